From an optimization exercise on the open Yosys and OpenROAD flow, aimed at small area; shortcuts taken in it are not production practice. In this exercise RTL edits were held to simulation tests only and were not proved equivalent to the original. Runs are listed by start time; runs that overlapped did not see each other's results, and the first one shown may already differ from the original design. The series may have gaps, and a smaller design here may also do less where the tests do not look. Power figures rest on the tool's default switching activity, not on a simulated workload.

==> flow/design.v <==
`timescale 1ns / 1ps
module rampgen
  ( frequency,
    amplitude,
    M_AXIS_ACLK,
    M_AXIS_ARESETN,
    M_AXIS_TREADY,
    M_AXIS_TDATA,
    M_AXIS_TSTRB,
    M_AXIS_TLAST,
    M_AXIS_TVALID
  );
  parameter C_S_AXIS_TDATA_WIDTH = 256;
  input  [31:0] frequency;
  input  [31:0] amplitude;
  input wire  M_AXIS_ACLK;
  input wire  M_AXIS_ARESETN;
  input wire  M_AXIS_TREADY;
  output wire [C_S_AXIS_TDATA_WIDTH-1 : 0] M_AXIS_TDATA;
  output wire [(C_S_AXIS_TDATA_WIDTH/8)-1 : 0] M_AXIS_TSTRB;
  output wire  M_AXIS_TLAST;
  output reg  M_AXIS_TVALID;
  localparam SKIP = 3'd6;
  assign M_AXIS_TSTRB = {(C_S_AXIS_TDATA_WIDTH/8){1'b0}};
  assign M_AXIS_TLAST = 1'b0;
  wire clk = M_AXIS_ACLK;
  wire acc = M_AXIS_ARESETN & M_AXIS_TREADY;
  wire upd = M_AXIS_TVALID;           
  reg  [31:0] f_q;
  reg  [15:0] a_q;
  wire ev = !M_AXIS_ARESETN || (frequency != f_q) || (amplitude[15:0] != a_q);
  reg  [27:0] q;                       
  wire [27:0] q_step = q + frequency[27:0];
  reg  [5:0] cnt;
  reg  [2:0] skip;
  reg        xfer;
  wire [5:0] cnt_n = ev ? 6'd0 : (cnt == 6'd48) ? cnt : cnt + 6'd1;
  reg  mul, first, stag, run, rdy, snap, ld1, dbl_on, c17, c18;
  reg  [2:0] clr;                      
  reg  sel_r, sel_s16;                 
  wire [2:0] skip_n = ev ? 3'd0 : (cnt == 6'd31) ? SKIP :
                      (run && upd && skip != 3'd0) ? skip - 3'd1 : skip;
  wire xfer_n = ev ? 1'b0 : (cnt == 6'd31) ? 1'b1 : sel_r ? 1'b0 : xfer;
  always @(posedge clk) begin
    cnt  <= cnt_n;
    skip <= skip_n;
    xfer <= xfer_n;
    mul   <= (cnt_n < 6'd16) || (cnt_n >= 6'd32 && cnt_n < 6'd48);
    first <= (cnt_n == 6'd0) || (cnt_n == 6'd32);
    stag  <= (cnt_n >= 6'd17) && (cnt_n <= 6'd30);
    run   <= (cnt_n >= 6'd32);
    rdy   <= (cnt_n == 6'd48);
    snap  <= (cnt_n == 6'd31);
    ld1   <= (cnt_n == 6'd16);
    dbl_on <= (cnt_n >= 6'd17) && (cnt_n <= 6'd20);
    c17   <= (cnt_n == 6'd17);
    c18   <= (cnt_n == 6'd18);
    clr[0] <= (cnt_n == 6'd28);
    clr[1] <= (cnt_n == 6'd21);
    clr[2] <= (cnt_n == 6'd16);
    sel_r   <= acc && (cnt_n >= 6'd32) && (skip_n == 3'd0) && xfer_n && (cnt_n == 6'd48);
    sel_s16 <= acc && (cnt_n >= 6'd32) && (skip_n == 3'd0) && !(xfer_n && (cnt_n == 6'd48));
  end
  reg  [47:0] r;
  reg  [27:0] xs;
  wire [31:0] mx = (cnt < 6'd16) ? f_q : {xs, 4'b0000};
  wire        abit = a_q[~cnt[3:0]];
  wire [47:0] r_next = (first ? 48'd0 : {r[46:0], 1'b0}) + (abit ? {16'd0, mx} : 48'd0);
  reg  [31:0] d1;                      
  reg  [15:0] h1, h2, h4, hw;          
  reg  [15:0] p1, p2, p4;              
  wire [16:0] dbl_s = {hw, d1[{3'b111, ~(cnt[1:0] - 2'd1)}]};
  wire [17:0] dbl_t = {1'b0, dbl_s} - {2'b00, a_q};
  wire [15:0] dbl   = dbl_t[17] ? dbl_s[15:0] : dbl_t[15:0];
  wire [15:0] kin   = ld1 ? r[47:32] : dbl;
  wire [15:0] kout  = kin - a_q;
  wire [31:0] bus_l = sel_r ? r[31:0] : sel_s16 ? {d1[27:0], 4'b0000} : stag ? d1 : 32'd0;
  wire [15:0] bus_h = sel_r ? r[47:32] : sel_s16 ? hw : stag ? h1 : 16'd0;
  always @(posedge clk) begin
    M_AXIS_TVALID <= acc;
    f_q <= frequency;
    a_q <= amplitude[15:0];
    if (!M_AXIS_ARESETN)
      q <= 28'd0;
    else if (M_AXIS_TREADY)
      q <= q_step;
    if (mul)
      r <= r_next;
    if (snap)
      xs <= q_step;
    if (ld1) begin
      d1 <= r[31:0];
      h1 <= r[47:32];
      hw <= r[47:32];
    end
    if (dbl_on)
      hw <= dbl;
    if (c17)
      h2 <= dbl;
    if (c18)
      h4 <= dbl;
    if (ld1)
      p1 <= kout;
    if (c17)
      p2 <= kout;
    if (c18)
      p4 <= kout;
  end
  wire [15:0] sh [0:2];
  wire [31:0] sn [0:2];                
  genvar g;
  generate
    for (g = 0; g < 3; g = g + 1) begin : st
      localparam integer J = (g == 0) ? 2 : (g == 1) ? 9 : 14;
      reg  [15:0] h;
      reg  [31:0] l;
      wire [32:0] ls  = {1'b0, l} + {1'b0, bus_l};
      wire [16:0] u   = {1'b0, h} + {1'b0, bus_h} + {16'd0, ls[32]};
      wire [17:0] t   = {1'b0, u} - {2'b00, a_q};
      always @(posedge clk) begin
        l <= clr[g] ? 32'd0 : ls[31:0];
        h <= clr[g] ? 16'd0 : t[17] ? u[15:0] : t[15:0];
      end
      assign sh[g] = h;
      assign sn[g] = clr[g] ? 32'd0 : ls[31:0];
    end
  endgenerate
  wire [15:0] samp [0:15];
  assign samp[2]  = sh[0];
  assign samp[9]  = sh[1];
  assign samp[14] = sh[2];
  generate
    for (g = 0; g < 16; g = g + 1) begin : dl
      if (g != 2 && g != 9 && g != 14) begin : c
        localparam integer S = (g <= 4 || g == 6) ? 0 : (g <= 11 || g == 13) ? 1 : 2;
        localparam integer B = (S == 0) ? 2 : (S == 1) ? 9 : 14;
        localparam integer K = g - B;
        localparam integer KA = (K < 0) ? -K : K;
        wire [31:0] dk = (KA == 1) ? d1 : (KA == 2) ? {d1[30:0], 1'b0} : {d1[29:0], 2'b00};
        wire [15:0] hk = (KA == 1) ? h1 : (KA == 2) ? h2 : h4;
        wire [15:0] pk = (KA == 1) ? p1 : (KA == 2) ? p2 : p4;
        wire [15:0] hb = sh[S];
        wire [31:0] ln = sn[S];
        wire [32:0] cc;
        reg         cq;
        assign cc[0] = (K < 0);
        genvar i;
        for (i = 0; i < 32; i = i + 1) begin : cy
          wire dki = (K < 0) ? ~dk[i] : dk[i];
          assign cc[i+1] = (ln[i] & dki) | (cc[i] & (ln[i] | dki));
        end
        always @(posedge clk)
          cq <= cc[32];
        wire [15:0] xa = (K < 0) ? ~hk : hk;
        wire [15:0] xb = (K < 0) ? ~pk : pk;
        wire [16:0] ca, cb;
        wire [15:0] sa, sb;
        assign ca[0] = cq;
        assign cb[0] = cq;
        for (i = 0; i < 16; i = i + 1) begin : ad
          assign sa[i]   = hb[i] ^ xa[i] ^ ca[i];
          assign ca[i+1] = (hb[i] & xa[i]) | (ca[i] & (hb[i] ^ xa[i]));
          assign sb[i]   = hb[i] ^ xb[i] ^ cb[i];
          assign cb[i+1] = (hb[i] & xb[i]) | (cb[i] & (hb[i] ^ xb[i]));
        end
        if (K > 0) begin : p
          assign samp[g] = cb[16] ? sb : sa;
        end else begin : m
          assign samp[g] = ca[16] ? sa : sb;
        end
      end
    end
  endgenerate
  generate
    for (g = 0; g < 16; g = g + 1) begin : o
      assign M_AXIS_TDATA[16*g +: 16] = {~samp[g][15], samp[g][14:2], 2'b00};
    end
  endgenerate
endmodule
==> flow/run.sh <==
#!/bin/bash
# synth_recipe.tcl (not shown) runs the flow's synth.tcl, then flattens the netlist and writes it again
# the make line also repeats each setting of config.mk as NAME=value (left out here)
make -C /OpenROAD-flow-scripts/flow DESIGN_CONFIG=/design/flow/config.mk WORK_HOME=/design/flow/orfs CLKGATE_MAP_FILE= SYNTH_SCRIPT=/design/flow/synth_recipe.tcl finish
==> flow/config.mk <==
export PLATFORM = sky130hd
export DESIGN_NAME = rampgen
export DESIGN_NICKNAME = rampgen
export VERILOG_FILES = /design/flow/design.v
export SDC_FILE = /design/flow/constraint.sdc
export NUM_CORES = 4
export LEC_CHECK = 0
export CAP_MARGIN = 20
export CORE_MARGIN = 2
export CORE_UTILIZATION = 40
export SLEW_MARGIN = 20
==> flow/constraint.sdc <==
create_clock -name core_clock -period 10.0 [get_ports {M_AXIS_ACLK}]
set_input_delay 2.0000 -clock core_clock [delete_from_list [all_inputs] [get_ports {M_AXIS_ACLK}]]
set_output_delay 2.0000 -clock core_clock [all_outputs]
set_load 0.01 [all_outputs]
==> results.json, run 1 <==
{
  "status": "complete, no violations",
  "ys_seq_area_share_pct": 25.27,
  "ys_top_cells_by_area": "fa_1, edfxtp_1, dfxtp_1",
  "stdcell_count": 6823,
  "fill_cells": 11020,
  "via_per_inst": 5.589,
  "critPathLaunchType": "register",
  "synth.distinct_cells": 106,
  "slowest_stage": "fa_1",
  "path_clk_slew_ns": 0.06,
  "period_share_pct": 97.81,
  "dp_hpwl_um": 115000,
  "synth_ff_type": "dfxtp_1",
  "fin_crit_ns": 9.781,
  "insertion_delay_ns": 0.67,
  "grt_antenna_before_repair": 2,
  "ir_worst_vdd_uv": 132.9,
  "syn_area_um2": 46500,
  "num_antenna_cells": 0,
  "cts_root_buf": "clkbuf_16",
  "start_util_pct": 40.18,
  "crit_path_start": "h1[0]",
  "grt_overflow_total": 0,
  "cap_violations": 0,
  "io_pins": 357,
  "p_per_area_nw_per_um2": 206.9,
  "async_flop_share_pct": 0,
  "io_buffers": 275,
  "cp_cell_sequence": "inv_1 > ha_1 > a21o_1 > a21oi_1 > fa_2 > fa_1 > fa_1 > fa_2 > fa_1 > fa_1 > fa_1 > fa_1 > fa_1 > fa_1 > fa_1 > fa_1 > inv_1 > fa_1 > inv_1 > fa_2 > buf_12 > mux2i_2 > dlygate4sd2_1",
  "avgSynthCellArea_um2": 9.473,
  "vias": 38130,
  "rows": 125,
  "skew_ns": 0.04923,
  "ys_warn_count": 1,
  "yosysMostFrequentCell": "fa_1",
  "hold_path_class": "register to register",
  "grt_usage_pct": 23.80,
  "avgRoutedWirePerCell_um": 20.99,
  "synth_edf_count": 220,
  "endpoint_kind": "output port",
  "grt_max_degree": 58,
  "worst_ep_arrival_time_ns": 7.78,
  "area_growth_pct": 17.36,
  "grt_pass1_vias": 36840,
  "critPathKind": "register to output port",
  "dr.first_iter.drc_count": 2758,
  "first_pass_iters": 6,
  "hp-start": "r[5]",
  "leakage_nw": 22.91,
  "postRouteAntennaNets": 0,
  "cp_num_buf_inv": 5,
  "grt_pass1_wl_um": 220300,
  "setup_violations": 0,
  "fmaxAchievable_mhz": 102.2,
  "cts.htree.levels": 2,
  "synth_top_area_share_pct": 15.80,
  "slew-limit-headroom_pct": 27.59,
  "core_um2": 115700,
  "synth_cells": 4909,
  "dpl_cell_area_um2": 51780,
  "path_max_fanout": 15,
  "drt-total-wl_um": 143200,
  "cts_buffers": 56,
  "critical_path.top_delay_family": "adder cells",
  "cts_sinks": 477,
  "final_hold_viol_count": 0,
  "cpMostUsedCell": "fa_1",
  "tightest_slew_ns": 1.085,
  "ys_top_cells_by_count": "fa_1, inv_1, a21oi_1",
  "die_height_um": 345.0,
  "r2r_start": "stag",
  "ys_ff_latch": 477,
  "critical_path_required_ns": 8.00,
  "globalplace.congestion": 0.9455,
  "fin_area_um2": 54570,
  "die_x_um": 345.0,
  "die-area_um2": 119000,
  "nets": 6029,
  "remaining_drc_errors": 0,
  "cts_tree": "built",
  "netlist.top_cell.by_area": "fa_1",
  "final_core_util_pct": 47.15,
  "max_stage_delay_ns": 0.42,
  "cts_max_path_buffers": 3,
  "drive_above_1_share_pct": 15.21,
  "place_inst": 6706,
  "drv_slew": 0
}
power breakdown:
group / leakage [nW] / switching (mW) / internal, mW
sequential: 4.22 / 0.310 / 2.21
clock: 0.946 / 0.937 / 1.25
combinational: 17.7 / 3.47 / 3.12
layer usage:
layer | vias to the layer above | wire, um | track usage, %
met5 | - | 14 | 0
met4 | 2 | 4858 | 7.576
met3 | 195 | 6851 | 2.122
met2 | 1128 | 65800 | 38.60
met1 | 18670 | 65660 | 33.57
li1 | 18140 | - | -
worst paths after layout:
| path | end | slack, ns | depth (start not counted) |
|---|---|---|---|
| max | M_AXIS_TDATA[133] | 0.22 | 23 |
| min | d1[5] | 0.48 | 0 |
| max reg2reg | st[2].h[5] | 0.57 | 52 |
| min reg2reg | d1[5] | 0.48 | 0 |
state kept, by name (all words and copies together) (netlist names), 16 cells and up:
register / flops
a_q: 16
d1: 32
f_q: 32
h1: 16
h2: 16
h4: 16
hw: 16
p1: 16
p2: 16
p4: 16
q: 28
r: 48
st.h: 48
st.l: 96
xs: 28
worst reg2reg max path, delay by kind of cell (launching register included):
| family | cells | cell delay, ns |
|---|---|---|
| compound gates | 35 | 6.00 |
| xor+xnor | 1 | 0.07 |
| fa+ha+maj | 4 | 1.35 |
| mux | 1 | 0.21 |
| simple gates | 6 | 0.62 |
| flops | 1 | 0.36 |
| buf+inv | 5 | 0.67 |
cell usage in the layout, fill, tap and decap left out, drive strengths merged, types with 41 or more instances in the layout:
cell type / Yosys / routed
a211oi: 46 / 46
a21o: 101 / 101
a21oi: 360 / 360
a22oi: 55 / 55
a31oi: 42 / 42
buf: 139 / 268
clkbuf: 178 / 90
clkdlybuf4s50: 0 / 95
clkinv: 24 / 46
conb: 1 / 65
dfxtp: 257 / 257
dlygate4sd2: 0 / 127
edfxtp: 220 / 220
fa: 367 / 367
ha: 344 / 344
inv: 377 / 378
maj3: 117 / 117
mux2: 120 / 120
mux2i: 144 / 144
nand2: 319 / 319
nand3: 59 / 59
nor2: 316 / 316
nor2b: 75 / 75
nor3: 96 / 96
o21a: 41 / 41
o21ai: 227 / 227
o21bai: 85 / 85
xnor2: 174 / 174
xor2: 83 / 83
cell families after synthesis:
logic type      Yosys count  synth area share [%]
compound gates         1304                 18.72
xor+xnor                257                 4.840
fa+ha+maj               828                 27.65
buf+inv                 718                 6.673
flops                   477                 25.27
mux                     270                 6.296
other cells               1              0.008064
simple gates           1054                 10.54
cell type report:
| class | count | area, um^2 | share of cell area (%) |
|---|---|---|---|
| Multi-Input combinational cell | 3778 | 32770 | 60.05 |
| Clock buffer | 73 | 1577 | 2.889 |
| Timing Repair Buffer | 537 | 4664 | 8.547 |
| Inverter | 401 | 1506 | 2.760 |
| Tap cell | 1524 | 1907 | 3.494 |
| Clock inverter | 33 | 369.1 | 0.6763 |
| Sequential cell | 477 | 11780 | 21.58 |
per-stage QoR:
step / setup TNS [ns] / power (mW) / hold slack, ns / setup slack [ns]
finish: 0 / 11.29 / 0.4767 / 0.2192
global route: -0.3010 / 12.13 / 0.4883 / -0.04498
CTS: 0 / 11.30 / 0.4729 / 0.002533
detailed placement: -6.539 / 9.164 / 0.4667 / -0.2360
global placement: -2.924 / 9.031 / 0.4615 / -0.1469
floorplan: 0 / 6.088 / 0.4415 / 0.05812
what timing repair did:
| item | CTS | global route |
|---|---|---|
| hold buffers | 0 | 0 |
| gates resized for setup | 334 | 178 |
| buffers inserted | 6 | 5 |
| setup endpoints to repair | 228 | 209 |
| hold endpoints to repair | 0 | 0 |
| pin swaps | 4 | 16 |
==> run 2, diff against run 1 <==
--- a/flow/config.mk
+++ b/flow/config.mk
@@ -7,5 +7,6 @@
 export LEC_CHECK = 0
 export CAP_MARGIN = 20
 export CORE_MARGIN = 2
-export CORE_UTILIZATION = 40
+export CORE_UTILIZATION = 60
+export CTS_BUF_LIST = sky130_fd_sc_hd__clkbuf_4 sky130_fd_sc_hd__clkbuf_8
 export SLEW_MARGIN = 20
==> results.json, run 2 <==
{
  "drive_above_1_share_pct": 15.26,
  "critical_path_required_ns": 8.00,
  "nets": 6031,
  "setup_violations": 0,
  "synth_ff_type": "dfxtp_1",
  "grt_antenna_before_repair": 5,
  "grt_pass1_wl_um": 206600,
  "synth_edf_count": 220,
  "status": "complete, no violations",
  "hold_path_class": "register to register",
  "final_hold_viol_count": 0,
  "rows": 102,
  "path_max_fanout": 15,
  "use_met3_pct": 5.228,
  "die_x_um": 282.4,
  "p_switching_mw": 4.664,
  "critPathKind": "register to output port",
  "p_sw_share_pct": 42.15,
  "grt_overflow_total": 0,
  "max_stage_delay_ns": 0.43,
  "rsz0062_at_grt": "yes",
  "avgSynthCellArea_um2": 9.473,
  "ys_ff_latch": 477,
  "leakage_nw": 22.91,
  "ys_warn_count": 1,
  "internal_power_mw": 6.400,
  "largestRegisters": "st.l: 96 flops, r: 48 flops, st.h: 48 flops",
  "area_growth_pct": 15.45,
  "cts_root_buf": "clkbuf_8",
  "endpoint_kind": "output port",
  "async_flop_share_pct": 0,
  "insertion_delay_ns": 0.74,
  "final_common_cell": "inv_1",
  "dpl_cell_area_um2": 50900,
  "first_pass_iters": 6,
  "combinationalPowerShare_pct": 58.3,
  "worst_ep_arrival_time_ns": 7.85,
  "cap_violations": 0,
  "p_per_area_nw_per_um2": 206.1,
  "cts.htree.levels": 3,
  "largest_reg_flops": 96,
  "drv_slew": 0,
  "slew-limit-headroom_pct": 31.84,
  "ys_top_cells_by_count": "fa_1, inv_1, a21oi_1",
  "ys_top_cells_by_area": "fa_1, edfxtp_1, dfxtp_1",
  "dp_hpwl_um": 108300,
  "yosysMostFrequentCell": "fa_1",
  "skew_ns": 0.05898,
  "fin_area_um2": 53690,
  "met1_usage_pct": 45.63,
  "mostFrequentLayoutCells": "inv_1, ha_1, a21oi_1, nand2_1, nor2_1",
  "netlist.top_cell.by_area": "fa_1",
  "grt_pass1_vias": 36450,
  "io_buffers": 275,
  "power_mw": 11.06,
  "cts_max_path_buffers": 3,
  "die-area_um2": 79750,
  "cts_tree": "built",
  "grt_usage_pct": 33.58,
  "remaining_drc_errors": 0,
  "synth.distinct_cells": 106,
  "grt_most_used_layer": "met2",
  "ys_seq_area_share_pct": 25.27,
  "dr.first_iter.drc_count": 3173,
  "critPathLaunchType": "register",
  "grt_max_degree": 74,
  "globalplace.congestion": 0.9223,
  "period_share_pct": 98.51,
  "ir_worst_vdd_uv": 129.2,
  "cts_buffers": 90,
  "grt_use_met2_pct": 54.47,
  "io_pins": 357,
  "start_util_pct": 60.33,
  "die_height_um": 282.4,
  "core_um2": 77080,
  "drt-total-wl_um": 136300,
  "syn_area_um2": 46500,
  "p_seq_share_pct": 23.2,
  "fmaxAchievable_mhz": 101.5,
  "avgRoutedWirePerCell_um": 21.40,
  "largest-register": "st.l",
  "hold_slack_ns": 0.4749,
  "cts_hold_buf": 0,
  "cts_sinks": 477,
  "synth_top_area_share_pct": 15.80,
  "fin_crit_ns": 9.851,
  "tightest_slew_ns": 1.012,
  "postRouteAntennaNets": 0,
  "clockPowerShare_pct": 18.5,
  "critical_path.top_delay_family": "adder cells",
  "cp_cell_sequence": "inv_1 > ha_1 > a21o_1 > a21oi_1 > fa_1 > fa_1 > fa_2 > fa_2 > fa_1 > fa_1 > fa_1 > fa_1 > fa_1 > fa_1 > fa_1 > fa_1 > inv_1 > fa_1 > inv_1 > fa_1 > buf_12 > mux2i_2 > dlygate4sd2_1",
  "slowest_stage": "fa_1",
  "cpMostUsedCell": "fa_1",
  "synth_cells": 4909,
  "path_clk_slew_ns": 0.06,
  "cp_num_buf_inv": 5,
  "via_per_inst": 6.002,
  "vias": 38230
}
==> run 2: changes by cell type in the layout (fill, tap and decap cells not counted), sizes merged, moves of 4 or more <==
cell,delta
clkbuf,+43
buf,-37
dlymetal6s2s,+14
clkinv,+9
inv,+5
clkinvlp,-4
==> run 2: kinds of logic after synthesis <==
group / after synthesis / synth area share [%]
flip-flops: 477 / 25.27
XOR/XNOR: 257 / 4.840
buffers and inverters: 718 / 6.673
AND/OR/NAND/NOR: 1054 / 10.54
AO/OA/AOI/OAI: 1304 / 18.72
multiplexers: 270 / 6.296
adder cells (fa/ha/maj): 828 / 27.65
other: 1 / 0.008064
==> run 2: cell type report <==
class / count / area [um^2]
Multi-Input combinational cell: 3778 / 32670
Fill cell: 6222 / 23400
Sequential cell: 477 / 11780
Timing Repair Buffer: 505 / 4558
Clock buffer: 125 / 1533
Inverter: 401 / 1506
Tap cell: 1040 / 1301
Clock inverter: 41 / 330.3
Antenna cell: 2 / 5.005
==> run 2: stage by stage <==
stage | setup TNS, ns | utilization (%) | worst slack (ns) | std cells
final | 0 | 69.65 | 0.1493 | 6369
after global routing | -0.8198 | 69.64 | -0.06563 | 6368
after CTS | -0.6976 | 68.88 | -0.09334 | 6361
after detailed placement | -6.942 | 66.04 | -0.1944 | 6187
after global placement | -0.6186 | 66.04 | -0.04870 | 6187
after floorplan | 0 | - | 0.05812 | 4973
==> run 2: layer usage <==
layer	vias to the layer above	part of all wire (%)	routed length (um)
met2	1278	47	63380
met3	227	6.7	9114
met5	-	0.015	20
met4	2	3.7	5012
met1	18570	43	58770
li1	18150	-	-
==> run 2: power by group through the flow <==
stage | Sequential (mW) | Combinational, mW | Clock (mW)
2_1_floorplan | 2.53 | 3.55 | 0
3_3_place_gp | 2.59 | 6.25 | 0
3_5_place_dp | 2.60 | 6.47 | 0
4_1_cts | 2.56 | 6.33 | 2.08
5_1_grt | 2.60 | 7.09 | 2.16
6_report | 2.57 | 6.45 | 2.05
==> run 2: final timing paths <==
| kind | depth (start not counted) | endpoint | start | slack, ns |
|---|---|---|---|---|
| max | 23 | M_AXIS_TDATA[133] | h1[0] | 0.15 |
| min | 0 | h1[9] | r[41] | 0.47 |
| max reg2reg | 49 | st[1].h[7] | stag | 0.49 |
| min reg2reg | 0 | h1[9] | r[41] | 0.47 |
==> run 2: timing repair <==
action | in CTS | in global routing
buffers inserted | 8 | 5
gates resized for setup | 291 | 183
setup endpoints to repair | 228 | 192
cloned | 0 | 1
pin swaps | 1 | 22
==> run 3, diff against run 2 <==
--- a/flow/design.v
+++ b/flow/design.v
@@ -29,6 +29,7 @@
   reg  [31:0] f_q;
   reg  [15:0] a_q;
   wire ev = !M_AXIS_ARESETN || (frequency != f_q) || (amplitude[15:0] != a_q);
+  wire [15:0] na = ~a_q;
   reg  [27:0] q;                       
   wire [27:0] q_step = q + frequency[27:0];
   reg  [5:0] cnt;
@@ -37,10 +38,14 @@
   wire [5:0] cnt_n = ev ? 6'd0 : (cnt == 6'd48) ? cnt : cnt + 6'd1;
   reg  mul, first, stag, run, rdy, snap, ld1, dbl_on, c17, c18;
   reg  [2:0] clr;                      
-  reg  sel_r, sel_s16;                 
+  reg  [2:0] clrh;                     
+  reg  sel_r;                          
   wire [2:0] skip_n = ev ? 3'd0 : (cnt == 6'd31) ? SKIP :
                       (run && upd && skip != 3'd0) ? skip - 3'd1 : skip;
   wire xfer_n = ev ? 1'b0 : (cnt == 6'd31) ? 1'b1 : sel_r ? 1'b0 : xfer;
+  wire live_n   = acc && (cnt_n >= 6'd32) && (skip_n == 3'd0);
+  wire sel_r_n  = live_n && xfer_n && rdy;
+  wire sel_s_n  = live_n && !(xfer_n && rdy);
   always @(posedge clk) begin
     cnt  <= cnt_n;
     skip <= skip_n;
@@ -58,8 +63,8 @@
     clr[0] <= (cnt_n == 6'd28);
     clr[1] <= (cnt_n == 6'd21);
     clr[2] <= (cnt_n == 6'd16);
-    sel_r   <= acc && (cnt_n >= 6'd32) && (skip_n == 3'd0) && xfer_n && (cnt_n == 6'd48);
-    sel_s16 <= acc && (cnt_n >= 6'd32) && (skip_n == 3'd0) && !(xfer_n && (cnt_n == 6'd48));
+    clrh  <= clr;
+    sel_r <= sel_r_n;
   end
   reg  [47:0] r;
   reg  [27:0] xs;
@@ -74,12 +79,14 @@
   wire [15:0] dbl   = dbl_t[17] ? dbl_s[15:0] : dbl_t[15:0];
   wire [15:0] kin   = ld1 ? r[47:32] : dbl;
   wire [15:0] kout  = kin - a_q;
-  wire [31:0] bus_l = sel_r ? r[31:0] : sel_s16 ? {d1[27:0], 4'b0000} : stag ? d1 : 32'd0;
-  wire [15:0] bus_h = sel_r ? r[47:32] : sel_s16 ? hw : stag ? h1 : 16'd0;
+  wire [31:0] bus_l = sel_r_n ? r[31:0] : sel_s_n ? {d1[27:0], 4'b0000} : stag ? d1 : 32'd0;
+  wire [15:0] bus_h = sel_r_n ? r[47:32] : sel_s_n ? hw : stag ? h1 : 16'd0;
+  reg  [15:0] bh;
   always @(posedge clk) begin
     M_AXIS_TVALID <= acc;
     f_q <= frequency;
     a_q <= amplitude[15:0];
+    bh  <= bus_h;
     if (!M_AXIS_ARESETN)
       q <= 28'd0;
     else if (M_AXIS_TREADY)
@@ -107,22 +114,32 @@
       p4 <= kout;
   end
   wire [15:0] sh [0:2];
-  wire [31:0] sn [0:2];                
-  genvar g;
+  wire [31:0] sl [0:2];
+  genvar g, i;
   generate
     for (g = 0; g < 3; g = g + 1) begin : st
-      localparam integer J = (g == 0) ? 2 : (g == 1) ? 9 : 14;
       reg  [15:0] h;
       reg  [31:0] l;
-      wire [32:0] ls  = {1'b0, l} + {1'b0, bus_l};
-      wire [16:0] u   = {1'b0, h} + {1'b0, bus_h} + {16'd0, ls[32]};
-      wire [17:0] t   = {1'b0, u} - {2'b00, a_q};
+      reg         pc;                  
+      wire [32:0] ls = {1'b0, l} + {1'b0, bus_l};
       always @(posedge clk) begin
-        l <= clr[g] ? 32'd0 : ls[31:0];
-        h <= clr[g] ? 16'd0 : t[17] ? u[15:0] : t[15:0];
+        l  <= clr[g] ? 32'd0 : ls[31:0];
+        pc <= ls[32];
       end
+      wire [16:0] cu, ct;
+      wire [15:0] u, t;
+      assign cu[0] = pc;
+      assign ct[0] = 1'b1;
+      for (i = 0; i < 16; i = i + 1) begin : ad
+        assign u[i]    = h[i] ^ bh[i] ^ cu[i];
+        assign cu[i+1] = (h[i] & bh[i]) | (cu[i] & (h[i] ^ bh[i]));
+        assign t[i]    = u[i] ^ na[i] ^ ct[i];
+        assign ct[i+1] = (u[i] & na[i]) | (ct[i] & (u[i] ^ na[i]));
+      end
+      always @(posedge clk)
+        h <= clrh[g] ? 16'd0 : (cu[16] | ct[16]) ? t : u;
       assign sh[g] = h;
-      assign sn[g] = clr[g] ? 32'd0 : ls[31:0];
+      assign sl[g] = l;
     end
   endgenerate
   wire [15:0] samp [0:15];
@@ -140,14 +157,13 @@
         wire [15:0] hk = (KA == 1) ? h1 : (KA == 2) ? h2 : h4;
         wire [15:0] pk = (KA == 1) ? p1 : (KA == 2) ? p2 : p4;
         wire [15:0] hb = sh[S];
-        wire [31:0] ln = sn[S];
+        wire [31:0] lb = sl[S];
         wire [32:0] cc;
         reg         cq;
         assign cc[0] = (K < 0);
-        genvar i;
         for (i = 0; i < 32; i = i + 1) begin : cy
           wire dki = (K < 0) ? ~dk[i] : dk[i];
-          assign cc[i+1] = (ln[i] & dki) | (cc[i] & (ln[i] | dki));
+          assign cc[i+1] = (lb[i] & dki) | (cc[i] & (lb[i] | dki));
         end
         always @(posedge clk)
           cq <= cc[32];
--- a/flow/config.mk
+++ b/flow/config.mk
@@ -7,6 +7,5 @@
 export LEC_CHECK = 0
 export CAP_MARGIN = 20
 export CORE_MARGIN = 2
-export CORE_UTILIZATION = 60
-export CTS_BUF_LIST = sky130_fd_sc_hd__clkbuf_4 sky130_fd_sc_hd__clkbuf_8
+export CORE_UTILIZATION = 40
 export SLEW_MARGIN = 20
==> results.json, run 3 <==
{
  "status": "complete, no violations",
  "fmaxAchievable_mhz": 101.4,
  "cts_sinks": 498,
  "die-area_um2": 114600,
  "fill_cells": 10460,
  "cts.htree.levels": 2,
  "worst_ep_arrival_time_ns": 7.87,
  "ir_worst_vdd_uv": 130.9,
  "rows": 122,
  "grt_pass1_wl_um": 199500,
  "slew-limit-headroom_pct": 24.00,
  "synth_ff_type": "dfxtp_1",
  "rsz0062_at_grt": "no",
  "cts_buffers": 56,
  "leakage_nw": 20.80,
  "synth_top_area_share_pct": 20.16,
  "final_core_util_pct": 46.24,
  "core_um2": 110800,
  "drv_slew": 0,
  "hold_path_class": "register to register",
  "grt_max_degree": 84,
  "synth_edf_count": 220,
  "grt_overflow_total": 0,
  "p_per_area_nw_per_um2": 225.5,
  "async_flop_share_pct": 0,
  "setup_violations": 0,
  "grt_pass1_vias": 32850,
  "skew_ns": 0.02547,
  "vias": 33570,
  "cap_violations": 0,
  "synth_cells": 4563,
  "ys_ff_latch": 498,
  "path_max_fanout": 7,
  "die_height_um": 338.6,
  "cts_root_buf": "clkbuf_16",
  "cts_max_path_buffers": 3,
  "grt_antenna_before_repair": 2,
  "nets": 5496,
  "period_share_pct": 98.65,
  "mostFrequentLayoutCells": "nor2_1, inv_1, fa_1, dfxtp_1, a21oi_1",
  "syn_area_um2": 44780,
  "insertion_delay_ns": 0.64,
  "ys_warn_count": 1,
  "largestRegisters": "st.l: 96 flops, r: 48 flops, st.h: 48 flops",
  "io_pins": 357,
  "start_util_pct": 40.41,
  "ys_seq_area_share_pct": 27.18,
  "cts_tree": "built",
  "multiInputGateArea_um2": 30500,
  "drt-total-wl_um": 129400,
  "dr.first_iter.drc_count": 2410,
  "avgSynthCellArea_um2": 9.814,
  "final_hold_viol_count": 0,
  "endpoint_kind": "output port",
  "dp_hpwl_um": 103900,
  "critPathKind": "register to output port",
  "globalplace.congestion": 0.8989,
  "largest-register": "st.l",
  "first_pass_iters": 6,
  "yosysMostFrequentCell": "fa_1",
  "area_growth_pct": 14.42,
  "die_x_um": 338.6,
  "critPathLaunchType": "register",
  "drive_above_1_share_pct": 12.18,
  "netlist.top_cell.by_area": "fa_1",
  "final_common_cell": "nor2_1",
  "fin_setup_tns_ns": 0,
  "grt_usage_pct": 22.20,
  "ys_top_cells_by_count": "fa_1, nor2_1, inv_1",
  "avgRoutedWirePerCell_um": 20.68,
  "synth.distinct_cells": 82,
  "tightest_slew_ns": 1.138,
  "seqCellArea_um2": 12190,
  "ys_top_cells_by_area": "fa_1, edfxtp_1, dfxtp_1",
  "critical_path_required_ns": 8.00,
  "fin_crit_ns": 9.865,
  "largest_reg_flops": 96,
  "remaining_drc_errors": 0,
  "path_clk_slew_ns": 0.06,
  "postRouteAntennaNets": 0,
  "via_per_inst": 5.363,
  "io_buffers": 275
}
## run 3: cell count changes after synthesis, moves of 29 or more
cell      change
nand2_1      -64
xnor2_1      -44
nor2_1       +69
a21oi_1      -80
a22oi_1      -29
o21bai_1     -46
fa_1         +84
nand3_1      +61
a21o_1       -50
ha_1         -90
## run 3: final cells by class
cell class / count / area share, %
clock buffers: 75 / 3.138
well taps: 1488 / 3.634
diodes: 1 / 0.004884
multi-input cells: 3441 / 59.53
clock inverters: 30 / 0.5812
inverters: 368 / 2.696
flip-flops and latches: 498 / 23.79
repair buffers: 359 / 6.627
## run 3: cell families after synthesis
| group | count (synthesis) | share of synthesized area (%) |
|---|---|---|
| AO/OA/AOI/OAI | 998 | 14.51 |
| XOR/XNOR | 206 | 4.029 |
| adder cells (fa/ha/maj) | 811 | 29.66 |
| buffers and inverters | 688 | 6.653 |
| flip-flops | 498 | 27.18 |
| multiplexers | 291 | 7.047 |
| other | 1 | 0.008374 |
| AND/OR/NAND/NOR | 1070 | 10.92 |
## run 3: power breakdown
part	internal [mW]	switching, mW
registers	2.30	0.383
logic	3.23	3.52
clock network	1.21	0.903
total	6.74	4.81
## run 3: repair_timing
item | CTS | global route
gates resized for setup | 323 | 107
hold endpoints to repair | 0 | 0
hold buffers | 0 | 0
setup buffers | 2 | 0
pin swaps | 9 | 14
cloned | 0 | 0
endpoints found under the setup margin | 182 | 162
## run 3: routing by layer
metal | part of all wire, % | track usage [%] | up-vias
li1 | - | - | 16190
met1 | 45 | 30.68 | 16220
met2 | 46 | 36.50 | 981
met3 | 5.3 | 2.866 | 177
met4 | 2.9 | 6.241 | 2
met5 | 0.012 | 0 | -
## run 3: per-stage QoR
| step | hold WS, ns | power, mW | cells | area [um^2] | setup slack [ns] |
|---|---|---|---|---|---|
| 6_report | 0.4745 | 11.55 | 6260 | 51240 | 0.1347 |
| 5_1_grt | 0.4941 | 12.37 | 6259 | 51240 | 0.001196 |
| 4_1_cts | 0.4734 | 11.60 | 6259 | 51070 | 0.0001075 |
| 3_5_place_dp | 0.4572 | 9.621 | 6152 | 48820 | 0.005488 |
| 3_3_place_gp | 0.4581 | 9.480 | 6152 | 48820 | 0.006382 |
| 2_1_floorplan | 0.3765 | 6.323 | 4627 | 45020 | 1.023 |
## run 3: critical path, stage by stage, from the launching register on
cell             delay, ns
dfxtp_2               0.37
buf_4                 0.17
ha_1                  0.29
inv_1                 0.04
a21oi_1               0.17
o21bai_1              0.18
fa_1                  0.45
fa_2                  0.39
fa_1                  0.41
fa_1                  0.43
fa_2                  0.39
fa_1                  0.43
fa_1                  0.41
fa_1                  0.41
fa_1                  0.43
fa_1                  0.45
fa_1                  0.40
fa_1                  0.45
fa_1                  0.40
xor2_1                0.14
nor2_1                0.05
a21oi_1               0.11
clkdlybuf4s15_2       0.27
## run 3: worst paths after layout
check                  start                 to  slack [ns]  cells after the start
setup reg to reg      cnt[1]             p1[15]        0.83                     41
hold reg to reg        r[13]             d1[13]        0.47                      0
hold / removal         r[13]             d1[13]        0.47                      0
setup / recovery  st[1].h[0]  M_AXIS_TDATA[175]        0.13                     22
==> run 4, diff against run 3 <==
==> flow/flow/run.sh (new file) <==
#!/bin/bash
# Own layout flow: the standard flow (standard synthesis unchanged), with
# plain minimum-size buffers on the ports and a clock tree without dummy loads.
set -euo pipefail
export BUFFER_PORTS_ARGS="-buffer_cell sky130_fd_sc_hd__buf_1"
export CTS_ARGS="-sink_clustering_enable -repair_clock_nets -dont_use_dummy_load"
bash standard.sh > standard_flow.log 2>&1
==> flow/standard.sh (new file) <==
#!/bin/bash
# synth_recipe.tcl (not shown) runs the flow's synth.tcl, then flattens the netlist and writes it again
# the make line also repeats each setting of config.mk as NAME=value (left out here)
make -C /OpenROAD-flow-scripts/flow DESIGN_CONFIG=/design/flow/config.mk WORK_HOME=/design/flow/orfs CLKGATE_MAP_FILE= SYNTH_SCRIPT=/design/flow/synth_recipe.tcl "${@:-finish}"
removed: flow/run.sh
==> results.json, run 4 <==
{
  "status": "complete, no violations",
  "endpoint_kind": "output port",
  "critPathLaunchType": "register",
  "worst_ep_arrival_time_ns": 7.85,
  "io_pins": 357,
  "cts_tree": "built",
  "first_pass_iters": 9,
  "ys_top_cells_by_area": "fa_1, edfxtp_1, dfxtp_1",
  "dp_hpwl_um": 102500,
  "ys_seq_area_share_pct": 27.18,
  "grt_usage_pct": 21.89,
  "leakage_nw": 19.47,
  "path_clk_slew_ns": 0.06,
  "mostFrequentLayoutCells": "fa_1, nor2_1, inv_1, dfxtp_1, a21oi_1",
  "grt_antenna_before_repair": 7,
  "cts_hold_buf": 0,
  "hold_path_class": "register to register",
  "largest-register": "st.l",
  "avgRoutedWirePerCell_um": 20.66,
  "cap_violations": 0,
  "core_um2": 110800,
  "globalplace.congestion": 0.8786,
  "grt_max_degree": 72,
  "fin_setup_tns_ns": 0,
  "dp_slack_ns": 0.2598,
  "die-area_um2": 114600,
  "cts.htree.levels": 2,
  "dpl_cell_area_um2": 46890,
  "start_util_pct": 40.41,
  "yosysMostFrequentCell": "fa_1",
  "synth.distinct_cells": 82,
  "use_met3_pct": 3.275,
  "hold_slack_ns": 0.4683,
  "io_buffers": 275,
  "drt-total-wl_um": 128100,
  "die_height_um": 338.6,
  "grt_pass1_wl_um": 197500,
  "place_inst": 6142,
  "setup_violations": 0,
  "largestRegisters": "st.l: 96 flops, r: 48 flops, st.h: 48 flops",
  "final_core_util_pct": 44.12,
  "slowest_stage": "fa_1",
  "drv_slew": 0,
  "syn_area_um2": 44780,
  "power_mw": 10.44,
  "fin_area_um2": 48890,
  "async_flop_share_pct": 0,
  "grt_most_used_layer": "met2",
  "dr.first_iter.drc_count": 2378,
  "drive_above_1_share_pct": 9.675,
  "avgSynthCellArea_um2": 9.814,
  "cts_max_path_buffers": 3,
  "ys_ff_latch": 498,
  "netlist.top_cell.by_area": "fa_1",
  "synth_top_area_share_pct": 20.16,
  "remaining_drc_errors": 0,
  "ir_worst_vdd_uv": 173.0,
  "vias": 33660,
  "synth_ff_type": "dfxtp_1",
  "critPathKind": "register to output port",
  "ys_top_cells_by_count": "fa_1, nor2_1, inv_1",
  "nets": 5487,
  "ys_warn_count": 1,
  "met1_usage_pct": 30.18,
  "critical_path_required_ns": 8.00,
  "die_x_um": 338.6,
  "grt_use_met2_pct": 35.93,
  "cp_cell_sequence": "inv_1 > ha_1 > inv_1 > a21oi_2 > o21bai_2 > fa_1 > fa_1 > fa_2 > fa_1 > fa_2 > fa_2 > fa_1 > fa_2 > fa_1 > fa_1 > fa_1 > fa_1 > inv_1 > fa_1 > inv_1 > fa_1 > buf_6 > mux2_2 > buf_2",
  "via_per_inst": 5.427,
  "period_share_pct": 98.47,
  "skew_ns": 0.06879,
  "path_max_fanout": 16,
  "postRouteAntennaNets": 0,
  "cts_root_buf": "clkbuf_16",
  "p_per_area_nw_per_um2": 213.4,
  "tightest_slew_ns": 1.042,
  "cts_buffers": 57,
  "fmaxAchievable_mhz": 101.6,
  "slew-limit-headroom_pct": 30.41,
  "fin_crit_ns": 9.847,
  "fin_ws_ns": 0.1533,
  "insertion_delay_ns": 0.64,
  "grt_pass1_vias": 32630,
  "largest_reg_flops": 96,
  "cp_num_buf_inv": 6,
  "final_common_cell": "fa_1",
  "stdcell_count": 6203,
  "cts_sinks": 498,
  "max_stage_delay_ns": 0.42,
  "area_growth_pct": 9.181,
  "grt_overflow_total": 0,
  "final_hold_viol_count": 0,
  "synth_cells": 4563,
  "rows": 122,
  "critical_path.top_delay_family": "adder cells",
  "cpMostUsedCell": "fa_1",
  "synth_edf_count": 220
}
run 4: cell counts after synthesis:
Identical to the previous run, type by type.
run 4: worst register-to-register path: cells and delay by family, from the launching register on:
| family | cells | cell delay, ns |
|---|---|---|
| compound gates | 26 | 5.08 |
| xor+xnor | 2 | 0.37 |
| fa+ha+maj | 3 | 0.93 |
| buf+inv | 1 | 0.17 |
| flops | 1 | 0.44 |
| mux | 3 | 1.04 |
| simple gates | 6 | 0.82 |
run 4: worst paths after layout:
kind / startpoint / depth (start not counted) / slack [ns] / end
setup / recovery: p1[0] / 24 / 0.15 / M_AXIS_TDATA[55]
hold / removal: r[9] / 0 / 0.47 / d1[9]
setup reg to reg: cnt[1] / 41 / 0.89 / p1[15]
hold reg to reg: r[9] / 0 / 0.47 / d1[9]
run 4: metal layers:
layer	part of all wire, %	vias to the layer above
li1	-	16120
met5	0.044	-
met2	47	985
met1	45	16370
met3	5.6	176
met4	2.7	8
run 4: final cells by class:
type	count	area (um^2)
inverter	368	1381
multi-input combinational	3441	30350
sequential	498	12190
clock buffer	57	1426
fill	10700	61930
tap	1488	1862
timing repair buffer	349	1677
antenna	2	5.005
run 4: power breakdown:
group          internal (mW)  total [mW]  switching [mW]  leakage [nW]
clock                  0.988        1.79           0.802         0.702
combinational           2.49        5.95            3.47          14.4
sequential              2.30        2.69           0.388          4.37
total                   5.78        10.4            4.66          19.5
run 4: cell families after synthesis:
logic type | synth area share [%]
other | 0.008374
muxes | 7.047
AOI/OAI and AO/OA | 14.51
and+or+nand+nor | 10.92
buffers and inverters | 6.653
xor gates and xnor gates | 4.029
adders and majority gates | 29.66
DFF | 27.18
run 4: repair_timing:
| item | 4_1_cts | 5_1_grt |
|---|---|---|
| endpoints found under the setup margin | 169 | 185 |
| setup buffers | 1 | 1 |
| gates resized for setup | 61 | 112 |
| pin swaps | 1 | 1 |
==> run 5, diff against run 4 <==
--- a/flow/design.v
+++ b/flow/design.v
@@ -36,10 +36,12 @@
   reg  [2:0] skip;
   reg        xfer;
   wire [5:0] cnt_n = ev ? 6'd0 : (cnt == 6'd48) ? cnt : cnt + 6'd1;
-  reg  mul, first, stag, run, rdy, snap, ld1, dbl_on, c17, c18;
+  reg  mul, first, stag, run, rdy, snap, ld1, dbl_on, c17, c18, c19;
   reg  [2:0] clr;                      
   reg  [2:0] clrh;                     
   reg  sel_r;                          
+  reg  sel_s;                          
+  reg  stag_h;                         
   wire [2:0] skip_n = ev ? 3'd0 : (cnt == 6'd31) ? SKIP :
                       (run && upd && skip != 3'd0) ? skip - 3'd1 : skip;
   wire xfer_n = ev ? 1'b0 : (cnt == 6'd31) ? 1'b1 : sel_r ? 1'b0 : xfer;
@@ -60,11 +62,14 @@
     dbl_on <= (cnt_n >= 6'd17) && (cnt_n <= 6'd20);
     c17   <= (cnt_n == 6'd17);
     c18   <= (cnt_n == 6'd18);
+    c19   <= (cnt_n == 6'd19);
     clr[0] <= (cnt_n == 6'd28);
     clr[1] <= (cnt_n == 6'd21);
     clr[2] <= (cnt_n == 6'd16);
     clrh  <= clr;
     sel_r <= sel_r_n;
+    sel_s <= sel_s_n;
+    stag_h <= stag;
   end
   reg  [47:0] r;
   reg  [27:0] xs;
@@ -75,18 +80,30 @@
   reg  [15:0] h1, h2, h4, hw;          
   reg  [15:0] p1, p2, p4;              
   wire [16:0] dbl_s = {hw, d1[{3'b111, ~(cnt[1:0] - 2'd1)}]};
-  wire [17:0] dbl_t = {1'b0, dbl_s} - {2'b00, a_q};
-  wire [15:0] dbl   = dbl_t[17] ? dbl_s[15:0] : dbl_t[15:0];
-  wire [15:0] kin   = ld1 ? r[47:32] : dbl;
-  wire [15:0] kout  = kin - a_q;
+  wire [17:0] cdb, ckm;
+  wire [16:0] dbl_t;
+  wire [15:0] kout;
+  assign cdb[0] = 1'b1;
+  assign ckm[0] = 1'b1;
+  genvar i;
+  generate
+    for (i = 0; i < 17; i = i + 1) begin : db
+      wire nai = (i < 16) ? na[i] : 1'b1;
+      assign dbl_t[i] = dbl_s[i] ^ nai ^ cdb[i];
+      assign cdb[i+1] = (dbl_s[i] & nai) | (cdb[i] & (dbl_s[i] ^ nai));
+    end
+    for (i = 0; i < 16; i = i + 1) begin : km
+      assign kout[i]  = hw[i] ^ na[i] ^ ckm[i];
+      assign ckm[i+1] = (hw[i] & na[i]) | (ckm[i] & (hw[i] ^ na[i]));
+    end
+  endgenerate
+  wire [15:0] dbl   = cdb[17] ? dbl_t[15:0] : dbl_s[15:0];
   wire [31:0] bus_l = sel_r_n ? r[31:0] : sel_s_n ? {d1[27:0], 4'b0000} : stag ? d1 : 32'd0;
-  wire [15:0] bus_h = sel_r_n ? r[47:32] : sel_s_n ? hw : stag ? h1 : 16'd0;
-  reg  [15:0] bh;
+  wire [15:0] bh    = sel_r ? r[47:32] : sel_s ? hw : stag_h ? h1 : 16'd0;
   always @(posedge clk) begin
     M_AXIS_TVALID <= acc;
     f_q <= frequency;
     a_q <= amplitude[15:0];
-    bh  <= bus_h;
     if (!M_AXIS_ARESETN)
       q <= 28'd0;
     else if (M_AXIS_TREADY)
@@ -106,16 +123,16 @@
       h2 <= dbl;
     if (c18)
       h4 <= dbl;
-    if (ld1)
+    if (c17)
       p1 <= kout;
-    if (c17)
+    if (c18)
       p2 <= kout;
-    if (c18)
+    if (c19)
       p4 <= kout;
   end
   wire [15:0] sh [0:2];
   wire [31:0] sl [0:2];
-  genvar g, i;
+  genvar g;
   generate
     for (g = 0; g < 3; g = g + 1) begin : st
       reg  [15:0] h;
==> results.json, run 5 <==
{
  "status": "complete, no violations",
  "synth_ff_type": "dfxtp_1",
  "cts.htree.levels": 2,
  "slew-limit-headroom_pct": 17.36,
  "setup_violations": 0,
  "hold_depth": 0,
  "die-area_um2": 113000,
  "largest-register": "st.l",
  "endpoint_kind": "output port",
  "hold_path_class": "register to register",
  "netlist.top_cell.by_area": "fa_1",
  "tightest_slew_ns": 1.224,
  "synth_cells": 4478,
  "cp_cell_sequence": "inv_1 > ha_1 > inv_1 > a21oi_1 > o21bai_2 > fa_1 > fa_2 > fa_1 > fa_2 > fa_1 > fa_2 > fa_1 > fa_1 > fa_2 > fa_1 > fa_2 > fa_1 > inv_1 > fa_1 > inv_1 > fa_1 > buf_6 > mux2_2 > buf_1",
  "avgSynthCellArea_um2": 9.856,
  "cts_sinks": 485,
  "cts_buffers": 56,
  "synth_edf_count": 220,
  "grt_pass1_wl_um": 199400,
  "cts_root_buf": "clkbuf_16",
  "met1_usage_pct": 32.34,
  "fin_setup_tns_ns": 0,
  "die_height_um": 336.2,
  "grt_use_met2_pct": 36.85,
  "max_stage_delay_ns": 0.42,
  "ys_ff_latch": 485,
  "io_pins": 357,
  "start_util_pct": 40.43,
  "grt_max_degree": 69,
  "avgRoutedWirePerCell_um": 21.33,
  "insertion_delay_ns": 0.65,
  "hold_slack_ns": 0.4399,
  "dp_hpwl_um": 104300,
  "cts_max_path_buffers": 3,
  "critical_path_required_ns": 8.00,
  "vias": 33650,
  "drt-total-wl_um": 130300,
  "globalplace.congestion": 0.9111,
  "yosysMostFrequentCell": "fa_1",
  "cap_violations": 0,
  "drive_above_1_share_pct": 8.828,
  "path_clk_slew_ns": 0.06,
  "worst_ep_arrival_time_ns": 7.83,
  "io_buffers": 275,
  "power_mw": 10.19,
  "fin_crit_ns": 9.826,
  "grt_usage_pct": 22.91,
  "final_common_cell": "fa_1",
  "critical_path.top_delay_family": "adder cells",
  "ir_worst_vdd_uv": 158.6,
  "core_um2": 109200,
  "drv_slew": 0,
  "slowest_stage": "fa_1",
  "dr.first_iter.drc_count": 2795,
  "grt_overflow_total": 0,
  "grt_most_used_layer": "met2",
  "first_pass_iters": 5,
  "ys_top_cells_by_area": "fa_1, edfxtp_1, dfxtp_1",
  "ys_seq_area_share_pct": 26.99,
  "cpMostUsedCell": "fa_1",
  "final_hold_viol_count": 0,
  "path_max_fanout": 16,
  "ys_warn_count": 1,
  "remaining_drc_errors": 0,
  "ys_top_cells_by_count": "fa_1, a21oi_1, nor2_1",
  "fin_area_um2": 48040,
  "syn_area_um2": 44130,
  "rows": 121,
  "mostFrequentLayoutCells": "fa_1, nor2_1, inv_1, a21oi_1, nand2_1",
  "period_share_pct": 98.26,
  "die_x_um": 336.2,
  "use_met3_pct": 3.010,
  "via_per_inst": 5.507,
  "grt_pass1_vias": 32220,
  "final_core_util_pct": 44.01,
  "synth_top_area_share_pct": 21.68,
  "postRouteAntennaNets": 0,
  "cts_tree": "built",
  "largestRegisters": "st.l: 96 flops, r: 48 flops, st.h: 48 flops",
  "area_growth_pct": 8.856,
  "async_flop_share_pct": 0,
  "critPathKind": "register to output port",
  "r2r_cells": 24,
  "skew_ns": 0.07829,
  "nets": 5405,
  "path_depth": 24,
  "critPathLaunchType": "register",
  "dpl_cell_area_um2": 46220,
  "cp_num_buf_inv": 6,
  "grt_antenna_before_repair": 3,
  "fmaxAchievable_mhz": 101.8,
  "largest_reg_flops": 96,
  "leakage_nw": 19.27,
  "p_per_area_nw_per_um2": 212.2,
  "synth.distinct_cells": 89
}
==> run 5: cells by family (layout without fill, tap and decap cells) <==
| family | Yosys count | after routing | synth area share (%) |
|---|---|---|---|
| and+or+nand+nor | 1061 | 1061 | 11.33 |
| DFF | 485 | 485 | 26.99 |
| xor gates and xnor gates | 209 | 209 | 4.148 |
| adders and majority gates | 781 | 781 | 29.88 |
| muxes | 234 | 234 | 5.772 |
| buffers and inverters | 654 | 745 | 6.546 |
| other | 1 | 66 | 0.008497 |
| AOI/OAI and AO/OA | 1053 | 1053 | 15.33 |
==> run 5: area by class of cell <==
class,count,area (um^2)
clock buffer,56,1401
tap,1476,1847
fill,10570,61110
multi-input combinational,3403,29870
inverter,328,1234
sequential,485,11930
antenna,1,2.502
timing repair buffer,361,1758
==> run 5: what timing repair did <==
item,CTS,global route
endpoints found under the setup margin,160,182
pin swaps,1,0
buffers inserted,3,2
gates resized for setup,47,73
hold buffers,0,0
==> run 5: worst paths after layout <==
check | from | endpoint | slack (ns)
min | r[13] | d1[13] | 0.44
min reg2reg | r[13] | d1[13] | 0.44
max | p2[0] | M_AXIS_TDATA[71] | 0.17
max reg2reg | sel_s | st[1].h[0] | 0.57
==> run 5: worst register-to-register path, stage by stage (launching register included) <==
cell and delay, ns:
dfxtp_1 0.63, a22oi_1 0.17, nor2_1 0.11, a21oi_1 0.11, fa_1 0.46, fa_1 0.52, inv_1 0.06, fa_1 0.46
fa_1 0.41, fa_1 0.40, fa_1 0.42, fa_1 0.40, fa_1 0.40, fa_1 0.41, fa_1 0.43, fa_1 0.39
fa_1 0.38, fa_1 0.39, fa_1 0.45, fa_1 0.42, fa_1 0.38, inv_1 0.08, fa_1 0.32, nand2_1 0.61
a211oi_1 0.45
==> run 5: metal layers <==
metal	up-vias	share of wire, %
li1	15860	-
met1	16490	45
met2	1102	46
met3	190	6.0
met4	4	2.7
met5	-	0.021
==> run 5: report_power, final <==
| group | internal, mW | total [mW] | switching (mW) |
|---|---|---|---|
| Clock | 0.972 | 1.78 | 0.805 |
| Sequential | 2.24 | 2.66 | 0.425 |
| Combinational | 2.40 | 5.75 | 3.36 |
==> run 5: through the flow <==
stage,std cells,setup slack (ns)
2_1_floorplan,4542,1.040
3_3_place_gp,6048,0.3377
3_5_place_dp,6048,0.3144
4_1_cts,6107,0.007138
5_1_grt,6109,-0.01441
6_report,6110,0.1742
==> run 6, diff against run 5 <==
==> flow/flow/run.sh (replaced) <==
#!/bin/bash
# Own layout flow: the standard flow (standard synthesis unchanged), with
# plain minimum-size buffers on the ports and a clock tree without dummy loads.
set -euo pipefail
export BUFFER_PORTS_ARGS="-buffer_cell sky130_fd_sc_hd__buf_1"
export CTS_ARGS="-sink_clustering_enable -repair_clock_nets -dont_use_dummy_load -buf_list {sky130_fd_sc_hd__clkbuf_4 sky130_fd_sc_hd__clkbuf_8}"
bash standard.sh > standard_flow.log 2>&1
--- a/flow/config.mk
+++ b/flow/config.mk
@@ -7,5 +7,6 @@
 export LEC_CHECK = 0
 export CAP_MARGIN = 20
 export CORE_MARGIN = 2
-export CORE_UTILIZATION = 40
+export CORE_UTILIZATION = 60
+export CTS_BUF_LIST = sky130_fd_sc_hd__clkbuf_4 sky130_fd_sc_hd__clkbuf_8
 export SLEW_MARGIN = 20
==> results.json, run 6 <==
{
  "grt_pass1_wl_um": 192600,
  "avgSynthCellArea_um2": 9.856,
  "seqCellArea_um2": 11930,
  "synth_compound_area_share_pct": 15.33,
  "timing.rr.end": "st[0].h[0]",
  "grt_overflow_total": 0,
  "async_flop_share_pct": 0,
  "largest_reg_flops": 96,
  "first_pass_iters": 6,
  "tightest_slew_ns": 1.117,
  "largestRegisters": "st.l: 96 flops, r: 48 flops, st.h: 48 flops",
  "synth_cells": 4478,
  "synth_ff_type": "dfxtp_1",
  "setup_violations": 0,
  "ir_worst_vdd_uv": 254.3,
  "cts_sinks": 485,
  "ys_warn_count": 1,
  "dr.first_iter.drc_count": 3196,
  "cts_max_path_buffers": 3,
  "ys_top_cells_by_area": "fa_1, edfxtp_1, dfxtp_1",
  "grt_usage_pct": 33.58,
  "netlist.top_cell.by_area": "fa_1",
  "fin_crit_ns": 9.862,
  "critical_path_required_ns": 8.00,
  "multiInputGateArea_um2": 29860,
  "hold_path_class": "register to register",
  "avgRoutedWirePerCell_um": 22.62,
  "yosysMostFrequentCell": "fa_1",
  "r2r_start": "stag_h",
  "ys_top_cells_by_count": "fa_1, a21oi_1, nor2_1",
  "cp-endpoint": "M_AXIS_TDATA[199]",
  "fmaxAchievable_mhz": 101.4,
  "period_share_pct": 98.62,
  "start_util_pct": 60.60,
  "grt_antenna_before_repair": 1,
  "status": "complete, no violations",
  "remaining_drc_errors": 0,
  "postRouteAntennaNets": 0,
  "grt_max_degree": 83,
  "slew-limit-headroom_pct": 25.05,
  "ys_ff_latch": 485,
  "fill_cells": 6149,
  "leakage_nw": 19.13,
  "p_per_area_nw_per_um2": 209.2,
  "path_clk_slew_ns": 0.05,
  "critPathLaunchType": "register",
  "endpoint_kind": "output port",
  "final_common_cell": "fa_1",
  "drv_slew": 0,
  "die_x_um": 275.2,
  "vias": 33920,
  "nets": 5423,
  "mostFrequentLayoutCells": "fa_1, a21oi_1, nor2_1, inv_1, nand2_1",
  "rsz0062_at_grt": "yes",
  "drive_above_1_share_pct": 8.923,
  "r2r_cells": 26,
  "globalplace.congestion": 0.9042,
  "final_core_util_pct": 64.73,
  "largest-register": "st.l",
  "grt_pass1_vias": 32140,
  "cts_buffers": 88,
  "synth_top_area_share_pct": 21.68,
  "critPathKind": "register to output port",
  "via_per_inst": 6.043,
  "final_hold_viol_count": 0,
  "cap_violations": 0,
  "synth_mux_area_share_pct": 5.772,
  "cts_tree": "built",
  "area_growth_pct": 6.815,
  "synth_top_family_by_area": "adder cells",
  "syn_area_um2": 44130,
  "synth_xor_area_share_pct": 4.148,
  "dp_hpwl_um": 101500,
  "io_buffers": 275,
  "die_height_um": 275.2,
  "die-area_um2": 75740,
  "worst_ep_arrival_time_ns": 7.86,
  "cts.htree.levels": 3,
  "synth-simple-area-share_pct": 11.33,
  "path_max_fanout": 16,
  "ys_seq_area_share_pct": 26.99,
  "rows": 99,
  "skew_ns": 0.1283,
  "io_pins": 357,
  "hold_slack_ns": 0.4786,
  "synth_edf_count": 220,
  "insertion_delay_ns": 0.76,
  "cts_hold_buf": 0,
  "synth_fa_ha_area_share_pct": 29.88,
  "drt-total-wl_um": 126900,
  "ff2ff_setup_slack_ns": 0.59,
  "synth.distinct_cells": 89,
  "core_um2": 72830,
  "cts_root_buf": "clkbuf_8",
  "crit_path_start": "st[2].h[0]"
}
run 6: changes by cell type in the layout (fill, tap and decap cells not counted), moves of 2 or more:
cell and delta:
fa_2 -14, clkbuf_2 +4, mux2i_1 -3, buf_1 -3
buf_2 -2, buf_4 -14, o21bai_1 +3, clkbuf_16 -56
mux2i_4 +3, buf_6 -4, fa_1 +14, o21bai_2 -3
buf_12 +4, clkbuf_8 +88
run 6: power breakdown:
group / internal (mW) / switching (mW) / total, mW
Sequential: 2.24 / 0.423 / 2.66
Clock: 0.770 / 0.787 / 1.56
Combinational: 2.39 / 3.25 / 5.64
Total: 5.40 / 4.46 / 9.86
run 6: worst min path at each step:
| stage | startpoint | to | slack (ns) | cells past startpoint |
|---|---|---|---|---|
| CTS | r[3] | d1[3] | 0.48 | 0 |
| global placement | r[3] | d1[3] | 0.47 | 0 |
| finish | r[3] | d1[3] | 0.48 | 0 |
| floorplan | clr[0] | clrh[0] | 0.33 | 0 |
| global route | r[3] | d1[3] | 0.48 | 0 |
| detailed placement | r[3] | d1[3] | 0.47 | 0 |
run 6: cell type report:
cell class	instances	area share, %
inverter	328	2.617
sequential	485	25.31
timing repair buffer	347	3.610
clock buffer	88	2.569
tap	959	2.545
multi-input combinational	3403	63.34
antenna	2	0.01062
run 6: cells by family after synthesis:
group / after synthesis
AOI/OAI and AO/OA: 1053
xor gates and xnor gates: 209
adders and majority gates: 781
buffers and inverters: 654
DFF: 485
muxes: 234
other: 1
and+or+nand+nor: 1061
run 6: timing repair:
item / 4_1_cts / 5_1_grt
gates resized for setup: 23 / 91
endpoints found under the setup margin: 145 / 181
endpoints found under the hold margin: 0 / 0
gates cloned: 0 / 0
pin swaps: 0 / 0
buffers inserted: 0 / 6
run 6: through the flow:
step	worst slack, ns	setup TNS [ns]	std cells	power [mW]	cell area (um^2)
after floorplan	1.040	0	4542	6.219	44380
after global placement	0.4889	0	5515	7.897	45460
after detailed placement	0.4046	0	5515	8.079	45460
after CTS	0.00004086	0	5603	9.679	46730
after global routing	-0.01910	-0.05810	5611	10.70	47140
final	0.1384	0	5612	9.861	47140
run 6: worst max-delay path, stage by stage (launching register included):
cell     delay (ns)
dfxtp_1        0.32
buf_4          0.16
ha_1           0.27
a21o_1         0.11
a21oi_1        0.08
fa_1           0.39
fa_1           0.43
fa_1           0.43
fa_1           0.40
fa_1           0.41
fa_1           0.42
fa_1           0.41
fa_1           0.40
fa_1           0.42
fa_1           0.41
fa_1           0.43
fa_1           0.38
inv_1          0.08
fa_1           0.16
inv_1          0.05
fa_1           0.38
buf_6          0.20
mux2i_1        0.26
buf_1          0.19
run 6: metal layers:
layer | up-vias | part of all wire (%) | GRT usage (%)
met1 | 16540 | 44 | 48.09
met4 | 0 | 3.4 | 10.78
met2 | 1261 | 45 | 51.87
li1 | 15890 | - | -
met3 | 225 | 7.5 | 6.220
met5 | - | 0 | 0
==> run 7, diff against run 6 <==
--- a/flow/design.v
+++ b/flow/design.v
@@ -36,7 +36,7 @@
   reg  [2:0] skip;
   reg        xfer;
   wire [5:0] cnt_n = ev ? 6'd0 : (cnt == 6'd48) ? cnt : cnt + 6'd1;
-  reg  mul, first, stag, run, rdy, snap, ld1, dbl_on, c17, c18, c19;
+  reg  mul, stag, run, rdy, snap, ld1, dbl_on, c17, c18, c19;
   reg  [2:0] clr;                      
   reg  [2:0] clrh;                     
   reg  sel_r;                          
@@ -53,7 +53,6 @@
     skip <= skip_n;
     xfer <= xfer_n;
     mul   <= (cnt_n < 6'd16) || (cnt_n >= 6'd32 && cnt_n < 6'd48);
-    first <= (cnt_n == 6'd0) || (cnt_n == 6'd32);
     stag  <= (cnt_n >= 6'd17) && (cnt_n <= 6'd30);
     run   <= (cnt_n >= 6'd32);
     rdy   <= (cnt_n == 6'd48);
@@ -72,10 +71,12 @@
     stag_h <= stag;
   end
   reg  [47:0] r;
-  reg  [27:0] xs;
-  wire [31:0] mx = (cnt < 6'd16) ? f_q : {xs, 4'b0000};
-  wire        abit = a_q[~cnt[3:0]];
-  wire [47:0] r_next = (first ? 48'd0 : {r[46:0], 1'b0}) + (abit ? {16'd0, mx} : 48'd0);
+  reg  [17:0] a3;                      
+  wire [1:0]  m  = r[1:0];
+  wire [17:0] ma = (m == 2'd0) ? 18'd0 : (m == 2'd1) ? {2'b00, a_q} :
+                   (m == 2'd2) ? {1'b0, a_q, 1'b0} : a3;
+  wire [17:0] rs = {2'b00, r[47:32]} + ma;
+  wire [47:0] r_next = {2'b00, rs[17:2], rs[1:0], r[31:2]};
   reg  [31:0] d1;                      
   reg  [15:0] h1, h2, h4, hw;          
   reg  [15:0] p1, p2, p4;              
@@ -108,10 +109,13 @@
       q <= 28'd0;
     else if (M_AXIS_TREADY)
       q <= q_step;
-    if (mul)
+    a3 <= {1'b0, amplitude[15:0], 1'b0} + {2'b00, amplitude[15:0]};
+    if (ev)
+      r <= {16'd0, frequency};
+    else if (snap)
+      r <= {16'd0, q_step, 4'b0000};
+    else if (mul)
       r <= r_next;
-    if (snap)
-      xs <= q_step;
     if (ld1) begin
       d1 <= r[31:0];
       h1 <= r[47:32];
==> results.json, run 7 <==
{
  "grt_usage_pct": 34.06,
  "ys_seq_area_share_pct": 26.13,
  "final_hold_viol_count": 0,
  "synth.distinct_cells": 87,
  "insertion_delay_ns": 0.74,
  "grt_pass1_wl_um": 192400,
  "rows": 98,
  "largest_reg_flops": 96,
  "io_pins": 357,
  "slowest_stage": "edfxtp_1",
  "syn_area_um2": 42980,
  "ys_top_cells_by_count": "fa_1, nor2_1, inv_1",
  "grt_antenna_before_repair": 4,
  "via_per_inst": 6.043,
  "slew-limit-headroom_pct": 28.41,
  "cp_num_buf_inv": 4,
  "mostFrequentLayoutCells": "fa_1, nor2_1, inv_1, a21oi_1, nand2_1",
  "critical_path_required_ns": 8.00,
  "synth_cells": 4406,
  "final_common_cell": "fa_1",
  "cts_tree": "built",
  "postRouteAntennaNets": 0,
  "largest-register": "st.l",
  "cts.htree.levels": 3,
  "die-area_um2": 73800,
  "worst_ep_arrival_time_ns": 7.79,
  "core_um2": 71240,
  "grt_most_used_layer": "met2",
  "synth_edf_count": 176,
  "grt_pass1_vias": 32290,
  "setup_violations": 0,
  "async_flop_share_pct": 0,
  "ys_ff_latch": 473,
  "leakage_nw": 19.03,
  "synth_ff_type": "dfxtp_1",
  "fmaxAchievable_mhz": 102.1,
  "drt-total-wl_um": 125400,
  "critical_path.top_delay_family": "adder cells",
  "critPathKind": "register to output port",
  "die_height_um": 271.7,
  "die_x_um": 271.7,
  "ir_worst_vdd_uv": 300.4,
  "vias": 33530,
  "yosysMostFrequentCell": "fa_1",
  "synth_top_area_share_pct": 22.31,
  "cts_buffers": 87,
  "tightest_slew_ns": 1.060,
  "fin_ws_ns": 0.2069,
  "cts_root_buf": "clkbuf_8",
  "skew_ns": 0.1311,
  "cts_sinks": 473,
  "use_met3_pct": 6.687,
  "avgSynthCellArea_um2": 9.756,
  "p_per_area_nw_per_um2": 214.8,
  "remaining_drc_errors": 0,
  "drv_slew": 0,
  "globalplace.congestion": 0.9801,
  "met1_usage_pct": 49.14,
  "endpoint_kind": "output port",
  "netlist.top_cell.by_area": "fa_1",
  "path_max_fanout": 12,
  "max_stage_delay_ns": 0.46,
  "start_util_pct": 60.34,
  "fin_area_um2": 46070,
  "hold_path_class": "register to register",
  "critPathLaunchType": "register",
  "status": "complete, no violations",
  "drive_above_1_share_pct": 8.660,
  "fin_crit_ns": 9.793,
  "dr.first_iter.drc_count": 3059,
  "path_clk_slew_ns": 0.05,
  "area_growth_pct": 7.166,
  "dp_hpwl_um": 101200,
  "first_pass_iters": 6,
  "grt_max_degree": 78,
  "cp_cell_sequence": "ha_1 > a21o_1 > a21o_1 > fa_1 > fa_1 > fa_1 > fa_2 > fa_1 > fa_2 > fa_1 > fa_1 > fa_1 > fa_1 > fa_2 > fa_1 > inv_1 > fa_1 > inv_1 > fa_2 > buf_12 > mux2_2 > buf_1",
  "dpl_cell_area_um2": 44330,
  "fin_setup_tns_ns": 0,
  "largestRegisters": "st.l: 96 flops, r: 48 flops, st.h: 48 flops",
  "grt_use_met2_pct": 51.74,
  "cpMostUsedCell": "fa_1",
  "dp_slack_ns": 0.3170,
  "nets": 5371,
  "io_buffers": 275,
  "ys_warn_count": 1,
  "ys_top_cells_by_area": "fa_1, dfxtp_1, edfxtp_1",
  "cts_max_path_buffers": 3,
  "fill_cells": 5968,
  "cap_violations": 0,
  "period_share_pct": 97.93,
  "grt_overflow_total": 0,
  "avgRoutedWirePerCell_um": 22.60
}
==> run 7: changes by cell type after synthesis, moves of 13 or more <==
cell,change
a21o_1,-13
a21oi_1,-25
dfxtp_1,+32
edfxtp_1,-44
inv_1,+14
mux2i_1,+31
nand3_1,-19
nor2_1,+40
nor2b_1,-69
o21ai_0,+54
xnor2_1,-38
xor2_1,+20
==> run 7: timing repair <==
action / in CTS / in global routing
buffers inserted: 1 / 19
gates cloned: 0 / 0
hold endpoints to repair: 0 / 0
setup endpoints to repair: 173 / 166
gates resized for setup: 18 / 66
hold buffers: 0 / 0
pin swaps: 0 / 6
==> run 7: cell type report <==
cell class / count / area (um^2) / area share, %
inverters: 341 / 1280 / 2.779
multi-input cells: 3332 / 29320 / 63.65
clock buffers: 87 / 1197 / 2.599
repair buffers: 363 / 1826 / 3.963
diodes: 2 / 5.005 / 0.01086
well taps: 950 / 1189 / 2.580
flip-flops and latches: 473 / 11250 / 24.42
==> run 7: worst register-to-register path: cells and delay by family, from the launching register on <==
| kind | cells | cell delay, ns |
|---|---|---|
| adders and majority gates | 17 | 6.89 |
| and+or+nand+nor | 4 | 0.86 |
| DFF | 1 | 0.49 |
| AOI/OAI and AO/OA | 3 | 0.57 |
| buffers and inverters | 3 | 0.36 |
==> run 7: cell families (layout without fill, tap and decap cells) <==
| logic type | after synthesis | after routing | synth area share [%] |
|---|---|---|---|
| compound gates | 1064 | 1064 | 15.89 |
| simple gates | 955 | 955 | 9.847 |
| fa+ha+maj | 795 | 795 | 31.03 |
| buf+inv | 665 | 791 | 6.762 |
| flops | 473 | 473 | 26.13 |
| mux | 262 | 262 | 6.439 |
| xor+xnor | 191 | 191 | 3.892 |
| other cells | 1 | 67 | 0.008724 |
==> run 7: path summary, 6_finish.rpt <==
path | start | end | slack [ns] | depth (start not counted)
setup / recovery | p1[0] | M_AXIS_TDATA[244] | 0.21 | 22
hold / removal | stag | stag_h | 0.32 | 0
setup reg to reg | stag_h | st[1].h[13] | 0.60 | 27
hold reg to reg | stag | stag_h | 0.32 | 0
==> run 7: report_power, final <==
group | total [mW] | switching (mW) | internal, mW
Sequential | 2.56 | 0.398 | 2.16
Clock | 1.54 | 0.782 | 0.761
Combinational | 5.79 | 3.42 | 2.37
==> run 7: metrics by stage <==
stage                     hold slack, ns  util, %  instances  power [mW]
final                             0.3199    64.66       5548       9.897
after global routing              0.3312    64.66       5547       10.67
after CTS                         0.3190    63.97       5526       9.664
after detailed placement          0.3403    62.23       5438       8.088
after global placement            0.3361    62.23       5438       7.933
after floorplan                   0.3806        -       4470       6.136
==> run 7: per-layer routing <==
metal | wire, um | part of all wire, % | up-vias
met5 | 12 | 0.0096 | -
li1 | - | - | 15630
met4 | 4272 | 3.4 | 2
met3 | 9916 | 7.9 | 208
met1 | 55600 | 44 | 16430
met2 | 55590 | 44 | 1264
==> run 8, diff against run 7 <==
==> flow/flow/run.sh (replaced) <==
#!/bin/bash
# Own layout flow: the standard flow (standard synthesis unchanged), with
# plain minimum-size buffers on the ports and a clock tree without dummy loads.
set -euo pipefail
export BUFFER_PORTS_ARGS="-buffer_cell sky130_fd_sc_hd__buf_1"
export CTS_ARGS="-sink_clustering_enable -repair_clock_nets -dont_use_dummy_load -buf_list {sky130_fd_sc_hd__clkbuf_2 sky130_fd_sc_hd__clkbuf_4}"
bash standard.sh > standard_flow.log 2>&1
--- a/flow/config.mk
+++ b/flow/config.mk
@@ -7,6 +7,6 @@
 export LEC_CHECK = 0
 export CAP_MARGIN = 20
 export CORE_MARGIN = 2
-export CORE_UTILIZATION = 60
-export CTS_BUF_LIST = sky130_fd_sc_hd__clkbuf_4 sky130_fd_sc_hd__clkbuf_8
+export CORE_UTILIZATION = 75
+export CTS_BUF_LIST = sky130_fd_sc_hd__clkbuf_2 sky130_fd_sc_hd__clkbuf_4
 export SLEW_MARGIN = 20
==> results.json, run 8 <==
{
  "synth_mux_area_share_pct": 6.439,
  "final_common_cell": "fa_1",
  "cts_tree": "built",
  "tightest_slew_ns": 1.208,
  "grt_antenna_before_repair": 10,
  "cts_max_path_buffers": 3,
  "status": "failed layout checks",
  "largestRegisters": "st.l: 96 flops, r: 48 flops, st.h: 48 flops",
  "die_height_um": 243.4,
  "via_per_inst": 6.775,
  "nets": 5413,
  "avgRoutedWirePerCell_um": 25.39,
  "period_share_pct": 104.0,
  "p_per_area_nw_per_um2": 244.3,
  "leakage_nw": 19.06,
  "globalplace.congestion": 0.9584,
  "dr.first_iter.drc_count": 4611,
  "io_buffers": 275,
  "drt-total-wl_um": 137400,
  "cpMostUsedCell": "fa_2",
  "die-area_um2": 59240,
  "yosysMostFrequentCell": "fa_1",
  "ys_top_cells_by_count": "fa_1, nor2_1, inv_1",
  "final_hold_viol_count": 0,
  "synth_fa_ha_area_share_pct": 31.03,
  "synth_edf_count": 176,
  "synth_xor_area_share_pct": 3.892,
  "syn_area_um2": 42980,
  "mostFrequentLayoutCells": "fa_1, nor2_1, inv_1, nand2_1",
  "ys_ff_latch": 473,
  "ys_warn_count": 1,
  "largest_reg_flops": 96,
  "grt_max_degree": 73,
  "cts.htree.levels": 4,
  "synth_top_family_by_area": "adder cells",
  "critical_path_required_ns": 8.00,
  "cp_cell_sequence": "inv_1 > ha_1 > inv_1 > a21oi_1 > o21bai_1 > fa_2 > fa_2 > fa_1 > fa_2 > fa_2 > fa_2 > fa_2 > fa_2 > fa_1 > fa_2 > fa_1 > fa_1 > inv_1 > fa_1 > inv_1 > fa_2 > buf_4 > mux2_2 > buf_1",
  "fin_ws_ns": -0.4017,
  "grt_usage_pct": 43.65,
  "die_x_um": 243.4,
  "max_stage_delay_ns": 0.42,
  "remaining_drc_errors": 0,
  "final_core_util_pct": 82.10,
  "fin_crit_ns": 10.40,
  "synth_ff_type": "dfxtp_1",
  "hold_path_class": "register to register",
  "start_util_pct": 76.09,
  "grt_overflow_total": 0,
  "path_max_fanout": 8,
  "slew-limit-headroom_pct": 18.61,
  "fin_setup_tns_ns": -9.024,
  "cts_hold_buf": 0,
  "grt_pass1_vias": 34410,
  "netlist.top_cell.by_area": "fa_1",
  "drv_slew": 0,
  "path_clk_slew_ns": 0.07,
  "critical_path.top_delay_family": "adder cells",
  "first_pass_iters": 6,
  "ff2ff_setup_slack_ns": 0.61,
  "cts_buffers": 135,
  "fmaxAchievable_mhz": 96.14,
  "so_faults": "setup timing",
  "ys_seq_area_share_pct": 26.13,
  "worst_ep_arrival_time_ns": 8.40,
  "grt_pass1_wl_um": 198000,
  "vias": 36670,
  "place_inst": 5232,
  "avgSynthCellArea_um2": 9.756,
  "io_pins": 357,
  "cts_sinks": 473,
  "cap_violations": 0,
  "cts_root_buf": "clkbuf_4",
  "drive_above_1_share_pct": 13.28,
  "async_flop_share_pct": 0,
  "core_um2": 56500,
  "cp_num_buf_inv": 6,
  "synth_cells": 4406,
  "synth-simple-area-share_pct": 9.847,
  "synth_top_area_share_pct": 22.31,
  "stdcell_count": 5412,
  "synth.distinct_cells": 87,
  "slowest_stage": "mux2_2",
  "area_growth_pct": 7.906,
  "synth_compound_area_share_pct": 15.89,
  "largest-register": "st.l",
  "skew_ns": 0.1349,
  "ys_top_cells_by_area": "fa_1, dfxtp_1, edfxtp_1",
  "postRouteAntennaNets": 0,
  "insertion_delay_ns": 1.05,
  "dp_hpwl_um": 99150,
  "critPathKind": "register to output port",
  "critPathLaunchType": "register",
  "setup_violations": 55,
  "endpoint_kind": "output port",
  "ir_worst_vdd_uv": 321.2,
  "rows": 87
}
==> run 8: cell counts after synthesis <==
Identical to the previous run, type by type.
==> run 8: cells by family after synthesis <==
| family | Yosys count |
|---|---|
| AO/OA/AOI/OAI | 1064 |
| XOR/XNOR | 191 |
| adder cells (fa/ha/maj) | 795 |
| buffers and inverters | 665 |
| flip-flops | 473 |
| multiplexers | 262 |
| other | 1 |
| AND/OR/NAND/NOR | 955 |
==> run 8: where the power goes <==
group | switching [mW] | internal (mW)
registers | 0.452 | 2.16
clock network | 0.799 | 0.611
logic | 4.35 | 2.96
==> run 8: repair_timing <==
action | 4_1_cts | 5_1_grt
setup buffers | 25 | 2
setup endpoints to repair | 182 | 182
pin swaps | 7 | 5
gates resized for setup | 133 | 172
==> run 8: cell type report <==
| type | count | area (um^2) |
|---|---|---|
| Fill cell | 3370 | 10110 |
| Inverter | 341 | 1280 |
| Sequential cell | 473 | 11250 |
| Antenna cell | 18 | 45.04 |
| Multi-Input combinational cell | 3332 | 29940 |
| Clock buffer | 135 | 1013 |
| Tap cell | 756 | 945.9 |
| Timing Repair Buffer | 357 | 1916 |
==> run 8: layer usage <==
layer  up-vias  part of all wire, %  wire length (um)  GRT usage, %
met1     17450                   36             50010         59.15
met5         -                 0.14               198             0
met4         6                  6.7              9201         22.57
li1      15790                    -                 -             -
met2      2731                   43             58550         64.72
met3       688                   14             19430         11.91
==> run 8: final timing paths <==
path	depth (start not counted)	endpoint	startpoint
setup / recovery	24	M_AXIS_TDATA[186]	p2[0]
hold / removal	0	clrh[0]	clr[0]
setup reg to reg	25	st[1].h[6]	sel_s
hold reg to reg	0	clrh[0]	clr[0]
==> run 8: through the flow <==
stage               setup slack (ns)  total power, mW  hold WS (ns)  area [um^2]
floorplan                      1.040            6.136        0.3806        43230
global placement              0.5211            7.843        0.3382        44000
detailed placement            0.3944            8.198        0.3454        44000
CTS                         -0.02195            10.02        0.3302        45770
global route                 -0.5361            11.86        0.3454        46350
finish                       -0.4017            11.33        0.3222        46380
==> run 9, diff against run 8 <==
--- a/flow/design.v
+++ b/flow/design.v
@@ -36,7 +36,8 @@
   reg  [2:0] skip;
   reg        xfer;
   wire [5:0] cnt_n = ev ? 6'd0 : (cnt == 6'd48) ? cnt : cnt + 6'd1;
-  reg  mul, stag, run, rdy, snap, ld1, dbl_on, c17, c18, c19;
+  reg  mul, stag, run, rdy, snap, ld1, dbl_on, c17, c18;
+  reg  pl1, pl2, pl3;                  
   reg  [2:0] clr;                      
   reg  [2:0] clrh;                     
   reg  sel_r;                          
@@ -61,7 +62,9 @@
     dbl_on <= (cnt_n >= 6'd17) && (cnt_n <= 6'd20);
     c17   <= (cnt_n == 6'd17);
     c18   <= (cnt_n == 6'd18);
-    c19   <= (cnt_n == 6'd19);
+    pl1   <= sel_r_n;
+    pl2   <= pl1 && !ev;
+    pl3   <= pl2 && !ev;
     clr[0] <= (cnt_n == 6'd28);
     clr[1] <= (cnt_n == 6'd21);
     clr[2] <= (cnt_n == 6'd16);
@@ -79,7 +82,10 @@
   wire [47:0] r_next = {2'b00, rs[17:2], rs[1:0], r[31:2]};
   reg  [31:0] d1;                      
   reg  [15:0] h1, h2, h4, hw;          
-  reg  [15:0] p1, p2, p4;              
+  wire [15:0] p1 = r[15:0];
+  wire [15:0] p2 = r[31:16];
+  wire [15:0] p4 = r[47:32];
+  wire [15:0] ks = pl1 ? h1 : pl2 ? h2 : h4;
   wire [16:0] dbl_s = {hw, d1[{3'b111, ~(cnt[1:0] - 2'd1)}]};
   wire [17:0] cdb, ckm;
   wire [16:0] dbl_t;
@@ -94,8 +100,8 @@
       assign cdb[i+1] = (dbl_s[i] & nai) | (cdb[i] & (dbl_s[i] ^ nai));
     end
     for (i = 0; i < 16; i = i + 1) begin : km
-      assign kout[i]  = hw[i] ^ na[i] ^ ckm[i];
-      assign ckm[i+1] = (hw[i] & na[i]) | (ckm[i] & (hw[i] ^ na[i]));
+      assign kout[i]  = ks[i] ^ na[i] ^ ckm[i];
+      assign ckm[i+1] = (ks[i] & na[i]) | (ckm[i] & (ks[i] ^ na[i]));
     end
   endgenerate
   wire [15:0] dbl   = cdb[17] ? dbl_t[15:0] : dbl_s[15:0];
@@ -116,6 +122,12 @@
       r <= {16'd0, q_step, 4'b0000};
     else if (mul)
       r <= r_next;
+    else if (pl1)
+      r[15:0] <= kout;
+    else if (pl2)
+      r[31:16] <= kout;
+    else if (pl3)
+      r[47:32] <= kout;
     if (ld1) begin
       d1 <= r[31:0];
       h1 <= r[47:32];
@@ -127,12 +139,6 @@
       h2 <= dbl;
     if (c18)
       h4 <= dbl;
-    if (c17)
-      p1 <= kout;
-    if (c18)
-      p2 <= kout;
-    if (c19)
-      p4 <= kout;
   end
   wire [15:0] sh [0:2];
   wire [31:0] sl [0:2];
==> flow/flow/run.sh (replaced) <==
#!/bin/bash
# Own layout flow: the standard flow (standard synthesis unchanged), with
# plain minimum-size buffers on the ports and a clock tree without dummy loads.
set -euo pipefail
export BUFFER_PORTS_ARGS="-buffer_cell sky130_fd_sc_hd__buf_1"
export CTS_ARGS="-sink_clustering_enable -repair_clock_nets -dont_use_dummy_load -buf_list {sky130_fd_sc_hd__clkbuf_4 sky130_fd_sc_hd__clkbuf_8}"
bash standard.sh > standard_flow.log 2>&1
--- a/flow/config.mk
+++ b/flow/config.mk
@@ -7,6 +7,6 @@
 export LEC_CHECK = 0
 export CAP_MARGIN = 20
 export CORE_MARGIN = 2
-export CORE_UTILIZATION = 75
-export CTS_BUF_LIST = sky130_fd_sc_hd__clkbuf_2 sky130_fd_sc_hd__clkbuf_4
+export CORE_UTILIZATION = 60
+export CTS_BUF_LIST = sky130_fd_sc_hd__clkbuf_4 sky130_fd_sc_hd__clkbuf_8
 export SLEW_MARGIN = 20
==> results.json, run 9 <==
{
  "dp_slack_ns": 0.3038,
  "rsz0062_at_grt": "yes",
  "final_common_cell": "fa_1",
  "largest-register": "st.l",
  "cts_hold_buf": 0,
  "leakage_nw": 19.07,
  "fin_crit_ns": 9.883,
  "ys_top_cells_by_area": "fa_1, dfxtp_1, edfxtp_1",
  "slew-limit-headroom_pct": 19.94,
  "nets": 5519,
  "p_per_area_nw_per_um2": 225.6,
  "drt-total-wl_um": 145900,
  "cpMostUsedCell": "fa_1",
  "hold_slack_ns": 0.4623,
  "cts.htree.levels": 3,
  "final_hold_viol_count": 0,
  "postRouteAntennaNets": 0,
  "cts_max_path_buffers": 3,
  "setup_violations": 0,
  "ys_seq_area_share_pct": 23.24,
  "grt_pass1_vias": 33600,
  "cp_cell_sequence": "buf_4 > ha_1 > a21o_1 > a21oi_1 > fa_1 > fa_1 > fa_1 > fa_1 > fa_1 > fa_1 > fa_1 > fa_1 > fa_1 > fa_1 > fa_1 > fa_1 > inv_1 > fa_1 > inv_1 > fa_2 > buf_12 > mux2i_2 > buf_1",
  "r2r_start": "sel_s",
  "skew_ns": 0.1038,
  "ys_warn_count": 1,
  "place_inst": 5571,
  "rows": 97,
  "period_share_pct": 98.83,
  "fmaxAchievable_mhz": 101.2,
  "area_growth_pct": 8.706,
  "synth_edf_count": 128,
  "hold_path_class": "register to register",
  "cts_buffers": 83,
  "final_core_util_pct": 65.75,
  "first_pass_iters": 9,
  "core_um2": 69790,
  "critical_path_required_ns": 8.00,
  "cts_root_buf": "clkbuf_8",
  "multiInputGateArea_um2": 30220,
  "yosysMostFrequentCell": "fa_1",
  "io_buffers": 275,
  "largestRegisters": "st.l: 96 flops, r: 48 flops, st.h: 48 flops",
  "path_clk_slew_ns": 0.06,
  "start_util_pct": 60.49,
  "fill_cells": 5858,
  "crit_path_start": "st[1].h[0]",
  "dr.first_iter.drc_count": 4037,
  "die_height_um": 269.2,
  "dp_hpwl_um": 115900,
  "critPathKind": "register to output port",
  "die-area_um2": 72490,
  "critPathLaunchType": "register",
  "path_max_fanout": 14,
  "globalplace.congestion": 1.004,
  "syn_area_um2": 42210,
  "ys_top_cells_by_count": "fa_1, nor2_1, a21oi_1",
  "seqCellArea_um2": 9824,
  "ir_worst_vdd_uv": 279.1,
  "synth_cells": 4518,
  "cts_sinks": 426,
  "grt_usage_pct": 39.58,
  "slowest_stage": "fa_1",
  "avgSynthCellArea_um2": 9.343,
  "ys_ff_latch": 426,
  "die_x_um": 269.2,
  "power_mw": 10.35,
  "async_flop_share_pct": 0,
  "via_per_inst": 6.283,
  "status": "complete, no violations",
  "synth_ff_type": "dfxtp_1",
  "grt_pass1_wl_um": 214100,
  "avgRoutedWirePerCell_um": 25.65,
  "fin_ws_ns": 0.1169,
  "drive_above_1_share_pct": 9.760,
  "grt_overflow_total": 0,
  "io_pins": 357,
  "drv_slew": 0,
  "grt_antenna_before_repair": 3,
  "grt_max_degree": 66,
  "netlist.top_cell.by_area": "fa_1",
  "largest_reg_flops": 96,
  "remaining_drc_errors": 0,
  "vias": 35730,
  "mostFrequentLayoutCells": "fa_1, nor2_1, a21oi_1, nand2_1, inv_1",
  "endpoint_kind": "output port",
  "cts_tree": "built",
  "hp-start": "clr[1]",
  "synth_top_area_share_pct": 22.72,
  "stdcell_count": 5686,
  "worst_ep_arrival_time_ns": 7.88,
  "insertion_delay_ns": 0.71,
  "max_stage_delay_ns": 0.41,
  "cap_violations": 0,
  "tightest_slew_ns": 1.186,
  "synth.distinct_cells": 76
}
-- run 9: cell types whose count changed after synthesis, sizes merged, moves of 9 or more --
| cell | delta |
|---|---|
| inv | -24 |
| xnor2 | +12 |
| nor2 | +61 |
| clkbuf | +20 |
| xor2 | -14 |
| a21oi | +54 |
| o31ai | +9 |
| a22oi | -18 |
| edfxtp | -48 |
| nand2 | +15 |
| o21ai | +19 |
| a221oi | +11 |
-- run 9: layout make-up --
type / count / share of cell area (%)
well taps: 940 / 2.563
multi-input cells: 3489 / 65.85
flip-flops and latches: 426 / 21.41
inverters: 325 / 2.659
clock buffers: 83 / 2.490
repair buffers: 421 / 5.015
diodes: 2 / 0.01091
-- run 9: final timing paths --
path                                           to  slack, ns  depth (start not counted)
worst min-delay path                      clrh[1]       0.46                          0
worst max-delay path            M_AXIS_TDATA[132]       0.12                         23
worst max register to register         st[0].h[0]       0.86                         25
worst min register to register            clrh[1]       0.46                          0
-- run 9: cell families (layout without fill, tap and decap cells) --
kind of cell               after synthesis  after routing  synth area share, %
AOI/OAI and AO/OA                     1143           1143                17.11
and+or+nand+nor                       1042           1042                10.88
adders and majority gates              787            787                31.39
buffers and inverters                  667            829                6.871
DFF                                    426            426                23.24
muxes                                  263            263                6.583
xor gates and xnor gates               189            189                3.922
other                                    1             67             0.008884
-- run 9: repair_timing --
action | in CTS | in global routing
endpoints found under the hold margin | 0 | 0
buffers inserted | 16 | 14
gates resized for setup | 33 | 88
pin swaps | 2 | 0
endpoints found under the setup margin | 159 | 172
-- run 9: through the flow --
step	cell area [um^2]	setup TNS [ns]
after floorplan	42450	0
final	45890	0
after CTS	45320	-0.01149
after detailed placement	43910	0
after global placement	43910	0
after global routing	45890	-0.07203
-- run 9: worst max-delay path: cells and delay by family, from the launching register on --
kind / cells / cell delay (ns)
compound gates: 2 / 0.20
fa+ha+maj: 15 / 5.60
buf+inv: 5 / 0.69
flops: 1 / 0.37
mux: 1 / 0.38
-- run 9: power by group --
| part | switching (mW) | internal [mW] | total [mW] |
|---|---|---|---|
| registers | 0.336 | 1.94 | 2.28 |
| logic | 4.03 | 2.59 | 6.62 |
| clock network | 0.726 | 0.726 | 1.45 |
-- run 9: per-layer routing --
| layer | global-route usage, % | wire length (um) | vias to the layer above |
|---|---|---|---|
| met5 | 0 | 0 | - |
| met4 | 20.96 | 9001 | 0 |
| met3 | 7.783 | 13890 | 353 |
| met2 | 61.08 | 66000 | 1798 |
| met1 | 52.92 | 56960 | 17540 |
| li1 | - | - | 16040 |
==> run 10, diff against run 9 <==
==> flow/flow/run.sh (replaced) <==
#!/bin/bash
# Own layout flow: the standard flow (standard synthesis unchanged), with
# plain minimum-size buffers on the ports and a clock tree without dummy loads.
set -euo pipefail
export BUFFER_PORTS_ARGS="-buffer_cell sky130_fd_sc_hd__buf_1"
export CTS_ARGS="-sink_clustering_enable -repair_clock_nets -dont_use_dummy_load -buf_list {sky130_fd_sc_hd__clkbuf_4 sky130_fd_sc_hd__clkbuf_8} -sink_clustering_size 30"
bash standard.sh > standard_flow.log 2>&1
==> results.json, run 10 <==
{
  "mostFrequentLayoutCells": "fa_1, nor2_1, a21oi_1, nand2_1, inv_1",
  "grt_usage_pct": 39.58,
  "io_buffers": 275,
  "worst_ep_arrival_time_ns": 7.88,
  "grt_pass1_vias": 33600,
  "synth_compound_area_share_pct": 17.11,
  "leakage_nw": 19.07,
  "slew-limit-headroom_pct": 19.94,
  "grt_most_used_layer": "met2",
  "dp_slack_ns": 0.3038,
  "rows": 97,
  "max_stage_delay_ns": 0.41,
  "area_growth_pct": 8.706,
  "period_share_pct": 98.83,
  "cts_tree": "built",
  "postRouteAntennaNets": 0,
  "cp_num_buf_inv": 5,
  "grt_use_met2_pct": 61.08,
  "critPathLaunchType": "register",
  "cap_violations": 0,
  "drv_slew": 0,
  "insertion_delay_ns": 0.71,
  "grt_pass1_wl_um": 214100,
  "critPathKind": "register to output port",
  "final_common_cell": "fa_1",
  "synth_mux_area_share_pct": 6.583,
  "netlist.top_cell.by_area": "fa_1",
  "tightest_slew_ns": 1.186,
  "synth.distinct_cells": 76,
  "rsz0062_at_grt": "yes",
  "hold_path_class": "register to register",
  "synth_xor_area_share_pct": 3.922,
  "dr.first_iter.drc_count": 4037,
  "first_pass_iters": 9,
  "final_hold_viol_count": 0,
  "yosysMostFrequentCell": "fa_1",
  "endpoint_kind": "output port",
  "seqCellArea_um2": 9824,
  "cp_cell_sequence": "buf_4 > ha_1 > a21o_1 > a21oi_1 > fa_1 > fa_1 > fa_1 > fa_1 > fa_1 > fa_1 > fa_1 > fa_1 > fa_1 > fa_1 > fa_1 > fa_1 > inv_1 > fa_1 > inv_1 > fa_2 > buf_12 > mux2i_2 > buf_1",
  "avgSynthCellArea_um2": 9.343,
  "vias": 35730,
  "drive_above_1_share_pct": 9.760,
  "cts_sinks": 426,
  "ys_ff_latch": 426,
  "globalplace.congestion": 1.004,
  "ir_worst_vdd_uv": 279.1,
  "cpMostUsedCell": "fa_1",
  "slowest_stage": "fa_1",
  "die_x_um": 269.2,
  "path_clk_slew_ns": 0.06,
  "nets": 5519,
  "setup_violations": 0,
  "fill_cells": 5858,
  "cts_root_buf": "clkbuf_8",
  "drt-total-wl_um": 145900,
  "hold_slack_ns": 0.4623,
  "largest_reg_flops": 96,
  "avgRoutedWirePerCell_um": 25.65,
  "fmaxAchievable_mhz": 101.2,
  "async_flop_share_pct": 0,
  "critical_path.top_delay_family": "adder cells",
  "synth-simple-area-share_pct": 10.88,
  "cts_hold_buf": 0,
  "grt_overflow_total": 0,
  "synth_ff_type": "dfxtp_1",
  "use_met3_pct": 7.783,
  "largest-register": "st.l",
  "status": "complete, no violations",
  "p_per_area_nw_per_um2": 225.6,
  "core_um2": 69790,
  "cts_buffers": 83,
  "io_pins": 357,
  "die_height_um": 269.2,
  "fin_crit_ns": 9.883,
  "met1_usage_pct": 52.92,
  "die-area_um2": 72490,
  "grt_max_degree": 66,
  "critical_path_required_ns": 8.00,
  "synth_cells": 4518,
  "ys_top_cells_by_count": "fa_1, nor2_1, a21oi_1",
  "cts_max_path_buffers": 3,
  "multiInputGateArea_um2": 30220,
  "syn_area_um2": 42210,
  "path_max_fanout": 14,
  "start_util_pct": 60.49,
  "synth_top_area_share_pct": 22.72,
  "largestRegisters": "st.l: 96 flops, r: 48 flops, st.h: 48 flops",
  "ys_top_cells_by_area": "fa_1, dfxtp_1, edfxtp_1",
  "via_per_inst": 6.283,
  "fin_ws_ns": 0.1169,
  "skew_ns": 0.1038,
  "cts.htree.levels": 3,
  "synth_edf_count": 128,
  "dp_hpwl_um": 115900,
  "ys_seq_area_share_pct": 23.24,
  "synth_fa_ha_area_share_pct": 31.39,
  "remaining_drc_errors": 0,
  "ys_warn_count": 1,
  "synth_top_family_by_area": "adder cells",
  "grt_antenna_before_repair": 3
}
[run 10: cell counts after synthesis]
Identical to the previous run, type by type.
[run 10: logic make-up after synthesis]
logic type               after synthesis
other                                  1
flip-flops                           426
adder cells (fa/ha/maj)              787
AND/OR/NAND/NOR                     1042
AO/OA/AOI/OAI                       1143
buffers and inverters                667
XOR/XNOR                             189
multiplexers                         263
[run 10: worst paths after layout]
kind / slack [ns] / cells past startpoint / end / start
setup reg to reg: 0.86 / 25 / st[0].h[0] / sel_s
hold / removal: 0.46 / 0 / clrh[1] / clr[1]
setup / recovery: 0.12 / 23 / M_AXIS_TDATA[132] / st[1].h[0]
hold reg to reg: 0.46 / 0 / clrh[1] / clr[1]
[run 10: power breakdown]
part	switching, mW	internal (mW)
sequential	0.336	1.94
clock	0.726	0.726
combinational	4.03	2.59
total	5.09	5.26
[run 10: metal layers]
metal | part of all wire, % | vias to the layer above
met1 | 39 | 17540
met5 | 0 | -
met3 | 9.5 | 353
met2 | 45 | 1798
li1 | - | 16040
met4 | 6.2 | 0
[run 10: what timing repair did]
item | CTS | global route
gates cloned | 0 | 0
endpoints found under the setup margin | 159 | 172
pin swaps | 2 | 0
buffers inserted | 16 | 14
endpoints found under the hold margin | 0 | 0
gates resized for setup | 33 | 88
[run 10: through the flow]
step	total power, mW	std cells	TNS [ns]	utilization (%)	instance area [um^2]
after floorplan	5.908	4582	0	-	42450
after global placement	8.133	5571	0	62.92	43910
after detailed placement	8.270	5571	0	62.92	43910
after CTS	9.869	5670	-0.01149	64.94	45320
after global routing	10.94	5686	-0.07203	65.75	45890
final	10.35	5686	0	65.75	45890
[run 10: area by class of cell]
type	count	share of cell area [%]
sequential	426	21.41
antenna	2	0.01091
timing repair buffer	421	5.015
multi-input combinational	3489	65.85
clock buffer	83	2.490
inverter	325	2.659
tap	940	2.563
==> run 11, diff against run 10 <==
==> flow/flow/run.sh (replaced) <==
#!/bin/bash
# Own layout flow: the standard flow (standard synthesis unchanged), with
# plain minimum-size buffers on the ports and a clock tree without dummy loads.
set -euo pipefail
export BUFFER_PORTS_ARGS="-buffer_cell sky130_fd_sc_hd__buf_1"
export CTS_ARGS="-sink_clustering_enable -repair_clock_nets -dont_use_dummy_load -buf_list {sky130_fd_sc_hd__clkbuf_8 sky130_fd_sc_hd__clkbuf_16} -sink_clustering_size 30 -sink_clustering_max_diameter 60"
bash standard.sh > standard_flow.log 2>&1
==> results.json, run 11 <==
{
  "status": "complete, no violations",
  "largest-register": "st.l",
  "dp_hpwl_um": 115900,
  "io_pins": 357,
  "cts.htree.levels": 2,
  "dr.first_iter.drc_count": 4089,
  "setup_violations": 0,
  "final_hold_viol_count": 0,
  "die_x_um": 269.2,
  "insertion_delay_ns": 0.65,
  "mostFrequentLayoutCells": "fa_1, nor2_1, a21oi_1, nand2_1, inv_1",
  "avgRoutedWirePerCell_um": 25.73,
  "syn_area_um2": 42210,
  "internal_power_mw": 5.281,
  "async_flop_share_pct": 0,
  "fin_crit_ns": 9.882,
  "synth_cells": 4518,
  "ys_top_cells_by_area": "fa_1, dfxtp_1, edfxtp_1",
  "vias": 35440,
  "dp_slack_ns": 0.3038,
  "hold_depth": 2,
  "first_pass_iters": 8,
  "path_max_fanout": 8,
  "rsz0062_at_grt": "yes",
  "grt_usage_pct": 39.41,
  "timing.rr.end": "st[0].h[0]",
  "drive_above_1_share_pct": 8.838,
  "area_growth_pct": 8.658,
  "p_seq_share_pct": 22.0,
  "synth.distinct_cells": 76,
  "grt_antenna_before_repair": 2,
  "grt_max_degree": 66,
  "place_inst": 5571,
  "stdcell_count": 5659,
  "fmaxAchievable_mhz": 101.2,
  "p_sw_share_pct": 48.82,
  "ir_worst_vdd_uv": 273.9,
  "drv_slew": 0,
  "cts_hold_buf": 0,
  "synth_edf_count": 128,
  "cts_buffers": 47,
  "r2r_start": "h1[0]",
  "grt_pass1_wl_um": 213400,
  "period_share_pct": 98.82,
  "endpoint_kind": "output port",
  "critical_path_required_ns": 8.00,
  "worst_ep_arrival_time_ns": 7.88,
  "drt-total-wl_um": 145600,
  "ff2ff_setup_slack_ns": 0.78,
  "core_um2": 69790,
  "cap_violations": 0,
  "cts_max_path_buffers": 3,
  "leakage_nw": 19.10,
  "hp-start": "q[22]",
  "grt_pass1_vias": 33490,
  "p_switching_mw": 5.037,
  "skew_ns": 0.1036,
  "power_mw": 10.32,
  "p_per_area_nw_per_um2": 225.0,
  "ys_seq_area_share_pct": 23.24,
  "critPathKind": "register to output port",
  "hold_path_class": "register to register",
  "clockPowerShare_pct": 14.8,
  "ys_warn_count": 1,
  "synth_top_area_share_pct": 22.72,
  "fin_ws_ns": 0.1175,
  "r2r_cells": 27,
  "synth_ff_type": "dfxtp_1",
  "netlist.top_cell.by_area": "fa_1",
  "start_util_pct": 60.49,
  "io_buffers": 275,
  "grt_overflow_total": 0,
  "critPathLaunchType": "register",
  "rows": 97,
  "ys_top_cells_by_count": "fa_1, nor2_1, a21oi_1",
  "cts_tree": "built",
  "nets": 5493,
  "largestRegisters": "st.l: 96 flops, r: 48 flops, st.h: 48 flops",
  "remaining_drc_errors": 0,
  "path_clk_slew_ns": 0.08,
  "tightest_slew_ns": 1.283,
  "final_common_cell": "fa_1",
  "largest_reg_flops": 96,
  "cts_root_buf": "clkbuf_16",
  "yosysMostFrequentCell": "fa_1",
  "via_per_inst": 6.262,
  "globalplace.congestion": 1.004,
  "ys_ff_latch": 426,
  "postRouteAntennaNets": 0,
  "die_height_um": 269.2,
  "avgSynthCellArea_um2": 9.343,
  "slew-limit-headroom_pct": 13.37,
  "cts_sinks": 426,
  "min_to": "q[22]",
  "combinationalPowerShare_pct": 63.2,
  "die-area_um2": 72490
}
run 11: what timing repair did:
action | in CTS | in global routing
pin swaps | 0 | 2
setup buffers | 11 | 29
setup endpoints to repair | 155 | 168
gates resized for setup | 21 | 69
run 11: power groups by stage:
stage	clock network (mW)	registers [mW]	logic [mW]
CTS	1.55	2.26	6.11
global route	1.59	2.29	7.01
global placement	0	2.29	5.84
floorplan	0	2.32	3.59
finish	1.53	2.27	6.52
detailed placement	0	2.30	5.97
run 11: logic make-up after synthesis:
kind of cell | Yosys count | share of synthesized area (%)
flops | 426 | 23.24
other cells | 1 | 0.008884
xor+xnor | 189 | 3.922
buf+inv | 667 | 6.871
compound gates | 1143 | 17.11
mux | 263 | 6.583
simple gates | 1042 | 10.88
fa+ha+maj | 787 | 31.39
run 11: worst max-delay path by stage:
stage                                    to  cells past startpoint  start  slack, ns
after floorplan           M_AXIS_TDATA[168]                     25   r[0]       0.80
after global placement     M_AXIS_TDATA[53]                     23   r[0]       0.38
after detailed placement  M_AXIS_TDATA[165]                     23   r[0]       0.30
after CTS                  M_AXIS_TDATA[83]                     23  h4[0]      -0.05
after global routing        M_AXIS_TDATA[8]                     23  h2[0]      -0.05
final                     M_AXIS_TDATA[254]                     22   r[0]       0.12
run 11: metal layers:
layer | GRT usage, % | wire length (um) | vias up
met1 | 52.56 | 57270 | 17450
met5 | 0 | 0 | -
met3 | 7.766 | 13350 | 352
met4 | 21.48 | 9274 | 0
li1 | - | - | 15990
met2 | 60.68 | 65720 | 1650
run 11: area by class of cell:
cell class              count  area, um^2
multi-input cells        3489       30090
fillers                  5859       23920
flip-flops and latches    426        9821
repair buffers            431        2382
inverters                 325        1220
clock buffers              47        1176
well taps                 940        1176
diodes                      1       2.502
run 11: worst max-delay path: stages, from the launching register on:
cell and delay (ns):
edfxtp_1 0.51, ha_1 0.34, a21o_1 0.18, a21o_1 0.21, fa_2 0.35, fa_1 0.39, fa_1 0.39, fa_1 0.39
fa_1 0.39, fa_1 0.40, fa_2 0.36, fa_1 0.40, fa_1 0.40, fa_1 0.39, fa_1 0.38, fa_1 0.38
inv_1 0.08, fa_1 0.17, inv_1 0.06, fa_2 0.38, clkbuf_4 0.20, a21oi_1 0.29, buf_1 0.20
run 11: per-stage QoR:
| step | instance area, um^2 | hold slack (ns) | util [%] | TNS [ns] |
|---|---|---|---|---|
| final | 45870 | 0.4834 | 65.72 | 0 |
| after global routing | 45870 | 0.5153 | 65.72 | -0.4253 |
| after CTS | 45260 | 0.4840 | 64.86 | -0.1952 |
| after detailed placement | 43910 | 0.4036 | 62.92 | 0 |
| after global placement | 43910 | 0.4025 | 62.92 | 0 |
| after floorplan | 42450 | 0.3602 | - | 0 |
==> run 12, diff against run 11 <==
==> flow/flow/run.sh (replaced) <==
#!/bin/bash
# Own layout flow: the standard flow (standard synthesis unchanged), with
# plain minimum-size buffers on the ports and a clock tree without dummy loads.
set -euo pipefail
export BUFFER_PORTS_ARGS="-buffer_cell sky130_fd_sc_hd__buf_1"
export CTS_ARGS="-sink_clustering_enable -repair_clock_nets -dont_use_dummy_load -buf_list {sky130_fd_sc_hd__clkbuf_16} -sink_clustering_size 40 -sink_clustering_max_diameter 60"
bash standard.sh > standard_flow.log 2>&1
==> results.json, run 12 <==
{
  "grt_pass1_wl_um": 213400,
  "status": "complete, no violations",
  "cts_buffers": 47,
  "ys_top_cells_by_area": "fa_1, dfxtp_1, edfxtp_1",
  "yosysMostFrequentCell": "fa_1",
  "synth_top_area_share_pct": 22.72,
  "period_share_pct": 98.94,
  "hold_depth": 2,
  "cts_root_buf": "clkbuf_16",
  "globalplace.congestion": 1.004,
  "rows": 97,
  "fin_setup_tns_ns": 0,
  "dpl_cell_area_um2": 43910,
  "cts.htree.levels": 2,
  "netlist.top_cell.by_area": "fa_1",
  "critPathLaunchType": "register",
  "final_hold_viol_count": 0,
  "ys_top_cells_by_count": "fa_1, nor2_1, a21oi_1",
  "place_inst": 5571,
  "start_util_pct": 60.49,
  "critPathKind": "register to output port",
  "hp-start": "q[22]",
  "setup_violations": 0,
  "via_per_inst": 6.266,
  "hold_slack_ns": 0.4808,
  "synth_ff_type": "dfxtp_1",
  "p_per_area_nw_per_um2": 224.8,
  "largest_reg_flops": 96,
  "ys_seq_area_share_pct": 23.24,
  "core_um2": 69790,
  "r2r_cells": 27,
  "r2r_start": "h1[0]",
  "die_x_um": 269.2,
  "drive_above_1_share_pct": 8.838,
  "avgRoutedWirePerCell_um": 25.70,
  "first_pass_iters": 6,
  "insertion_delay_ns": 0.65,
  "critical_path_required_ns": 8.00,
  "multiInputGateArea_um2": 30090,
  "dr.first_iter.drc_count": 3917,
  "async_flop_share_pct": 0,
  "skew_ns": 0.1057,
  "ys_warn_count": 1,
  "synth.distinct_cells": 76,
  "leakage_nw": 19.10,
  "endpoint_kind": "output port",
  "drv_slew": 0,
  "rsz0062_at_grt": "yes",
  "grt_overflow_total": 0,
  "dp_hpwl_um": 115900,
  "ys_ff_latch": 426,
  "ir_worst_vdd_uv": 274.2,
  "drt-total-wl_um": 145400,
  "min_to": "q[22]",
  "remaining_drc_errors": 0,
  "grt_max_degree": 66,
  "avgSynthCellArea_um2": 9.343,
  "seqCellArea_um2": 9821,
  "largest-register": "st.l",
  "stdcell_count": 5659,
  "synth_cells": 4518,
  "largestRegisters": "st.l: 96 flops, r: 48 flops, st.h: 48 flops",
  "die_height_um": 269.2,
  "timing.rr.end": "st[0].h[0]",
  "fill_cells": 5859,
  "cts_tree": "built",
  "vias": 35460,
  "slew-limit-headroom_pct": 18.34,
  "path_max_fanout": 13,
  "worst_ep_arrival_time_ns": 7.89,
  "io_buffers": 275,
  "mostFrequentLayoutCells": "fa_1, nor2_1, a21oi_1, nand2_1, inv_1",
  "synth_edf_count": 128,
  "ff2ff_setup_slack_ns": 0.80,
  "path_clk_slew_ns": 0.08,
  "fmaxAchievable_mhz": 101.1,
  "hold_path_class": "register to register",
  "grt_pass1_vias": 33500,
  "tightest_slew_ns": 1.212,
  "cts_max_path_buffers": 3,
  "grt_usage_pct": 39.39,
  "fin_area_um2": 45870,
  "grt_antenna_before_repair": 1,
  "final_common_cell": "fa_1",
  "nets": 5493,
  "area_growth_pct": 8.658,
  "postRouteAntennaNets": 0,
  "cts_sinks": 426,
  "die-area_um2": 72490,
  "syn_area_um2": 42210,
  "cap_violations": 0,
  "io_pins": 357,
  "fin_crit_ns": 9.894
}
run 12: worst max-delay path by stage:
stage / startpoint / end / slack, ns / cells after the start
2_1_floorplan: r[0] / M_AXIS_TDATA[168] / 0.80 / 25
5_1_grt: h1[0] / M_AXIS_TDATA[25] / -0.03 / 23
4_1_cts: h4[0] / M_AXIS_TDATA[83] / -0.05 / 23
3_5_place_dp: r[0] / M_AXIS_TDATA[165] / 0.30 / 23
6_report: st[1].h[1] / M_AXIS_TDATA[86] / 0.11 / 21
3_3_place_gp: r[0] / M_AXIS_TDATA[53] / 0.38 / 23
run 12: metal layers:
layer  track usage (%)  vias to the layer above  part of all wire, %
met3             7.846                      368                  9.4
met1             52.50                    17380                   39
met2             60.63                     1723                   45
li1                  -                    15990                    -
met5                 0                        -                    0
met4             21.49                        0                  6.6
run 12: metrics by stage:
stage / utilization [%] / setup WS [ns] / power (mW)
floorplan: - / 0.8010 / 5.908
global placement: 62.92 / 0.3752 / 8.133
detailed placement: 62.92 / 0.3038 / 8.270
CTS: 64.86 / -0.04994 / 9.915
global route: 65.72 / -0.03235 / 10.90
finish: 65.72 / 0.1063 / 10.31
run 12: kinds of logic after synthesis:
kind of cell | after synthesis | synth area share [%]
simple gates | 1042 | 10.88
fa+ha+maj | 787 | 31.39
buf+inv | 667 | 6.871
mux | 263 | 6.583
xor+xnor | 189 | 3.922
compound gates | 1143 | 17.11
other cells | 1 | 0.008884
flops | 426 | 23.24
run 12: layout make-up:
| type | count | share of cell area [%] |
|---|---|---|
| inverters | 325 | 2.660 |
| well taps | 940 | 2.564 |
| diodes | 1 | 0.005456 |
| clock buffers | 47 | 2.564 |
| flip-flops and latches | 426 | 21.41 |
| repair buffers | 431 | 5.194 |
| multi-input cells | 3489 | 65.60 |
run 12: repair_timing:
action	CTS	global route
hold buffers	0	0
resized for setup	21	69
pin swaps	0	2
buffers inserted	11	29
setup endpoints to repair	155	169
endpoints found under the hold margin	0	0
run 12: worst max-delay path, cell delays in order, from the launching register on:
cell	delay [ns]
dfxtp_1	0.68
ha_1	0.26
a21oi_1	0.10
fa_1	0.39
fa_1	0.42
fa_1	0.40
fa_1	0.39
fa_1	0.39
fa_1	0.41
fa_1	0.43
fa_1	0.41
fa_1	0.39
fa_1	0.40
fa_1	0.41
fa_1	0.39
inv_1	0.08
fa_1	0.17
inv_1	0.06
fa_2	0.38
buf_6	0.21
mux2i_2	0.34
buf_1	0.19
run 12: where the power goes:
group	internal, mW	switching, mW
clock network	0.819	0.708
logic	2.52	3.98
registers	1.94	0.335
==> run 13, diff against run 12 <==
==> flow/flow/run.sh (replaced) <==
#!/bin/bash
# Own layout flow: the standard flow (standard synthesis unchanged), with
# plain minimum-size buffers on the ports and a clock tree without dummy loads.
set -euo pipefail
export BUFFER_PORTS_ARGS="-buffer_cell sky130_fd_sc_hd__buf_1"
export CTS_ARGS="-sink_clustering_enable -repair_clock_nets -dont_use_dummy_load -buf_list {sky130_fd_sc_hd__clkbuf_4 sky130_fd_sc_hd__clkbuf_8}"
bash standard.sh > standard_flow.log 2>&1
--- a/flow/config.mk
+++ b/flow/config.mk
@@ -5,6 +5,7 @@
 export SDC_FILE = /design/flow/constraint.sdc
 export NUM_CORES = 4
 export LEC_CHECK = 0
+export ABC_AREA = 1
 export CAP_MARGIN = 20
 export CORE_MARGIN = 2
 export CORE_UTILIZATION = 60
==> results.json, run 13 <==
{
  "status": "complete, no violations",
  "ys_seq_area_share_pct": 23.26,
  "mostFrequentLayoutCells": "nand2_1, inv_1, fa_1, a21oi_1, dfxtp_1",
  "ys_top_cells_by_area": "fa_1, dfxtp_1, nand2_1",
  "dp_hpwl_um": 124000,
  "multiInputGateArea_um2": 28580,
  "final_hold_viol_count": 0,
  "drive_above_1_share_pct": 8.261,
  "p_switching_mw": 5.076,
  "ys_ff_latch": 426,
  "drv_slew": 0,
  "async_flop_share_pct": 0,
  "synth_ff_type": "dfxtp_1",
  "period_share_pct": 98.80,
  "slew-limit-headroom_pct": 25.18,
  "fin_setup_tns_ns": 0,
  "p_seq_share_pct": 22.4,
  "fill_cells": 6164,
  "synth_edf_count": 128,
  "fin_area_um2": 45960,
  "avgRoutedWirePerCell_um": 24.23,
  "area_growth_pct": 8.965,
  "ys_warn_count": 1,
  "cts_buffers": 79,
  "ir_worst_vdd_uv": 274.4,
  "rsz0062_at_grt": "yes",
  "postRouteAntennaNets": 0,
  "leakage_nw": 21.27,
  "dr.first_iter.drc_count": 4476,
  "core_um2": 69790,
  "skew_ns": 0.09162,
  "cts_root_buf": "clkbuf_8",
  "fin_crit_ns": 9.880,
  "synth_cells": 5248,
  "syn_area_um2": 42180,
  "grt_pass1_wl_um": 228300,
  "tightest_slew_ns": 1.111,
  "fin_ws_ns": 0.1204,
  "first_pass_iters": 10,
  "cts_max_path_buffers": 3,
  "endpoint_kind": "output port",
  "cts_hold_buf": 0,
  "cap_violations": 0,
  "grt_max_degree": 51,
  "p_sw_share_pct": 50.77,
  "largest_reg_flops": 96,
  "seqCellArea_um2": 9818,
  "netlist.top_cell.by_area": "fa_1",
  "internal_power_mw": 4.921,
  "fmaxAchievable_mhz": 101.2,
  "remaining_drc_errors": 0,
  "largest-register": "st.l",
  "synth.distinct_cells": 67,
  "nets": 6319,
  "globalplace.congestion": 1.049,
  "combinationalPowerShare_pct": 63.4,
  "critPathLaunchType": "register",
  "largestRegisters": "st.l: 96 flops, r: 48 flops, st.h: 48 flops",
  "dpl_cell_area_um2": 43960,
  "drt-total-wl_um": 157300,
  "path_max_fanout": 7,
  "die_x_um": 269.1,
  "dp_slack_ns": 0.3579,
  "grt_pass1_vias": 35710,
  "avgSynthCellArea_um2": 8.037,
  "critical_path_required_ns": 8.00,
  "die-area_um2": 72430,
  "stdcell_count": 6490,
  "setup_violations": 0,
  "place_inst": 6355,
  "final_common_cell": "nand2_1",
  "grt_usage_pct": 42.51,
  "synth_top_area_share_pct": 22.74,
  "via_per_inst": 5.963,
  "io_pins": 357,
  "grt_antenna_before_repair": 6,
  "cts.htree.levels": 3,
  "cts_tree": "built",
  "yosysMostFrequentCell": "nand2_1",
  "hold_path_class": "register to register",
  "io_buffers": 275,
  "rows": 97,
  "p_per_area_nw_per_um2": 217.5,
  "ys_top_cells_by_count": "nand2_1, inv_1, fa_1",
  "vias": 38700,
  "path_clk_slew_ns": 0.06,
  "insertion_delay_ns": 0.71,
  "worst_ep_arrival_time_ns": 7.88,
  "die_height_um": 269.1,
  "critPathKind": "register to output port",
  "grt_overflow_total": 0,
  "cts_sinks": 426,
  "clockPowerShare_pct": 14.2,
  "start_util_pct": 60.44
}
## run 13: power by group through the flow
| stage | logic [mW] | clock network (mW) | registers [mW] |
|---|---|---|---|
| 5_1_grt | 6.84 | 1.49 | 2.25 |
| 6_report | 6.34 | 1.42 | 2.24 |
| 3_5_place_dp | 5.64 | 0 | 2.25 |
| 4_1_cts | 5.76 | 1.43 | 2.22 |
| 3_3_place_gp | 5.52 | 0 | 2.25 |
| 2_1_floorplan | 3.41 | 0 | 2.31 |
## run 13: cells by family (layout without fill, tap and decap cells)
kind of cell	after synthesis	in the layout	share of synthesized area, %
AO/OA/AOI/OAI	1223	1223	17.63
XOR/XNOR	81	81	1.682
adder cells (fa/ha/maj)	706	706	29.47
buffers and inverters	1051	1283	10.38
flip-flops	426	426	23.26
multiplexers	72	72	1.709
other	1	71	0.008891
AND/OR/NAND/NOR	1688	1688	15.86
## run 13: critical path, cell delays in order, from the launching register on
cell and delay (ns):
edfxtp_1 0.37, inv_1 0.12, ha_1 0.30, inv_1 0.05
o21bai_1 0.15, a21oi_1 0.13, fa_2 0.36, fa_1 0.38
fa_1 0.40, fa_1 0.40, fa_1 0.39, fa_1 0.39
fa_1 0.42, fa_1 0.41, fa_1 0.40, fa_1 0.39
fa_1 0.39, fa_1 0.37, inv_1 0.07, fa_1 0.15
inv_1 0.05, fa_2 0.37, buf_12 0.16, mux2i_2 0.30
buf_1 0.24
## run 13: cell type report
| cell class | instances | share of cell area, % |
|---|---|---|
| multi-input combinational | 3835 | 62.19 |
| sequential | 426 | 21.36 |
| inverter | 771 | 6.351 |
| timing repair buffer | 427 | 5.072 |
| tap | 940 | 2.559 |
| clock buffer | 79 | 2.366 |
| timing repair inverter | 6 | 0.07078 |
| antenna | 6 | 0.03267 |
## run 13: routing by layer
metal	share of wire (%)	up-vias	global-route usage, %
li1	-	17680	-
met2	43	2093	61.92
met3	12	432	12.75
met4	6.7	0	23.76
met1	38	18500	56.67
met5	0	-	0
## run 13: worst paths after layout
kind	start	to	slack, ns	cells after the start
worst max-delay path	h2[0]	M_AXIS_TDATA[115]	0.12	24
worst min-delay path	q[26]	q[26]	0.49	2
worst min register to register	q[26]	q[26]	0.49	2
worst max register to register	sel_s	st[0].h[2]	0.55	27
## run 13: per-stage QoR
step	utilization [%]	hold WS (ns)	power, mW
6_report	65.86	0.4855	9.998
5_1_grt	65.84	0.5139	10.59
4_1_cts	64.83	0.4887	9.404
3_5_place_dp	62.99	0.4692	7.896
3_3_place_gp	62.99	0.4661	7.767
2_1_floorplan	-	0.3290	5.716
## run 13: repair_timing
action,4_1_cts,5_1_grt
setup buffers,11,33
gates resized for setup,27,133
gates cloned,1,5
pin swaps,1,3
setup endpoints to repair,143,172
endpoints found under the hold margin,0,0

-- what the ideal ports hide --
The results above use ideal ports. As a check the final layouts listed here were re-extracted and re-timed, cells and wires unchanged. Step 1 assumes that a clkbuf_16 drives the clock port and a buf_2 every other input. Step 2 adds t to the input delays and takes it off the output delays; t is the mean of the earliest and latest rising clock arrival at the registers after step 1. Input paths then give back, and output paths get back, about the clock's delay inside the block. Three values: no drivers, after step 1, after step 2; two values: the first two.
run	t (ns)	slack for setup (ns)	worst hold slack (ns)	worst setup path after step 2	pins driven straight from the clock port
run 1	0.712	0.219 / 0.153 / 0.570	0.477 / 0.477 / 0.477	register to register	1
run 2	0.775	0.149 / 0.083 / 0.489	0.475 / 0.475 / 0.475	register to register	1
run 3	0.691	0.135 / 0.068 / 0.494	0.475 / 0.475 / 0.475	input to register	1
run 4	0.674	0.153 / 0.089 / 0.352	0.468 / 0.468 / 0.468	input to register	1
run 5	0.673	0.174 / 0.112 / 0.573	0.440 / 0.440 / 0.440	register to register	1
run 6	0.753	0.138 / 0.078 / 0.595	0.479 / 0.479 / 0.479	register to register	1
run 7	0.740	0.207 / 0.144 / 0.598	0.320 / 0.320 / 0.320	register to register	1
run 8	1.043	-0.402 / -0.464 / 0.579	0.322 / 0.322 / 0.322	register to output	1
run 9	0.730	0.117 / 0.049 / 0.580	0.462 / 0.462 / 0.462	input to register	1
run 10	0.730	0.117 / 0.049 / 0.580	0.462 / 0.462 / 0.462	input to register	1
run 11	0.670	0.118 / 0.047 / 0.717	0.483 / 0.483 / 0.483	register to output	1
run 12	0.672	0.106 / 0.035 / 0.707	0.481 / 0.481 / 0.481	register to output	1
run 13	0.734	0.120 / 0.053 / 0.555	0.485 / 0.485 / 0.485	register to register	1
